Context: an optimization exercise on an open-source flow, tuned for a short achievable clock period and few clock cycles. The choices shown serve that exercise and are no tape-out recipe.
RTL that was checked went through simulation tests only; none was proved equivalent to the original.
The runs stand in the order in which they began. Some may have run side by side, so a run need not build on the results above it, and the first need not be the original design.
The series may have gaps, and a smaller design here may also do less where the tests do not look.
No functional check of the RTL was part of runs 3 to 5 and 7 to 10.
No activity file was given, so power comes from the tool's default toggle rates.

==> design.v <==
`timescale 1ns / 1ps
module Mux_32(
    input SEL,
    input [31:0] in1,
    input [31:0] in2,
    output [31:0] out
    );
    assign out = (SEL)? in2 : in1;
endmodule
`timescale 1ns / 1ps
module Mux_5(
    input SEL,
    input [4:0] in1,
    input [4:0] in2,
    output [4:0] out
    );
    assign out = (SEL)? in2 : in1;
endmodule
`timescale 1ns / 1ps
module Signext(
    input [15:0] inst,
    output [31:0] data
    );
    assign data = (inst[15]) ? (inst | 32'hffff0000) : (inst | 32'h00000000);
endmodule
`timescale 1ns / 1ps
module Ctr(
    input [5:0] opCode,
    output reg regDst,
    output reg aluSrc,
    output reg memToReg,
    output reg regWrite,
    output reg memRead,
    output reg memWrite,
    output reg branch,
    output reg [1:0] aluOp,
    output reg jump
    );
    always @(*)
    begin
        case(opCode)
        6'b000000:  
        begin
            regDst = 1;
            aluSrc = 0;
            memToReg = 0;
            regWrite = 1;
            memRead = 0;
            memWrite = 0;
            branch = 0;
            aluOp = 2'b10;
            jump = 0;
        end
        6'b100011:  
        begin
            regDst = 0;
            aluSrc = 1;
            memToReg = 1;
            regWrite = 1;
            memRead = 1;
            memWrite = 0;
            branch = 0;
            aluOp = 2'b00;
            jump = 0;
        end
        6'b101011:  
        begin
            regDst = 0;
            aluSrc = 1;
            memToReg = 0;
            regWrite = 0;
            memRead = 0;
            memWrite = 1;
            branch = 0;
            aluOp = 2'b00;
            jump = 0;
        end
        6'b000100:  
        begin
            regDst = 0;
            aluSrc = 0;
            memToReg = 0;
            regWrite = 0;
            memRead = 0;
            memWrite = 0;
            branch = 1;
            aluOp = 2'b01;
            jump = 0;
        end
        6'b000010:  
        begin
            regDst = 0;
            aluSrc = 0;
            memToReg = 0;
            regWrite = 0;
            memRead = 0;
            memWrite = 0;
            branch = 0;
            aluOp = 2'b00;
            jump = 1;
        end
        default:
        begin
            regDst = 0;
            aluSrc = 0;
            memToReg = 0;
            regWrite = 0;
            memRead = 0;
            memWrite = 0;
            branch = 0;
            aluOp = 2'b00;
            jump = 0;
        end
        endcase
    end
endmodule
`timescale 1ns / 1ps
module ALUCtr(
    output reg [3:0] aluCtrOut,
    input [5:0] funct,
    input [1:0] aluOp
    );
    always @(*)
    begin
        casex({aluOp, funct})
        8'b00xxxxxx: aluCtrOut = 4'b0010;
        8'b1xxx0000: aluCtrOut = 4'b0010;
        8'b1xxx0010: aluCtrOut = 4'b0110;
        8'b1xxx0100: aluCtrOut = 4'b0000;
        8'b1xxx0101: aluCtrOut = 4'b0001;
        8'b1xxx1010: aluCtrOut = 4'b0111;
        8'bx1xxxxxx: aluCtrOut = 4'b0110;
        default: aluCtrOut = 4'b0000;
        endcase
    end
endmodule
`timescale 1ns / 1ps
module Alu(
    input [31:0] in1,
    input [31:0] in2,
    input [3:0] aluCtr,
    output reg zero,
    output reg [31:0] aluRes
    );
    always @(*)
    begin
        zero = 0;
        case (aluCtr)
        4'b0010:  
        begin
            aluRes = in1 + in2;
            if (aluRes == 0)
                zero = 1;
        end
        4'b0110:  
        begin
            aluRes = in1 - in2;
            if (aluRes == 0)
                zero = 1;
        end
        4'b0000:  
        begin
            aluRes = in1 & in2;
            if (aluRes == 0)
                zero = 1;
        end
        4'b0001:  
        begin
            aluRes = in1 | in2;
            if (aluRes == 0)
                zero = 1;
        end
        4'b1100:  
        begin
            aluRes = ~(in1 | in2);
            if (aluRes == 0)
                zero = 1;
        end
        4'b0111:  
        begin
            if (in1 < in2)
            begin
                aluRes = 1;
                zero = 0;
            end
            else 
            begin
                aluRes = 0;
                zero = 1;
            end
        end
        default: aluRes = 0;
        endcase
    end
endmodule
`timescale 1ns / 1ps
module Registers(
    input CLK,
    input [25:21] readReg1,
    input [20:16] readReg2,
    input [4:0] writeReg,
    input [31:0] writeData,
    input regWrite,
    input Reset,
    output reg [31:0] readData1,
    output reg [31:0] readData2
    );
    reg [31:0] regFile[0:31];
    always @ (*)
    begin
        if (readReg1)
            readData1 = (regWrite && writeReg == readReg1) ? writeData : regFile[readReg1];
        else 
            readData1 = 0;
        if (readReg2)
            readData2 = (regWrite && writeReg == readReg2) ? writeData : regFile[readReg2];
        else 
            readData2 = 0;
    end
    integer cnt;
    always @ (posedge CLK)
    begin
        if (Reset)                       
        begin
            for (cnt = 0; cnt < 32; cnt = cnt + 1)
                regFile[cnt] <= 0;
        end
        else if (regWrite)
            regFile[writeReg] <= writeData;
    end
endmodule
`timescale 1ns / 1ps
module Top(
    input clk,
    input reset,
    output [31:0] imem_addr,
    input [31:0] imem_rdata,
    output [31:0] dmem_addr,
    output [31:0] dmem_wdata,
    output dmem_we,
    input [31:0] dmem_rdata
    );
    reg [31:0] IFID_pcPlus4, IFID_instr;
    wire [4:0] IFID_INSTRS = IFID_instr[25:21], IFID_INSTRT = IFID_instr[20:16],
        IFID_INSTRD = IFID_instr[15:11];
    wire BRANCH;
    reg [31:0] IDEX_readData1, IDEX_readData2, IDEX_immSext;
    reg [4:0] IDEX_instrRs, IDEX_instrRt, IDEX_instrRd;
    reg [8:0] IDEX_ctrl;
    wire [1:0] IDEX_ALUOP = IDEX_ctrl[7:6];
    wire IDEX_REGDST = IDEX_ctrl[8], IDEX_ALUSRC= IDEX_ctrl[5], 
        IDEX_BRANCH = IDEX_ctrl[4], IDEX_MEMREAD = IDEX_ctrl[3], 
        IDEX_MEMWRITE = IDEX_ctrl[2], IDEX_REGWRITE = IDEX_ctrl[1],
        IDEX_MEMTOREG = IDEX_ctrl[0];
    reg [31:0] EXMEM_aluRes, EXMEM_writeData;
    reg [4:0] EXMEM_dstReg;
    reg [4:0] EXMEM_ctrl;
    reg EXMEM_zero;
    wire EXMEM_BRANCH = EXMEM_ctrl[4], EXMEM_MEMREAD = EXMEM_ctrl[3],
        EXMEM_MEMWRITE = EXMEM_ctrl[2], EXMEM_REGWRITE = EXMEM_ctrl[1],
        EXMEM_MEMTOREG = EXMEM_ctrl[0];
    reg [31:0] MEMWB_readData, MEMWB_aluRes;
    reg [4:0] MEMWB_dstReg;
    reg [1:0] MEMWB_ctrl;
    wire MEMWB_REGWRITE = MEMWB_ctrl[1], MEMWB_MEMTOREG = MEMWB_ctrl[0];
    wire [4:0] DST_REG;
    wire [8:0] CTRL_OUT;
    wire LOAD_STALL = IDEX_MEMREAD & 
        (IDEX_instrRt == IFID_INSTRS | IDEX_instrRt == IFID_INSTRT);
    wire BRANCH_STALL = CTRL_OUT[4] & (
        (IDEX_REGWRITE & DST_REG != 0 &
            (DST_REG == IFID_INSTRS | DST_REG == IFID_INSTRT)) |
        (EXMEM_REGWRITE & EXMEM_dstReg != 0 &
            (EXMEM_dstReg == IFID_INSTRS | EXMEM_dstReg == IFID_INSTRT)));
    wire STALL = LOAD_STALL | BRANCH_STALL;
    reg [31:0] PC;
    wire [31:0] PC_PLUS_4, BRANCH_ADDR, NEXT_PC, IF_INSTR;
    assign PC_PLUS_4 = PC + 4;
    Mux_32 nextPCMux(.in1(PC_PLUS_4), .in2(BRANCH_ADDR), .out(NEXT_PC),
        .SEL(BRANCH));
    assign imem_addr = PC;
    assign IF_INSTR = imem_rdata;
    always @ (posedge clk)
    begin
        if (reset)
        begin
            PC <= 0;
            IFID_pcPlus4 <= 0;
            IFID_instr <= 0;
        end
        else
        begin
            if (!STALL)
            begin
                IFID_pcPlus4 <= PC_PLUS_4;
                IFID_instr <= IF_INSTR;
                PC <= NEXT_PC;
            end
            if (BRANCH)
                IFID_instr <= 0;  
        end
    end
    Ctr mainCtrl(.opCode(IFID_instr[31:26]), .regDst(CTRL_OUT[8]), 
        .aluOp(CTRL_OUT[7:6]), .aluSrc(CTRL_OUT[5]), .branch(CTRL_OUT[4]),
        .memRead(CTRL_OUT[3]), .memWrite(CTRL_OUT[2]), .regWrite(CTRL_OUT[1]),
        .memToReg(CTRL_OUT[0]), .jump());
    wire [31:0] READ_DATA_1, READ_DATA_2, REG_WRITE_DATA;
    Registers regs(.CLK(clk), .readReg1(IFID_INSTRS), .readReg2(IFID_INSTRT), 
        .writeReg(MEMWB_dstReg), .writeData(REG_WRITE_DATA), 
        .regWrite(MEMWB_REGWRITE), .Reset(reset), .readData1(READ_DATA_1), 
        .readData2(READ_DATA_2));
    wire [31:0] IMM_SEXT;
    Signext sext(.inst(IFID_instr[15:0]), .data(IMM_SEXT));
    wire [31:0] IMM_SEXT_SHIFT = IMM_SEXT << 2;
    assign BRANCH_ADDR = IMM_SEXT_SHIFT + IFID_pcPlus4;
    assign BRANCH = (READ_DATA_1 == READ_DATA_2) & CTRL_OUT[4] & !STALL;
    always @ (posedge clk)
    begin
        if (reset)
        begin
            IDEX_ctrl <= 0;
            IDEX_readData1 <= 0;
            IDEX_readData2 <= 0;
            IDEX_immSext <= 0;
            IDEX_instrRs <= 0;
            IDEX_instrRt <= 0;
            IDEX_instrRd <= 0;
        end
        else
        begin
            IDEX_ctrl <= STALL ? 0 : CTRL_OUT;
            IDEX_readData1 <= READ_DATA_1;
            IDEX_readData2 <= READ_DATA_2;
            IDEX_immSext <= IMM_SEXT;
            IDEX_instrRs <= IFID_INSTRS;
            IDEX_instrRt <= IFID_INSTRT;
            IDEX_instrRd <= IFID_INSTRD;
        end
    end
    wire FWD_EX_A = 
        EXMEM_REGWRITE & EXMEM_dstReg != 0 & EXMEM_dstReg == IDEX_instrRs;
    wire FWD_EX_B = 
        EXMEM_REGWRITE & EXMEM_dstReg != 0 & EXMEM_dstReg == IDEX_instrRt;
    wire FWD_MEM_A = 
        MEMWB_REGWRITE & MEMWB_dstReg != 0 & 
        !(EXMEM_REGWRITE & EXMEM_dstReg != 0 & EXMEM_dstReg == IDEX_instrRs) &
        MEMWB_dstReg == IDEX_instrRs;
    wire FWD_MEM_B = 
        MEMWB_REGWRITE & MEMWB_dstReg != 0 & 
        !(EXMEM_REGWRITE & EXMEM_dstReg != 0 & EXMEM_dstReg == IDEX_instrRt) &
        MEMWB_dstReg == IDEX_instrRt;
    wire [31:0] ALU_SRC_A = FWD_EX_A ? EXMEM_aluRes : 
        FWD_MEM_A ? REG_WRITE_DATA : IDEX_readData1;
    wire [31:0] ALU_SRC_B = IDEX_ALUSRC ? IDEX_immSext : FWD_EX_B ? EXMEM_aluRes :
        FWD_EX_B ? EXMEM_aluRes : FWD_MEM_B ? REG_WRITE_DATA : IDEX_readData2;
    wire [31:0] MEM_WRITE_DATA = FWD_EX_B ? EXMEM_aluRes :
        FWD_EX_B ? EXMEM_aluRes : FWD_MEM_B ? REG_WRITE_DATA : IDEX_readData2;
    wire [3:0] ALU_CTRL_OUT;
    ALUCtr aluCtr(.funct(IDEX_immSext[5:0]), .aluOp(IDEX_ALUOP), 
        .aluCtrOut(ALU_CTRL_OUT));
    wire [31:0] ALU_RES;
    wire ZERO;
    Alu alu(.in1(ALU_SRC_A), .in2(ALU_SRC_B), .aluCtr(ALU_CTRL_OUT), .zero(ZERO),
        .aluRes(ALU_RES));
    Mux_5 dstRegMux(.in1(IDEX_instrRt), .in2(IDEX_instrRd), .SEL(IDEX_REGDST),
        .out(DST_REG));
    always @ (posedge clk)
    begin
        if (reset)
        begin
            EXMEM_ctrl <= 0;
            EXMEM_zero <= 0;
            EXMEM_aluRes <= 0;
            EXMEM_writeData <= 0;
            EXMEM_dstReg <= 0;
        end
        else
        begin
            EXMEM_ctrl <= IDEX_ctrl[4:0];
            EXMEM_zero <= ZERO;
            EXMEM_aluRes <= ALU_RES;
            EXMEM_writeData <= MEM_WRITE_DATA;
            EXMEM_dstReg <= DST_REG;
        end
    end
    wire [31:0] MEM_READ_DATA = dmem_rdata;
    assign dmem_addr = EXMEM_aluRes;
    assign dmem_wdata = EXMEM_writeData;
    assign dmem_we = EXMEM_MEMWRITE;
    always @ (posedge clk)
    begin
        if (reset)
        begin
            MEMWB_ctrl <= 0;
            MEMWB_readData <= 0;
            MEMWB_aluRes <= 0;
            MEMWB_dstReg <= 0;
        end
        else
        begin
            MEMWB_ctrl <= EXMEM_ctrl[1:0];
            MEMWB_readData <= MEM_READ_DATA;
            MEMWB_aluRes <= EXMEM_aluRes;
            MEMWB_dstReg <= EXMEM_dstReg;
        end
    end
    Mux_32 writeDataMux(.in2(MEMWB_readData), .in1(MEMWB_aluRes), 
        .SEL(MEMWB_MEMTOREG), .out(REG_WRITE_DATA));
endmodule
==> run.sh <==
#!/bin/bash
# synth_recipe.tcl (not shown) runs the flow's synth.tcl, then flattens the netlist and writes it again
# the make line also repeats each setting of config.mk as NAME=value (left out here)
make -C /OpenROAD-flow-scripts/flow DESIGN_CONFIG=/design/flow/config.mk WORK_HOME=/design/flow/orfs CLKGATE_MAP_FILE= SYNTH_SCRIPT=/design/flow/synth_recipe.tcl finish
==> config.mk <==
export PLATFORM = sky130hd
export DESIGN_NAME = Top
export DESIGN_NICKNAME = Top
export VERILOG_FILES = /design/flow/design.v
export SDC_FILE = /design/flow/constraint.sdc
export NUM_CORES = 4
export LEC_CHECK = 0
export CAP_MARGIN = 20
export CORE_MARGIN = 2
export CORE_UTILIZATION = 40
export SLEW_MARGIN = 20
==> constraint.sdc <==
create_clock -name core_clock -period 7.0 [get_ports {clk}]
set_input_delay 1.4000 -clock core_clock [delete_from_list [all_inputs] [get_ports {clk}]]
set_output_delay 1.4000 -clock core_clock [all_outputs]
set_load 0.01 [all_outputs]
==> impl_metrics.tcl, run 1 <==
set metrics [dict create \
    ys.flop_type "edfxtp_1" \
    status "complete, no violations" \
    insertion_delay_ns 0.83 \
    avgSynthCellArea_um2 11.8 \
    cts_buffers 150 \
    grt_pass1_vias 52600 \
    worst_path_largest_cell_delay_ns 0.63 \
    p_leak_nw 28.2 \
    cp_top_family "compound AO/OA/AOI/OAI gates" \
    wl_per_cell_um 29.9 \
    ir_worst_vdd_uv 223 \
    hold_viol_final 0 \
    totalPowerFinal_mw 20.0 \
    hpwlAfterDp_um 164000 \
    cts_root_buffer "clkbuf_16" \
    grt_use_met3_pct 7.55 \
    critPathLaunchType "flip-flop" \
    min_period_ns 6.32 \
    crit_chain "nor3_1, nand2_1, nand2_1, nor4_2, buf_6, nand2_1, o21ai_0, o21ai_0, mux2_2, ha_1, inv_1, a21oi_1, o211ai_1, a2111oi_0, o211ai_1, a211o_1, a21oi_1, o311ai_0, a221oi_1, and2_1, o32ai_1, a21oi_1" \
    yosys-top-cells-area "edfxtp_1 (42%), mux4_2 (15%), dfxtp_1 (9.6%), nor2_1 (6.7%), mux2i_1 (3.3%)" \
    synth_cell_types 77 \
    die_w_um 429 \
    synth_edf_count 1024 \
    path_max_fanout 64 \
    netlist_top_cells_count "nor2_1 (1300), edfxtp_1 (1024), mux4_2 (489)" \
    fmax_ghz 0.158 \
    synth_largest_area_cell "edfxtp_1" \
    crit_buf_inv 2 \
    yosys_warnings 5 \
    hp-class "reg -> reg" \
    slew_violations 0 \
    grt_overflow_total 0 \
    path_clk_slew_ns 0.06 \
    fin_worst_skew_ns 0.0434 \
    cts_buffer_depth 3 \
    ys_ff_latch 1370 \
    drv_cap 0 \
    port_buffers 162 \
    post_dp_cell_area_um2 77100 \
    antenna_found_initial 8 \
    grt-busiest-layer "met2" \
    num_vias 53400 \
    detail_route.first_pass.iterations 6 \
    area_growth_pct 13.2 \
    synthArstFlopShare_pct 0 \
    yosysSeqAreaShare_pct 52.0 \
    wirelength_um 258000 \
    crit_arrival_ns 7.07 \
    crit_type "reg -> reg" \
    cts-htree-levels 4 \
    setup_viol 0 \
    powerDensity_nw_per_um2 243 \
    grt_max_degree 175 \
    use_met1_pct 34.3 \
    drc 0 \
    fin_tns_setup_ns 0 \
    post-route-period-util_pct 90.3 \
    nFillCells 16200 \
    rows 156 \
    worst-slew-pin-transition_ns 1.13 \
    cts.sinks 1370 \
    start_util_pct 40.1 \
    syn_area_um2 72400 \
    worstPathRequired_ns 7.75 \
    die-area_um2 184000 \
    synth_most_common_cell "nor2_1" \
    relSlewSlack_pct 24.5 \
    viasPerCell 6.19 \
    post-cts-setup-buffer-count 0 \
    final_core_util_pct 45.5 \
    core_um2 180000 \
    synth_top_area_share_pct 42.5 \
    grt.total_usage_pct 27.5 \
    place_congestion 0.926 \
    worst_path_max_delay_cell "dfxtp_1" \
    ant_nets 0 \
    multi_input_area_um2 32500 \
    grt_pass1_wl_um 371000 \
    io_pins 163 \
    synthCells 6126 \
    regArea_um2 37700 \
    dieHeight_um 429 \
    fin_area_um2 82000 \
    grtUsageMet2_pct 45.3 \
    drt_iter0_markers 6577 \
    holdBufCountCts 0 \
    final_nets 6320 \
    end_kind "flip-flop" \
    drive_gt1_share_pct 16.9 \
    rsz0062_at_grt "false" \
    cts_tree "done" \
]
[cell usage in the layout, fill, tap and decap left out, types with 88 or more instances in the layout]
cell type / count
nor2_1: 1298
edfxtp_1: 1024
mux4_2: 489
dfxtp_1: 339
nand2_1: 313
o21ai_0: 230
buf_4: 210
mux2i_1: 205
nor2b_1: 193
a22oi_1: 168
clkdlybuf4s50_1: 161
a21oi_1: 155
clkbuf_16: 150
ha_1: 134
inv_1: 117
xnor2_1: 88
[cell type report]
| cell class | instances | share of cell area, % |
|---|---|---|
| Tap cell | 2370 | 3.62 |
| Multi-Input combinational cell | 4081 | 39.6 |
| Clock buffer | 198 | 4.94 |
| Timing Repair Buffer | 390 | 4.32 |
| Inverter | 124 | 0.568 |
| Antenna cell | 3 | 0.00916 |
| Sequential cell | 1370 | 46.0 |
| Clock inverter | 81 | 0.966 |
[registers in the layout (all words and copies together), names as in the netlist, named ones only]
name             flops
regs.regFile      1024
IDEX_readData2      32
IDEX_ctrl            7
MEMWB_ctrl           2
IFID_instr          32
EXMEM_writeData     32
IDEX_instrRt         5
IDEX_immSext        16
IDEX_instrRs         5
EXMEM_ctrl           3
MEMWB_dstReg         5
PC                  32
MEMWB_readData      32
MEMWB_aluRes        32
EXMEM_dstReg         5
IDEX_readData1      32
EXMEM_aluRes        32
IFID_pcPlus4        32
[through the flow]
stage	setup WS (ns)	hold slack, ns	instances
after floorplan	1.35	0.414	6126
after global placement	0.856	0.442	8334
after detailed placement	0.792	0.431	8334
after CTS	0.762	0.449	8613
after global routing	0.109	0.460	8614
final	0.676	0.447	8617
[kinds of logic (layout without fill, tap and decap cells)]
family	after synthesis	count (layout)	synth area share [%]
AND/OR/NAND/NOR	2099	2099	12.4
flip-flops	1370	1370	52.0
AO/OA/AOI/OAI	961	961	8.81
multiplexers	746	746	18.8
buffers and inverters	675	793	3.92
XOR/XNOR	138	138	1.67
adder cells (fa/ha/maj)	137	137	2.40
other	0	3	0
[routing by layer]
| metal | vias up | part of all wire [%] |
|---|---|---|
| met2 | 3289 | 48 |
| met4 | 14 | 4.3 |
| met5 | - | 0.039 |
| met1 | 26900 | 37 |
| li1 | 22600 | - |
| met3 | 609 | 11 |
[what timing repair did]
action | 4_1_cts | 5_1_grt
endpoints found under the hold margin | 0 | 0
gates resized for setup | 0 | 1
endpoints found under the setup margin | 0 | 2
[worst reg2reg max path: stages (launching register included)]
cell	delay (ns)
dfxtp_1	0.63
nor3_1	0.22
nand2_1	0.10
nand2_1	0.10
nor4_2	0.35
buf_6	0.41
nand2_1	0.11
o21ai_0	0.09
o21ai_0	0.13
mux2_2	0.31
ha_1	0.38
inv_1	0.08
a21oi_1	0.30
o211ai_1	0.23
a2111oi_0	0.60
o211ai_1	0.23
a211o_1	0.40
a21oi_1	0.29
o311ai_0	0.30
a221oi_1	0.56
and2_1	0.20
o32ai_1	0.08
a21oi_1	0.16
[power by group]
group	switching [mW]	internal (mW)	total [mW]
Combinational	1.72	1.05	2.77
Clock	3.49	4.38	7.88
Sequential	0.275	9.03	9.30
[path summary, 6_finish.rpt]
check	from	end	slack [ns]	depth (start not counted)
setup / recovery	MEMWB_dstReg[3]	EXMEM_aluRes[29]	0.68	22
hold / removal	IDEX_ctrl[2]	EXMEM_ctrl[2]	0.45	1
setup reg to reg	MEMWB_dstReg[3]	EXMEM_aluRes[29]	0.68	22
hold reg to reg	IDEX_ctrl[2]	EXMEM_ctrl[2]	0.45	1
Testbench counts, summed over its fixed seeds: cycles 79,816.
==> inputs of run 2 (changes only) <==
==> design.v (replaced) <==
`timescale 1ns / 1ps
module Mux_32(
    input SEL,
    input [31:0] in1,
    input [31:0] in2,
    output [31:0] out
    );
    assign out = (SEL)? in2 : in1;
endmodule
`timescale 1ns / 1ps
module Mux_5(
    input SEL,
    input [4:0] in1,
    input [4:0] in2,
    output [4:0] out
    );
    assign out = (SEL)? in2 : in1;
endmodule
`timescale 1ns / 1ps
module Signext(
    input [15:0] inst,
    output [31:0] data
    );
    assign data = (inst[15]) ? (inst | 32'hffff0000) : (inst | 32'h00000000);
endmodule
`timescale 1ns / 1ps
module Ctr(
    input [5:0] opCode,
    output reg regDst,
    output reg aluSrc,
    output reg memToReg,
    output reg regWrite,
    output reg memRead,
    output reg memWrite,
    output reg branch,
    output reg [1:0] aluOp,
    output reg jump
    );
    always @(*)
    begin
        case(opCode)
        6'b000000:  
        begin
            regDst = 1;
            aluSrc = 0;
            memToReg = 0;
            regWrite = 1;
            memRead = 0;
            memWrite = 0;
            branch = 0;
            aluOp = 2'b10;
            jump = 0;
        end
        6'b100011:  
        begin
            regDst = 0;
            aluSrc = 1;
            memToReg = 1;
            regWrite = 1;
            memRead = 1;
            memWrite = 0;
            branch = 0;
            aluOp = 2'b00;
            jump = 0;
        end
        6'b101011:  
        begin
            regDst = 0;
            aluSrc = 1;
            memToReg = 0;
            regWrite = 0;
            memRead = 0;
            memWrite = 1;
            branch = 0;
            aluOp = 2'b00;
            jump = 0;
        end
        6'b000100:  
        begin
            regDst = 0;
            aluSrc = 0;
            memToReg = 0;
            regWrite = 0;
            memRead = 0;
            memWrite = 0;
            branch = 1;
            aluOp = 2'b01;
            jump = 0;
        end
        6'b000010:  
        begin
            regDst = 0;
            aluSrc = 0;
            memToReg = 0;
            regWrite = 0;
            memRead = 0;
            memWrite = 0;
            branch = 0;
            aluOp = 2'b00;
            jump = 1;
        end
        default:
        begin
            regDst = 0;
            aluSrc = 0;
            memToReg = 0;
            regWrite = 0;
            memRead = 0;
            memWrite = 0;
            branch = 0;
            aluOp = 2'b00;
            jump = 0;
        end
        endcase
    end
endmodule
`timescale 1ns / 1ps
module ALUCtr(
    output reg [3:0] aluCtrOut,
    input [5:0] funct,
    input [1:0] aluOp
    );
    always @(*)
    begin
        casex({aluOp, funct})
        8'b00xxxxxx: aluCtrOut = 4'b0010;
        8'b1xxx0000: aluCtrOut = 4'b0010;
        8'b1xxx0010: aluCtrOut = 4'b0110;
        8'b1xxx0100: aluCtrOut = 4'b0000;
        8'b1xxx0101: aluCtrOut = 4'b0001;
        8'b1xxx1010: aluCtrOut = 4'b0111;
        8'bx1xxxxxx: aluCtrOut = 4'b0110;
        default: aluCtrOut = 4'b0000;
        endcase
    end
endmodule
`timescale 1ns / 1ps
module Alu(
    input [31:0] in1,
    input [31:0] in2,
    input [3:0] aluCtr,
    output reg zero,
    output reg [31:0] aluRes
    );
    always @(*)
    begin
        zero = 0;
        case (aluCtr)
        4'b0010:  
        begin
            aluRes = in1 + in2;
            if (aluRes == 0)
                zero = 1;
        end
        4'b0110:  
        begin
            aluRes = in1 - in2;
            if (aluRes == 0)
                zero = 1;
        end
        4'b0000:  
        begin
            aluRes = in1 & in2;
            if (aluRes == 0)
                zero = 1;
        end
        4'b0001:  
        begin
            aluRes = in1 | in2;
            if (aluRes == 0)
                zero = 1;
        end
        4'b1100:  
        begin
            aluRes = ~(in1 | in2);
            if (aluRes == 0)
                zero = 1;
        end
        4'b0111:  
        begin
            if (in1 < in2)
            begin
                aluRes = 1;
                zero = 0;
            end
            else 
            begin
                aluRes = 0;
                zero = 1;
            end
        end
        default: aluRes = 0;
        endcase
    end
endmodule
`timescale 1ns / 1ps
module Registers(
    input CLK,
    input [25:21] readReg1,
    input [20:16] readReg2,
    input [4:0] writeReg,
    input [31:0] writeData,
    input regWrite,
    input Reset,
    output reg [31:0] readData1,
    output reg [31:0] readData2
    );
    reg [31:0] regFile[0:31];
    always @ (*)
    begin
        if (readReg1)
            readData1 = (regWrite && writeReg == readReg1) ? writeData : regFile[readReg1];
        else 
            readData1 = 0;
        if (readReg2)
            readData2 = (regWrite && writeReg == readReg2) ? writeData : regFile[readReg2];
        else 
            readData2 = 0;
    end
    integer cnt;
    always @ (posedge CLK)
    begin
        if (Reset)                       
        begin
            for (cnt = 0; cnt < 32; cnt = cnt + 1)
                regFile[cnt] <= 0;
        end
        else if (regWrite)
            regFile[writeReg] <= writeData;
    end
endmodule
`timescale 1ns / 1ps
module Top(
    input clk,
    input reset,
    output [31:0] imem_addr,
    input [31:0] imem_rdata,
    output [31:0] dmem_addr,
    output [31:0] dmem_wdata,
    output dmem_we,
    input [31:0] dmem_rdata
    );
    reg [31:2] pcF, pcO;
    reg         bhS [0:31];
    reg [1:0]   bht [0:31];
    reg         huV, huT;        
    reg [4:0]   huI;
    reg        vD;
    reg [4:0]  rsD, rtD, dstD;
    reg [4:0]  keyD;
    reg [31:0] immD, rfA, rfB;
    reg        useRsD, useRtD, isImmD, rwD, ldD, stD, eLdD;
    reg        subD, andD, orD, sltD;
    reg        bqD, beqD, predD;
    reg        fXa, fXb, lXa, lXb, fMa, fMb;
    reg [31:2] altD;
    reg        vX, rwX, ldX, stX, eX, beqX, predX, bqX, sdLdX;
    reg        subX, andX, orX, sltX;
    reg [4:0]  dstX;
    reg [4:0]  idxX;
    reg [31:0] aX, bX, sdX;      
    reg [31:2] altX;
    reg        rwM, ldM, stM;
    reg [4:0]  dstM;
    reg [31:0] resM, wdM, addrR;
    reg [31:0] rf [1:31];
    wire [31:0] p0 = aX ^ bX;
    wire [31:0] g0 = aX & bX;
    wire [31:0] gl [0:5];
    wire [31:0] pl [0:5];
    assign gl[0] = {g0[31:1], g0[0] | (p0[0] & subX)};
    assign pl[0] = p0;
    genvar k, j;
    generate
        for (k = 0; k < 5; k = k + 1) begin : ks
            for (j = 0; j < 32; j = j + 1) begin : bt
                if (j >= (1 << k)) begin : m
                    assign gl[k+1][j] = gl[k][j] | (pl[k][j] & gl[k][j-(1<<k)]);
                    assign pl[k+1][j] = pl[k][j] & pl[k][j-(1<<k)];
                end else begin : c
                    assign gl[k+1][j] = gl[k][j];
                    assign pl[k+1][j] = pl[k][j];
                end
            end
        end
    endgenerate
    wire [31:0] cin = {gl[5][30:0], subX};
    wire cout = gl[5][31];
    wire [31:0] sum = p0 ^ cin;
    wire sltBit = ~cout;         
    wire useSum = !eX & !andX & !orX & !sltX;
    wire [31:0] xLog = eX ? dmem_rdata : andX ? (aX & bX) :
                       orX ? (aX | bX) : 32'd0;
    wire [31:0] xRes = useSum ? sum : sltX ? {31'd0, sltBit} : xLog;
    wire eqX = (aX == bX);
    wire misX = vX & beqX & (eqX != predX);
    wire [31:0] wbM = ldM ? dmem_rdata : resM;
    assign dmem_addr = addrR;
    assign dmem_wdata = wdM;
    assign dmem_we = stM;
    assign imem_addr = {pcO, 2'b00};
    wire fwdXrs = fXa, fwdXrt = fXb;
    wire ldXrs = lXa, ldXrt = lXb;
    wire fwdMrs = fMa, fwdMrt = fMb;
    wire [31:0] aOld = fwdMrs ? wbM : rfA;
    wire [31:0] tOld = fwdMrt ? wbM : rfB;
    wire [31:0] aEarly = fwdXrs ? xLog : aOld;
    wire [31:0] rtEarly = fwdXrt ? xLog : tOld;
    wire [31:0] bEarly = isImmD ? immD : rtEarly;
    wire aSum = fwdXrs & useSum, aSlt = fwdXrs & sltX;
    wire bSum = !isImmD & fwdXrt & useSum, bSlt = !isImmD & fwdXrt & sltX;
    wire tSum = fwdXrt & useSum, tSlt = fwdXrt & sltX;
    wire [31:0] sumB = (p0 ^ {32{subD}}) ^ cin;
    wire [31:0] aNext = aSum ? sum : aSlt ? {31'd0, sltBit} : aEarly;
    wire [31:0] bNext = bSum ? sumB :
                        bSlt ? {{31{subD}}, sltBit ^ subD} :
                        (bEarly ^ {32{subD}});
    wire [31:0] tNext = tSum ? sum : tSlt ? {31'd0, sltBit} : rtEarly;
    wire eLd = eLdD & !(vX & (ldX | stX));
    wire stallD = vD & ((useRsD & ldXrs) | (useRtD & ldXrt));
    wire goX = vD & !stallD & !misX;
    wire [4:0] idxF = pcF[6:2];
    wire [31:2] pcF1 = pcF + 30'd1;
    wire [31:0] fi = imem_rdata;
    wire [5:0] opF = fi[31:26];
    wire [4:0] rsF = fi[25:21], rtF = fi[20:16], rdF = fi[15:11];
    wire fR  = opF == 6'b000000;
    wire fLW = opF == 6'b100011;
    wire fSW = opF == 6'b101011;
    wire fBQ = opF == 6'b000100;
    wire [4:0] fDst = fR ? rdF : rtF;
    wire [31:0] fImm = {{16{fi[15]}}, fi[15:0]};
    wire [31:2] fTgt = pcF + fImm[29:0] + 30'd1;
    wire fSame = rsF == rtF;
    wire fBq = fBQ & (fi[15:0] != 16'd0);
    wire fPred = fBq & (fSame | (bhS[idxF] ? bht[idxF][1] : fi[15]));
    wire [3:0] fFn = fi[3:0];
    wire [31:0] fA = (rsF == 0) ? 32'd0 :
                     (rwM & (dstM == rsF)) ? wbM : rf[rsF];
    wire [31:0] fB = (rtF == 0) ? 32'd0 :
                     (rwM & (dstM == rtF)) ? wbM : rf[rtF];
    integer i;
    always @(posedge clk) begin
        aX <= aNext;
        bX <= bNext;
        sdX <= tNext;
        dstX <= dstD;
        altX <= altD;
        idxX <= keyD;
        dstM <= dstX;
        resM <= xRes;
        wdM <= sdLdX ? dmem_rdata : sdX;
        addrR <= (goX & eLd) ? immD : sum;
        if (rwM) rf[dstM] <= wbM;
        huI <= idxX;
        huT <= eqX;
        if (reset) begin
            pcF <= 0; pcO <= 0;
            vD <= 0;
            vX <= 0; rwX <= 0; ldX <= 0; stX <= 0; eX <= 0; beqX <= 0;
            predX <= 0; bqX <= 0; sdLdX <= 0;
            subX <= 0; andX <= 0; orX <= 0; sltX <= 0;
            rwM <= 0; ldM <= 0; stM <= 0;
            huV <= 0;
            for (i = 1; i < 32; i = i + 1) rf[i] <= 0;
            for (i = 0; i < 32; i = i + 1) bhS[i] <= 0;
        end else begin
            huV <= vX & bqX;
            if (huV) begin
                bhS[huI] <= 1;
                if (!bhS[huI]) bht[huI] <= huT ? 2'b10 : 2'b01;
                else if (huT & bht[huI] != 2'b11) bht[huI] <= bht[huI] + 2'd1;
                else if (!huT & bht[huI] != 2'b00) bht[huI] <= bht[huI] - 2'd1;
            end
            rwM <= vX & rwX;
            ldM <= vX & ldX;
            stM <= vX & stX;
            vX <= goX;
            rwX <= rwD; ldX <= ldD & !eLd; stX <= stD;
            eX <= goX & eLd;
            subX <= subD; andX <= andD; orX <= orD; sltX <= sltD;
            beqX <= beqD; predX <= predD; bqX <= bqD;
            sdLdX <= ldXrt;
            if (misX) begin
                pcF <= altX; pcO <= altX;
                vD <= 0;
                fXa <= 0; fXb <= 0; lXa <= 0; lXb <= 0; fMa <= 0; fMb <= 0;
            end else if (stallD) begin
                rfA <= aOld;
                rfB <= tOld;
                fXa <= 0; fXb <= 0; lXa <= 0; lXb <= 0;
                fMa <= vX & rwX & (dstX == rsD);
                fMb <= vX & rwX & (dstX == rtD);
            end else begin
                fXa <= vD & rwD & !(ldD & !eLd) & (dstD == rsF);
                fXb <= vD & rwD & !(ldD & !eLd) & (dstD == rtF);
                lXa <= vD & rwD & ldD & !eLd & (dstD == rsF);
                lXb <= vD & rwD & ldD & !eLd & (dstD == rtF);
                fMa <= vX & rwX & (dstX == rsF);
                fMb <= vX & rwX & (dstX == rtF);
                vD <= 1;
                rsD <= rsF; rtD <= rtF; dstD <= fDst;
                immD <= fImm;
                rfA <= fA; rfB <= fB;
                useRsD <= fR | fLW | fSW | fBQ;
                useRtD <= fR | fBQ;
                isImmD <= fLW | fSW;
                rwD <= (fR | fLW) & (fDst != 0);
                ldD <= fLW; stD <= fSW;
                eLdD <= fLW & (rsF == 0);
                subD <= fR & ((fFn == 4'b0010) | (fFn == 4'b1010));
                orD  <= fR & (fFn == 4'b0101);
                sltD <= fR & (fFn == 4'b1010);
                andD <= fR & !(fFn == 4'b0000 | fFn == 4'b0010 |
                               fFn == 4'b0101 | fFn == 4'b1010);
                bqD <= fBq;
                beqD <= fBq & !fSame;
                predD <= fPred;
                altD <= fPred ? pcF1 : fTgt;
                keyD <= idxF;
                pcF <= fPred ? fTgt : pcF1;
                pcO <= fPred ? fTgt : pcF1;
            end
        end
    end
endmodule
==> flow/run.sh (new file) <==
#!/bin/bash
# Standard layout, but the port buffers start as plain buffers (buf_4)
# instead of the delay buffers buffer_ports picks by default; the resizer
# then sizes them like any other buffer.
set -euo pipefail
export BUFFER_PORTS_ARGS="-buffer_cell sky130_fd_sc_hd__buf_4"
bash standard.sh finish > flow_make.log 2>&1
==> standard.sh (new file) <==
#!/bin/bash
# synth_recipe.tcl (not shown) runs the flow's synth.tcl, then flattens the netlist and writes it again
# the make line also repeats each setting of config.mk as NAME=value (left out here)
make -C /OpenROAD-flow-scripts/flow DESIGN_CONFIG=/design/flow/config.mk WORK_HOME=/design/flow/orfs CLKGATE_MAP_FILE= SYNTH_SCRIPT=/design/flow/synth_recipe.tcl "${@:-finish}"
--- a/config.mk
+++ b/config.mk
@@ -5,7 +5,10 @@
 export SDC_FILE = /design/flow/constraint.sdc
 export NUM_CORES = 4
 export LEC_CHECK = 0
+export ABC_CLOCK_PERIOD_IN_PS = 3000
 export CAP_MARGIN = 20
 export CORE_MARGIN = 2
-export CORE_UTILIZATION = 40
+export CORE_UTILIZATION = 60
+export SETUP_SLACK_MARGIN = 4.0
 export SLEW_MARGIN = 20
+export TNS_END_PERCENT = 10
removed: run.sh
==> impl_metrics.tcl, run 2 <==
set metrics [dict create \
    netlist_top_cells_count "nor2_1 (1325), dfxtp_1 (1320), a211oi_1 (1066)" \
    fin_tns_setup_ns 0 \
    grt_max_degree 203 \
    largest-register "rf" \
    start_util_pct 60.5 \
    place_congestion 0.953 \
    slew_violations 0 \
    place_ws_ns 2.21 \
    synth_most_common_cell "nor2_1" \
    synth_edf_count 246 \
    hold_viol_final 0 \
    hp-class "reg -> reg" \
    hold-path-cell-count 0 \
    end_kind "flip-flop" \
    largest_reg_flops 1024 \
    relSlewSlack_pct 15.0 \
    cp-startpoint "eX" \
    synthArstFlopShare_pct 0 \
    layout_commonest_cell "dfxtp_1" \
    grt.total_usage_pct 41.0 \
    crit_arrival_ns 3.97 \
    grt_overflow_total 0 \
    cts_tree "done" \
    area_growth_pct 16.8 \
    yosys-top-cells-area "dfxtp_1 (34%), mux4_2 (15%), a211oi_1 (10%), edfxtp_1 (9.6%), nor2_1 (6.4%)" \
    fin_worst_skew_ns 0.0396 \
    synth_top_family_by_area "multiplexers" \
    io_pins 163 \
    post-route-period-util_pct 47.2 \
    fmax_ghz 0.302 \
    wl_per_cell_um 31.9 \
    port_buffers 160 \
    cts_buffers 167 \
    hpwlAfterDp_um 156000 \
    drc 0 \
    syn_area_um2 77200 \
    critPathLaunchType "flip-flop" \
    synth_largest_area_cell "dfxtp_1" \
    antenna_found_initial 17 \
    synth_cell_types 78 \
    finalWorstSetupSlack_ns 3.69 \
    yosys.area_share.simple_pct 10.0 \
    final_nets 7609 \
    min_delay_worst_endpoint "altX[25]" \
    p_leak_nw 31.1 \
    holdBufCountCts 0 \
    core_um2 128000 \
    wirelength_um 295000 \
    largest_registers "rf x1024, bht x64" \
    ant_nets 0 \
    path_clk_slew_ns 0.06 \
    reg2reg_slack_ns 3.69 \
    ys_ff_latch 1566 \
    worst-slew-pin-transition_ns 1.27 \
    powerDensity_nw_per_um2 274 \
    final_core_util_pct 70.7 \
    min_from "altD[25]" \
    rsz0062_at_grt "true" \
    crit_type "reg -> reg" \
    drv_cap 0 \
    grt_pass1_wl_um 400000 \
    avgSynthCellArea_um2 10.3 \
    final_cell_mix "dfxtp_1 (1304), nor2_1 (1278), a211oi_1 (1059)" \
    ir_worst_vdd_uv 242 \
    path_max_fanout 62 \
    insertion_delay_ns 0.84 \
    synthXorXnorAreaFrac_pct 1.58 \
    finalHoldWorstSlack_ns 0.335 \
    yosys_warnings 1 \
    die_w_um 363 \
    cts-htree-levels 4 \
    cts.sinks 1566 \
    detail_route.first_pass.iterations 13 \
    yosysSeqAreaShare_pct 43.8 \
    rows 131 \
    drt_iter0_markers 9781 \
    ys.flop_type "dfxtp_1" \
    drive_gt1_share_pct 23.3 \
    synth_top_area_share_pct 34.2 \
    synth-adder-area-share_pct 1.63 \
    viasPerCell 7.10 \
    status "complete, no violations" \
    cts_buffer_depth 3 \
    worstPathRequired_ns 7.66 \
    min_period_ns 3.31 \
    synth_compound_area_share_pct 18.1 \
    regToRegStartpoint "eX" \
    die-area_um2 132000 \
    grt_pass1_vias 60200 \
    reg2reg_to "bX[0]" \
    num_vias 65700 \
    reg2regPathDepth 6 \
    synthCells 7488 \
    dieHeight_um 363 \
    cts_root_buffer "clkbuf_16" \
    setup_viol 0 \
    muxShareOfSynthArea_pct 20.4 \
]
## run 2: per-layer routing
metal / part of all wire, % / vias up / global-route usage [%] / wire [µm]
met5: 0.064 / - / 0 / 188
met4: 6.4 / 22 / 20.3 / 18900
met3: 14 / 1087 / 9.94 / 40200
met2: 43 / 4694 / 61.9 / 127000
met1: 37 / 31800 / 55.3 / 109000
li1: - / 28100 / - / -
## run 2: report_power, final
group / total, mW / switching, mW / internal [mW]
combinational: 5.70 / 3.79 / 1.92
clock: 9.05 / 3.82 / 5.23
sequential: 9.92 / 0.259 / 9.67
total: 24.7 / 7.86 / 16.8
## run 2: worst max path at each step
stage | to | slack [ns] | cells after the start
detailed placement | rfA[15] | 2.21 | 10
global route | pcO[26] | 3.63 | 14
finish | bX[0] | 3.69 | 6
CTS | pcO[26] | 3.48 | 10
floorplan | altD[10] | 2.47 | 12
global placement | rfA[15] | 2.19 | 10
## run 2: layout make-up
class,count,area (µm²)
clock inverters,59,592
fillers,9471,37300
multi-input cells,5029,42000
flip-flops and latches,1566,33800
repair buffers,540,6160
clock buffers,254,4960
diodes,4,10.0
well taps,1662,2080
inverters,140,549
## run 2: through the flow
step / area [µm²] / cells / total power, mW
detailed placement: 79800 / 8703 / 14.9
CTS: 86600 / 9078 / 24.0
floorplan: 77200 / 7489 / 13.0
global route: 90200 / 9251 / 25.3
global placement: 79700 / 8696 / 14.9
finish: 90200 / 9254 / 24.7
## run 2: cells by family after synthesis
| kind of cell | after synthesis |
|---|---|
| xor+xnor | 139 |
| compound gates | 2012 |
| flops | 1566 |
| mux | 899 |
| buf+inv | 911 |
| fa+ha+maj | 99 |
| simple gates | 1861 |
| other cells | 1 |
## run 2: worst max-delay path, cell delays in order, from the launching register on
cell and delay, ns:
dfxtp_2 0.38, buf_4 0.60, or4_1 1.02, nor2_1 0.09, or4b_2 0.63, o21ai_0 0.27
xnor2_1 0.10
## run 2: repair_timing
item / CTS / global route
buffers inserted: 49 / 117
pin swaps: 44 / 91
resized for setup: 132 / 285
cloned: 13 / 49
setup endpoints to repair: 1248 / 1302
Testbench counts for the RTL of run 2, summed over its fixed seeds: cycles 63,485.
==> inputs of run 3 (changes only) <==
--- a/design.v
+++ b/design.v
@@ -240,7 +240,7 @@
     output dmem_we,
     input [31:0] dmem_rdata
     );
-    reg [31:2] pcF, pcO;
+    reg [31:2] pcF;
     reg         bhS [0:31];
     reg [1:0]   bht [0:31];
     reg         huV, huT;        
@@ -252,8 +252,9 @@
     reg        useRsD, useRtD, isImmD, rwD, ldD, stD, eLdD;
     reg        subD, andD, orD, sltD;
     reg        bqD, beqD, predD;
-    reg        fXa, fXb, lXa, lXb, fMa, fMb;
-    reg [31:2] altD;
+    reg        fXa, fXb, lXa, lXb;
+    reg        fMLa, fMLb, fMAa, fMAb;    
+    reg [31:2] p1D, tgD;
     reg        vX, rwX, ldX, stX, eX, beqX, predX, bqX, sdLdX;
     reg        subX, andX, orX, sltX;
     reg [4:0]  dstX;
@@ -264,11 +265,12 @@
     reg [4:0]  dstM;
     reg [31:0] resM, wdM, addrR;
     reg [31:0] rf [1:31];
+    reg        rstR;
     wire [31:0] p0 = aX ^ bX;
     wire [31:0] g0 = aX & bX;
     wire [31:0] gl [0:5];
     wire [31:0] pl [0:5];
-    assign gl[0] = {g0[31:1], g0[0] | (p0[0] & subX)};
+    assign gl[0] = g0;
     assign pl[0] = p0;
     genvar k, j;
     generate
@@ -284,38 +286,40 @@
             end
         end
     endgenerate
-    wire [31:0] cin = {gl[5][30:0], subX};
+    wire [31:0] cin = {gl[5][30:0], 1'b0};
     wire cout = gl[5][31];
-    wire [31:0] sum = p0 ^ cin;
-    wire sltBit = ~cout;         
+    wire sltBit = cout;          
+    wire [31:0] pS = p0 ^ {32{subX}};    
     wire useSum = !eX & !andX & !orX & !sltX;
     wire [31:0] xLog = eX ? dmem_rdata : andX ? (aX & bX) :
                        orX ? (aX | bX) : 32'd0;
-    wire [31:0] xRes = useSum ? sum : sltX ? {31'd0, sltBit} : xLog;
+    wire [31:0] xE = sltX ? {31'd0, sltBit} : xLog;
+    wire [31:0] xRes = (cin & (useSum ? ~pS : xE)) | (~cin & (useSum ? pS : xE));
     wire eqX = (aX == bX);
     wire misX = vX & beqX & (eqX != predX);
     wire [31:0] wbM = ldM ? dmem_rdata : resM;
     assign dmem_addr = addrR;
     assign dmem_wdata = wdM;
     assign dmem_we = stM;
-    assign imem_addr = {pcO, 2'b00};
+    assign imem_addr = {pcF, 2'b00};
     wire fwdXrs = fXa, fwdXrt = fXb;
     wire ldXrs = lXa, ldXrt = lXb;
-    wire fwdMrs = fMa, fwdMrt = fMb;
-    wire [31:0] aOld = fwdMrs ? wbM : rfA;
-    wire [31:0] tOld = fwdMrt ? wbM : rfB;
+    wire [31:0] aOld = fMLa ? dmem_rdata : fMAa ? resM : rfA;
+    wire [31:0] tOld = fMLb ? dmem_rdata : fMAb ? resM : rfB;
     wire [31:0] aEarly = fwdXrs ? xLog : aOld;
     wire [31:0] rtEarly = fwdXrt ? xLog : tOld;
     wire [31:0] bEarly = isImmD ? immD : rtEarly;
     wire aSum = fwdXrs & useSum, aSlt = fwdXrs & sltX;
     wire bSum = !isImmD & fwdXrt & useSum, bSlt = !isImmD & fwdXrt & sltX;
     wire tSum = fwdXrt & useSum, tSlt = fwdXrt & sltX;
-    wire [31:0] sumB = (p0 ^ {32{subD}}) ^ cin;
-    wire [31:0] aNext = aSum ? sum : aSlt ? {31'd0, sltBit} : aEarly;
-    wire [31:0] bNext = bSum ? sumB :
-                        bSlt ? {{31{subD}}, sltBit ^ subD} :
-                        (bEarly ^ {32{subD}});
-    wire [31:0] tNext = tSum ? sum : tSlt ? {31'd0, sltBit} : rtEarly;
+    wire [31:0] pA = pS ^ {32{subD}};
+    wire [31:0] aE = aSlt ? {{31{subD}}, sltBit ^ subD} : (aEarly ^ {32{subD}});
+    wire [31:0] bE = bSlt ? {31'd0, sltBit} : bEarly;
+    wire [31:0] tE = tSlt ? {31'd0, sltBit} : rtEarly;
+    wire [31:0] aNext = (cin & (aSum ? ~pA : aE)) | (~cin & (aSum ? pA : aE));
+    wire [31:0] bNext = (cin & (bSum ? ~pS : bE)) | (~cin & (bSum ? pS : bE));
+    wire [31:0] tNext = (cin & (tSum ? ~pS : tE)) | (~cin & (tSum ? pS : tE));
+    wire [31:2] altD = predD ? p1D : tgD;
     wire eLd = eLdD & !(vX & (ldX | stX));
     wire stallD = vD & ((useRsD & ldXrs) | (useRtD & ldXrt));
     wire goX = vD & !stallD & !misX;
@@ -330,14 +334,15 @@
     wire fBQ = opF == 6'b000100;
     wire [4:0] fDst = fR ? rdF : rtF;
     wire [31:0] fImm = {{16{fi[15]}}, fi[15:0]};
-    wire [31:2] fTgt = pcF + fImm[29:0] + 30'd1;
+    wire [30:0] fTgt2 = {pcF, 1'b1} + {fImm[29:0], 1'b1};
+    wire [31:2] fTgt = fTgt2[30:1];      
     wire fSame = rsF == rtF;
     wire fBq = fBQ & (fi[15:0] != 16'd0);
-    wire fPred = fBq & (fSame | (bhS[idxF] ? bht[idxF][1] : fi[15]));
+    wire fPred = fBQ & (fSame | (bhS[idxF] ? bht[idxF][1] : fi[15]));
     wire [3:0] fFn = fi[3:0];
-    wire [31:0] fA = (rsF == 0) ? 32'd0 :
+    wire [31:0] fA = (rsF == 0 | rstR) ? 32'd0 :
                      (rwM & (dstM == rsF)) ? wbM : rf[rsF];
-    wire [31:0] fB = (rtF == 0) ? 32'd0 :
+    wire [31:0] fB = (rtF == 0 | rstR) ? 32'd0 :
                      (rwM & (dstM == rtF)) ? wbM : rf[rtF];
     integer i;
     always @(posedge clk) begin
@@ -350,19 +355,21 @@
         dstM <= dstX;
         resM <= xRes;
         wdM <= sdLdX ? dmem_rdata : sdX;
-        addrR <= (goX & eLd) ? immD : sum;
-        if (rwM) rf[dstM] <= wbM;
+        addrR <= (goX & eLd) ? immD : (cin & ~pS) | (~cin & pS);
+        rstR <= reset;
+        if (rstR) begin
+            for (i = 1; i < 32; i = i + 1) rf[i] <= 0;
+        end else if (rwM) rf[dstM] <= wbM;
         huI <= idxX;
         huT <= eqX;
         if (reset) begin
-            pcF <= 0; pcO <= 0;
+            pcF <= 0;
             vD <= 0;
             vX <= 0; rwX <= 0; ldX <= 0; stX <= 0; eX <= 0; beqX <= 0;
             predX <= 0; bqX <= 0; sdLdX <= 0;
             subX <= 0; andX <= 0; orX <= 0; sltX <= 0;
             rwM <= 0; ldM <= 0; stM <= 0;
             huV <= 0;
-            for (i = 1; i < 32; i = i + 1) rf[i] <= 0;
             for (i = 0; i < 32; i = i + 1) bhS[i] <= 0;
         end else begin
             huV <= vX & bqX;
@@ -382,23 +389,28 @@
             beqX <= beqD; predX <= predD; bqX <= bqD;
             sdLdX <= ldXrt;
             if (misX) begin
-                pcF <= altX; pcO <= altX;
-                vD <= 0;
-                fXa <= 0; fXb <= 0; lXa <= 0; lXb <= 0; fMa <= 0; fMb <= 0;
-            end else if (stallD) begin
+                pcF <= altX;
+            end else if (!stallD) begin
+                pcF <= fPred ? fTgt : pcF1;
+            end
+            vD <= !misX & (vD | !stallD);
+            if (stallD) begin
                 rfA <= aOld;
                 rfB <= tOld;
                 fXa <= 0; fXb <= 0; lXa <= 0; lXb <= 0;
-                fMa <= vX & rwX & (dstX == rsD);
-                fMb <= vX & rwX & (dstX == rtD);
+                fMLa <= vX & rwX & ldX & (dstX == rsD);
+                fMLb <= vX & rwX & ldX & (dstX == rtD);
+                fMAa <= vX & rwX & !ldX & (dstX == rsD);
+                fMAb <= vX & rwX & !ldX & (dstX == rtD);
             end else begin
                 fXa <= vD & rwD & !(ldD & !eLd) & (dstD == rsF);
                 fXb <= vD & rwD & !(ldD & !eLd) & (dstD == rtF);
                 lXa <= vD & rwD & ldD & !eLd & (dstD == rsF);
                 lXb <= vD & rwD & ldD & !eLd & (dstD == rtF);
-                fMa <= vX & rwX & (dstX == rsF);
-                fMb <= vX & rwX & (dstX == rtF);
-                vD <= 1;
+                fMLa <= vX & rwX & ldX & (dstX == rsF);
+                fMLb <= vX & rwX & ldX & (dstX == rtF);
+                fMAa <= vX & rwX & !ldX & (dstX == rsF);
+                fMAb <= vX & rwX & !ldX & (dstX == rtF);
                 rsD <= rsF; rtD <= rtF; dstD <= fDst;
                 immD <= fImm;
                 rfA <= fA; rfB <= fB;
@@ -416,10 +428,9 @@
                 bqD <= fBq;
                 beqD <= fBq & !fSame;
                 predD <= fPred;
-                altD <= fPred ? pcF1 : fTgt;
+                p1D <= pcF1;
+                tgD <= fTgt;
                 keyD <= idxF;
-                pcF <= fPred ? fTgt : pcF1;
-                pcO <= fPred ? fTgt : pcF1;
             end
         end
     end
==> impl_metrics.tcl, run 3 <==
set metrics [dict create \
    hold-path-cell-count 0 \
    setup_viol 0 \
    hp-class "reg -> reg" \
    drv_cap 0 \
    cts_buffer_depth 3 \
    place_ws_ns 1.80 \
    hold_viol_final 0 \
    path_max_fanout 16 \
    powerDensity_nw_per_um2 292 \
    antenna_found_initial 9 \
    synthCells 6195 \
    cts-htree-levels 4 \
    grtUsageMet2_pct 62.1 \
    ys_ff_latch 1599 \
    grt_overflow_total 0 \
    drive_gt1_share_pct 27.9 \
    cp_top_family "multiplexers" \
    min_from "idxX[2]" \
    core_um2 133000 \
    switching_share_pct 31.4 \
    largest_registers "rf x1024, bht x64" \
    grt_pass1_wl_um 398000 \
    ant_nets 0 \
    wirelength_um 283000 \
    grt_max_degree 96 \
    fin_tns_setup_ns 0 \
    viasPerCell 7.08 \
    rows 134 \
    cts_root_buffer "clkbuf_16" \
    place_congestion 0.915 \
    power.share.clock_pct 33.1 \
    synth_edf_count 1270 \
    reg2reg_to "rf[9][4]" \
    slew_violations 0 \
    worst_path_max_delay_cell "mux4_2" \
    final_cells 8189 \
    p_sw_mw 8.57 \
    grt-busiest-layer "met2" \
    seq_power_share_pct 42.2 \
    layout_commonest_cell "nor2_1" \
    port_buffers 160 \
    io_pins 163 \
    yosys-top-cells-area "edfxtp_1 (47%), mux4_2 (17%), dfxtp_1 (8.2%), nor2_1 (6.4%), mux2i_1 (3.1%)" \
    ir_worst_vdd_uv 216 \
    crit_type "in -> reg" \
    use_met1_pct 56.6 \
    drc 0 \
    cts_buffers 166 \
    holdBufCountCts 0 \
    critical-path-top-cell-by-count "mux4_2" \
    status "complete, no violations" \
    hpwlAfterDp_um 160000 \
    grt.total_usage_pct 40.9 \
    area_growth_pct 16.2 \
    grt_pass1_vias 55600 \
    yosysSeqAreaShare_pct 55.6 \
    synth_cell_types 70 \
    final_nets 6441 \
    end_kind "flip-flop" \
    detail_route.first_pass.iterations 8 \
    regToRegStartpoint "rwM" \
    final_cell_mix "nor2_1 (1337), edfxtp_1 (1270), mux4_2 (615)" \
    die-area_um2 137000 \
    path_clk_slew_ns 0.06 \
    finalWorstSetupSlack_ns 3.65 \
    crit_chain "buf_16, mux4_2, mux4_2, nor2b_1, nor3_1, a21oi_1, o22ai_1" \
    start_util_pct 60.3 \
    avgSynthCellArea_um2 13.0 \
    insertion_delay_ns 0.82 \
    reg2reg_slack_ns 3.72 \
    worst-slew-pin-transition_ns 1.25 \
    dpl.cell_count 7718 \
    worstPathRequired_ns 7.51 \
    yosys_warnings 1 \
    cts.sinks 1599 \
    drt_iter0_markers 9120 \
    grt_use_met3_pct 11.4 \
    worst_path_largest_cell_delay_ns 0.58 \
    die_w_um 370 \
    critPathLaunchType "primary input" \
    fin_worst_skew_ns 0.0307 \
    synthArstFlopShare_pct 0 \
    relSlewSlack_pct 16.8 \
    combPwrFrac_pct 24.7 \
    p_int_mw 18.7 \
    nFillCells 9312 \
    cts_tree "done" \
    post-route-period-util_pct 47.8 \
    ys.flop_type "edfxtp_1" \
    reg2regPathDepth 6 \
    syn_area_um2 80400 \
    rsz0062_at_grt "true" \
    dieHeight_um 370 \
    largest-register "rf" \
    min_delay_worst_endpoint "huI[2]" \
    netlist_top_cells_count "nor2_1 (1368), edfxtp_1 (1270), mux4_2 (615)" \
    fmax_ghz 0.299 \
    p_leak_nw 34.6 \
    cp-startpoint "imem_rdata[16]" \
    crit_buf_inv 1 \
    num_vias 57900 \
    synth_most_common_cell "nor2_1" \
    totalPowerFinal_mw 27.3 \
    crit_arrival_ns 3.86 \
    wl_per_cell_um 34.6 \
    synth_top_area_share_pct 47.4 \
    largest_reg_flops 1024 \
    synth_largest_area_cell "edfxtp_1" \
    min_period_ns 3.35 \
]
[run 3: final cells by class]
class,instances,area [µm²],share of cell area [%]
Multi-Input combinational cell,3922,35300,37.8
Tap cell,1768,2210,2.37
Clock inverter,89,945,1.01
Timing Repair Buffer,463,5150,5.51
Clock buffer,218,4530,4.85
Sequential cell,1599,44800,47.9
Inverter,125,475,0.509
Timing Repair inverter,1,5.00,0.00536
Antenna cell,4,10.0,0.0107
[run 3: routing by layer]
layer / vias to the layer above / part of all wire, %
met5: - / 0.017
met3: 806 / 14
met1: 29200 / 36
met2: 4518 / 45
met4: 8 / 4.5
li1: 23400 / -
[run 3: timing repair]
item / in CTS / in global routing
endpoints found under the hold margin: 0 / 0
gates cloned: 34 / 12
endpoints found under the setup margin: 809 / 853
resized for setup: 292 / 134
buffers inserted: 78 / 28
pin swaps: 54 / 32
[run 3: worst max path at each step]
stage                         end  cells after the start  slack (ns)
final                      rfB[2]                      7        3.65
after global placement    rfB[27]                      8        1.79
after global routing      pcF[11]                     13        3.72
after CTS                  aX[26]                     11        3.64
after floorplan              andD                      3        3.30
after detailed placement  rfB[27]                      8        1.80
[run 3: through the flow]
step | area (µm²) | hold slack [ns] | util, %
5_1_grt | 93400 | 0.342 | 70.1
4_1_cts | 92200 | 0.332 | 69.1
3_5_place_dp | 83600 | 0.314 | 62.7
2_1_floorplan | 80700 | 0.310 | -
6_report | 93400 | 0.331 | 70.1
3_3_place_gp | 83600 | 0.315 | 62.7
[run 3: power groups by stage]
stage / combinational (mW) / sequential (mW) / clock [mW]
3_5_place_dp: 5.44 / 11.6 / 0
6_report: 6.73 / 11.5 / 9.03
3_3_place_gp: 5.39 / 11.6 / 0
5_1_grt: 7.01 / 11.6 / 9.40
4_1_cts: 6.05 / 11.5 / 9.05
2_1_floorplan: 3.43 / 11.5 / 0
[run 3: cell families after synthesis]
logic type      after synthesis  share of synthesized area (%)
simple gates               1876                           9.72
xor+xnor                    180                           1.96
buf+inv                     682                           3.24
mux                         988                           22.1
other cells                   1                        0.00466
fa+ha+maj                    97                           1.52
flops                      1599                           55.6
compound gates              772                           5.88
==> inputs of run 4 (changes only) <==
--- a/design.v
+++ b/design.v
@@ -243,11 +243,14 @@
     reg [31:2] pcF;
     reg         bhS [0:31];
     reg [1:0]   bht [0:31];
-    reg         huV, huT;        
-    reg [4:0]   huI;
+    reg         huV;             
+    reg [4:0]   huI;             
+    reg [1:0]   huN;
     reg        vD;
     reg [4:0]  rsD, rtD, dstD;
     reg [4:0]  keyD;
+    reg        bsD;              
+    reg [1:0]  bcD;
     reg [31:0] immD, rfA, rfB;
     reg        useRsD, useRtD, isImmD, rwD, ldD, stD, eLdD;
     reg        subD, andD, orD, sltD;
@@ -259,6 +262,8 @@
     reg        subX, andX, orX, sltX;
     reg [4:0]  dstX;
     reg [4:0]  idxX;
+    reg        bsX;
+    reg [1:0]  bcX;
     reg [31:0] aX, bX, sdX;      
     reg [31:2] altX;
     reg        rwM, ldM, stM;
@@ -339,6 +344,9 @@
     wire fSame = rsF == rtF;
     wire fBq = fBQ & (fi[15:0] != 16'd0);
     wire fPred = fBQ & (fSame | (bhS[idxF] ? bht[idxF][1] : fi[15]));
+    wire selT = fPred & !misX & !stallD & !reset;
+    wire [31:2] pcOther = reset ? 30'd0 : misX ? altX : stallD ? pcF : pcF1;
+    wire [31:2] pcNext = selT ? fTgt : pcOther;
     wire [3:0] fFn = fi[3:0];
     wire [31:0] fA = (rsF == 0 | rstR) ? 32'd0 :
                      (rwM & (dstM == rsF)) ? wbM : rf[rsF];
@@ -352,6 +360,8 @@
         dstX <= dstD;
         altX <= altD;
         idxX <= keyD;
+        bsX <= bsD;
+        bcX <= bcD;
         dstM <= dstX;
         resM <= xRes;
         wdM <= sdLdX ? dmem_rdata : sdX;
@@ -361,9 +371,11 @@
             for (i = 1; i < 32; i = i + 1) rf[i] <= 0;
         end else if (rwM) rf[dstM] <= wbM;
         huI <= idxX;
-        huT <= eqX;
+        huN <= !bsX ? (eqX ? 2'b10 : 2'b01) :
+               eqX ? (bcX == 2'b11 ? 2'b11 : bcX + 2'd1) :
+                     (bcX == 2'b00 ? 2'b00 : bcX - 2'd1);
+        pcF <= pcNext;
         if (reset) begin
-            pcF <= 0;
             vD <= 0;
             vX <= 0; rwX <= 0; ldX <= 0; stX <= 0; eX <= 0; beqX <= 0;
             predX <= 0; bqX <= 0; sdLdX <= 0;
@@ -375,9 +387,7 @@
             huV <= vX & bqX;
             if (huV) begin
                 bhS[huI] <= 1;
-                if (!bhS[huI]) bht[huI] <= huT ? 2'b10 : 2'b01;
-                else if (huT & bht[huI] != 2'b11) bht[huI] <= bht[huI] + 2'd1;
-                else if (!huT & bht[huI] != 2'b00) bht[huI] <= bht[huI] - 2'd1;
+                bht[huI] <= huN;
             end
             rwM <= vX & rwX;
             ldM <= vX & ldX;
@@ -388,11 +398,6 @@
             subX <= subD; andX <= andD; orX <= orD; sltX <= sltD;
             beqX <= beqD; predX <= predD; bqX <= bqD;
             sdLdX <= ldXrt;
-            if (misX) begin
-                pcF <= altX;
-            end else if (!stallD) begin
-                pcF <= fPred ? fTgt : pcF1;
-            end
             vD <= !misX & (vD | !stallD);
             if (stallD) begin
                 rfA <= aOld;
@@ -431,6 +436,8 @@
                 p1D <= pcF1;
                 tgD <= fTgt;
                 keyD <= idxF;
+                bsD <= bhS[idxF];
+                bcD <= bht[idxF];
             end
         end
     end
==> impl_metrics.tcl, run 4 <==
set metrics [dict create \
    p_sw_mw 8.22 \
    finalWorstSetupSlack_ns 3.51 \
    slew_violations 0 \
    status "complete, no violations" \
    rows 133 \
    muxShareOfSynthArea_pct 21.1 \
    drv_cap 0 \
    switching_share_pct 30.9 \
    grt_overflow_total 0 \
    final_cells 8115 \
    detail_route.first_pass.iterations 6 \
    hp-class "reg -> reg" \
    core_um2 132000 \
    finalHoldWorstSlack_ns 0.330 \
    min_period_ns 3.49 \
    grt_pass1_vias 55300 \
    yosysSeqAreaShare_pct 56.6 \
    ir_worst_vdd_uv 241 \
    crit_arrival_ns 4.17 \
    start_util_pct 60.5 \
    synthArstFlopShare_pct 0 \
    port_buffers 160 \
    antenna_found_initial 10 \
    grt.total_usage_pct 40.6 \
    post-route-period-util_pct 49.9 \
    hpwlAfterDp_um 156000 \
    path_clk_slew_ns 0.06 \
    synth_largest_area_cell "edfxtp_1" \
    grt_max_degree 67 \
    worstPathRequired_ns 7.68 \
    drive_gt1_share_pct 24.6 \
    num_vias 57200 \
    final_nets 6379 \
    power.share.clock_pct 33.3 \
    reg2reg_slack_ns 3.51 \
    drt_iter0_markers 9048 \
    wirelength_um 276000 \
    p_leak_nw 34.3 \
    crit_type "reg -> reg" \
    setup_viol 0 \
    path_max_fanout 7 \
    synth_cell_types 70 \
    post_dp_cell_area_um2 83200 \
    dpl.cell_count 7680 \
    ys_ff_latch 1606 \
    wl_per_cell_um 34.0 \
    viasPerCell 7.04 \
    largest-register "rf" \
    synthXorXnorAreaFrac_pct 1.94 \
    synth_compound_area_share_pct 6.06 \
    holdBufCountCts 0 \
    dieHeight_um 369 \
    seq_power_share_pct 43.5 \
    fin_worst_skew_ns 0.0261 \
    place_ws_ns 2.24 \
    avgSynthCellArea_um2 13.0 \
    yosys.area_share.simple_pct 9.58 \
    synth_top_area_share_pct 49.0 \
    fin_tns_setup_ns 0 \
    fmax_ghz 0.286 \
    cts_tree "done" \
    totalPowerFinal_mw 26.6 \
    synth_top_family_by_area "multiplexers" \
    netlist_top_cells_count "nor2_1 (1397), edfxtp_1 (1303), mux4_2 (572)" \
    cts_buffers 168 \
    powerDensity_nw_per_um2 290 \
    relSlewSlack_pct 20.7 \
    p_int_mw 18.4 \
    insertion_delay_ns 0.81 \
    critPathLaunchType "flip-flop" \
    grt_pass1_wl_um 392000 \
    combPwrFrac_pct 23.2 \
    final_cell_mix "nor2_1 (1391), edfxtp_1 (1303), mux4_2 (572)" \
    largest_reg_flops 1024 \
    cts-htree-levels 4 \
    ant_nets 0 \
    area_growth_pct 15.0 \
    final_core_util_pct 69.6 \
    cts.sinks 1606 \
    layout_commonest_cell "nor2_1" \
    synth-adder-area-share_pct 1.51 \
    ys.flop_type "edfxtp_1" \
    yosys-top-cells-area "edfxtp_1 (49%), mux4_2 (16%), dfxtp_1 (7.6%), nor2_1 (6.6%), mux2i_1 (3.6%)" \
    synth_most_common_cell "nor2_1" \
    end_kind "flip-flop" \
    synthCells 6147 \
    drc 0 \
    fin_area_um2 91800 \
    die-area_um2 136000 \
    cts_buffer_depth 3 \
    synth_edf_count 1303 \
    syn_area_um2 79800 \
    hold-path-cell-count 0 \
    nFillCells 9201 \
    io_pins 163 \
    cts_root_buffer "clkbuf_16" \
    reg2regPathDepth 11 \
    yosys_warnings 1 \
    hold_viol_final 0 \
    largest_registers "rf x1024, bht x64" \
    rsz0062_at_grt "true" \
    place_congestion 0.949 \
    worst-slew-pin-transition_ns 1.19 \
    die_w_um 369 \
]
run 4: changes by cell type after synthesis, sizes merged, moves of 39 or more:
cell and delta:
mux4 -43, o21ai +71, a221oi +79, nand2 +59
a21oi -101, nor3 -39
run 4: area by class of cell:
class / instances / area, µm² / area share, %
Sequential cell: 1606 / 45200 / 49.3
Multi-Input combinational cell: 3882 / 33500 / 36.5
Timing Repair Buffer: 433 / 4980 / 5.42
Clock buffer: 217 / 4630 / 5.04
Tap cell: 1755 / 2200 / 2.39
Clock inverter: 88 / 727 / 0.792
Inverter: 127 / 492 / 0.536
Antenna cell: 7 / 17.5 / 0.0191
run 4: worst min path at each step:
stage / startpoint / to / slack (ns)
floorplan: idxX[0] / huI[0] / 0.31
global route: idxX[3] / huI[3] / 0.34
CTS: idxX[3] / huI[3] / 0.33
finish: idxX[3] / huI[3] / 0.33
global placement: idxX[2] / huI[2] / 0.31
detailed placement: idxX[4] / huI[4] / 0.31
run 4: cells by family after synthesis:
logic type / Yosys count
simple gates: 1880
flops: 1606
mux: 955
compound gates: 770
buf+inv: 662
xor+xnor: 177
fa+ha+maj: 96
other cells: 1
run 4: worst max-delay path, cell delays in order (launching register included):
cell	delay, ns
dfxtp_4	0.40
buf_12	0.13
mux4_2	0.54
mux4_2	0.51
nand2_2	0.10
o311ai_4	0.20
o311a_1	0.37
o21a_4	0.13
and3_4	0.24
buf_12	0.16
mux2_4	0.30
mux2_4	0.26
run 4: metal layers:
| metal | routed length, µm | up-vias | share of wire [%] | GRT usage, % |
|---|---|---|---|---|
| li1 | - | 23200 | - | - |
| met1 | 100000 | 28700 | 36 | 56.4 |
| met2 | 123000 | 4527 | 44 | 60.1 |
| met3 | 39600 | 799 | 14 | 12.0 |
| met4 | 13300 | 2 | 4.8 | 17.6 |
| met5 | 11 | - | 0.0040 | 0 |
run 4: timing repair:
| item | CTS | global route |
|---|---|---|
| cloned | 38 | 0 |
| endpoints found under the setup margin | 592 | 742 |
| buffers inserted | 72 | 7 |
| endpoints found under the hold margin | 0 | 0 |
| pin swaps | 65 | 20 |
| resized for setup | 273 | 37 |
run 4: power by group through the flow:
stage / clock network (mW) / registers, mW / logic (mW)
after floorplan: 0 / 11.6 / 3.37
after global placement: 0 / 11.8 / 5.36
after detailed placement: 0 / 11.8 / 5.50
after CTS: 8.88 / 11.6 / 5.83
after global routing: 9.24 / 11.7 / 6.46
final: 8.86 / 11.6 / 6.18
==> inputs of run 5 (changes only) <==
--- a/design.v
+++ b/design.v
@@ -240,37 +240,30 @@
     output dmem_we,
     input [31:0] dmem_rdata
     );
-    reg [31:2] pcF;
+    reg [31:2] pcF, pcO;
     reg         bhS [0:31];
     reg [1:0]   bht [0:31];
-    reg         huV;             
-    reg [4:0]   huI;             
-    reg [1:0]   huN;
+    reg         huV, huT;        
+    reg [4:0]   huI;
     reg        vD;
     reg [4:0]  rsD, rtD, dstD;
     reg [4:0]  keyD;
-    reg        bsD;              
-    reg [1:0]  bcD;
     reg [31:0] immD, rfA, rfB;
     reg        useRsD, useRtD, isImmD, rwD, ldD, stD, eLdD;
     reg        subD, andD, orD, sltD;
     reg        bqD, beqD, predD;
-    reg        fXa, fXb, lXa, lXb;
-    reg        fMLa, fMLb, fMAa, fMAb;    
-    reg [31:2] p1D, tgD;
+    reg        fXa, fXb, lXa, lXb, fMa, fMb;
+    reg [31:2] altD;
     reg        vX, rwX, ldX, stX, eX, beqX, predX, bqX, sdLdX;
     reg        subX, andX, orX, sltX;
     reg [4:0]  dstX;
     reg [4:0]  idxX;
-    reg        bsX;
-    reg [1:0]  bcX;
     reg [31:0] aX, bX, sdX;      
     reg [31:2] altX;
     reg        rwM, ldM, stM;
     reg [4:0]  dstM;
     reg [31:0] resM, wdM, addrR;
     reg [31:0] rf [1:31];
-    reg        rstR;
     wire [31:0] p0 = aX ^ bX;
     wire [31:0] g0 = aX & bX;
     wire [31:0] gl [0:5];
@@ -306,11 +299,12 @@
     assign dmem_addr = addrR;
     assign dmem_wdata = wdM;
     assign dmem_we = stM;
-    assign imem_addr = {pcF, 2'b00};
+    assign imem_addr = {pcO, 2'b00};
     wire fwdXrs = fXa, fwdXrt = fXb;
     wire ldXrs = lXa, ldXrt = lXb;
-    wire [31:0] aOld = fMLa ? dmem_rdata : fMAa ? resM : rfA;
-    wire [31:0] tOld = fMLb ? dmem_rdata : fMAb ? resM : rfB;
+    wire fwdMrs = fMa, fwdMrt = fMb;
+    wire [31:0] aOld = fwdMrs ? wbM : rfA;
+    wire [31:0] tOld = fwdMrt ? wbM : rfB;
     wire [31:0] aEarly = fwdXrs ? xLog : aOld;
     wire [31:0] rtEarly = fwdXrt ? xLog : tOld;
     wire [31:0] bEarly = isImmD ? immD : rtEarly;
@@ -324,7 +318,6 @@
     wire [31:0] aNext = (cin & (aSum ? ~pA : aE)) | (~cin & (aSum ? pA : aE));
     wire [31:0] bNext = (cin & (bSum ? ~pS : bE)) | (~cin & (bSum ? pS : bE));
     wire [31:0] tNext = (cin & (tSum ? ~pS : tE)) | (~cin & (tSum ? pS : tE));
-    wire [31:2] altD = predD ? p1D : tgD;
     wire eLd = eLdD & !(vX & (ldX | stX));
     wire stallD = vD & ((useRsD & ldXrs) | (useRtD & ldXrt));
     wire goX = vD & !stallD & !misX;
@@ -339,18 +332,14 @@
     wire fBQ = opF == 6'b000100;
     wire [4:0] fDst = fR ? rdF : rtF;
     wire [31:0] fImm = {{16{fi[15]}}, fi[15:0]};
-    wire [30:0] fTgt2 = {pcF, 1'b1} + {fImm[29:0], 1'b1};
-    wire [31:2] fTgt = fTgt2[30:1];      
+    wire [31:2] fTgt = pcF + fImm[29:0] + 30'd1;
     wire fSame = rsF == rtF;
     wire fBq = fBQ & (fi[15:0] != 16'd0);
-    wire fPred = fBQ & (fSame | (bhS[idxF] ? bht[idxF][1] : fi[15]));
-    wire selT = fPred & !misX & !stallD & !reset;
-    wire [31:2] pcOther = reset ? 30'd0 : misX ? altX : stallD ? pcF : pcF1;
-    wire [31:2] pcNext = selT ? fTgt : pcOther;
+    wire fPred = fBq & (fSame | (bhS[idxF] ? bht[idxF][1] : fi[15]));
     wire [3:0] fFn = fi[3:0];
-    wire [31:0] fA = (rsF == 0 | rstR) ? 32'd0 :
+    wire [31:0] fA = (rsF == 0) ? 32'd0 :
                      (rwM & (dstM == rsF)) ? wbM : rf[rsF];
-    wire [31:0] fB = (rtF == 0 | rstR) ? 32'd0 :
+    wire [31:0] fB = (rtF == 0) ? 32'd0 :
                      (rwM & (dstM == rtF)) ? wbM : rf[rtF];
     integer i;
     always @(posedge clk) begin
@@ -360,34 +349,30 @@
         dstX <= dstD;
         altX <= altD;
         idxX <= keyD;
-        bsX <= bsD;
-        bcX <= bcD;
         dstM <= dstX;
         resM <= xRes;
         wdM <= sdLdX ? dmem_rdata : sdX;
         addrR <= (goX & eLd) ? immD : (cin & ~pS) | (~cin & pS);
-        rstR <= reset;
-        if (rstR) begin
-            for (i = 1; i < 32; i = i + 1) rf[i] <= 0;
-        end else if (rwM) rf[dstM] <= wbM;
+        if (rwM) rf[dstM] <= wbM;
         huI <= idxX;
-        huN <= !bsX ? (eqX ? 2'b10 : 2'b01) :
-               eqX ? (bcX == 2'b11 ? 2'b11 : bcX + 2'd1) :
-                     (bcX == 2'b00 ? 2'b00 : bcX - 2'd1);
-        pcF <= pcNext;
+        huT <= eqX;
         if (reset) begin
+            pcF <= 0; pcO <= 0;
             vD <= 0;
             vX <= 0; rwX <= 0; ldX <= 0; stX <= 0; eX <= 0; beqX <= 0;
             predX <= 0; bqX <= 0; sdLdX <= 0;
             subX <= 0; andX <= 0; orX <= 0; sltX <= 0;
             rwM <= 0; ldM <= 0; stM <= 0;
             huV <= 0;
+            for (i = 1; i < 32; i = i + 1) rf[i] <= 0;
             for (i = 0; i < 32; i = i + 1) bhS[i] <= 0;
         end else begin
             huV <= vX & bqX;
             if (huV) begin
                 bhS[huI] <= 1;
-                bht[huI] <= huN;
+                if (!bhS[huI]) bht[huI] <= huT ? 2'b10 : 2'b01;
+                else if (huT & bht[huI] != 2'b11) bht[huI] <= bht[huI] + 2'd1;
+                else if (!huT & bht[huI] != 2'b00) bht[huI] <= bht[huI] - 2'd1;
             end
             rwM <= vX & rwX;
             ldM <= vX & ldX;
@@ -398,24 +383,24 @@
             subX <= subD; andX <= andD; orX <= orD; sltX <= sltD;
             beqX <= beqD; predX <= predD; bqX <= bqD;
             sdLdX <= ldXrt;
-            vD <= !misX & (vD | !stallD);
-            if (stallD) begin
+            if (misX) begin
+                pcF <= altX; pcO <= altX;
+                vD <= 0;
+                fXa <= 0; fXb <= 0; lXa <= 0; lXb <= 0; fMa <= 0; fMb <= 0;
+            end else if (stallD) begin
                 rfA <= aOld;
                 rfB <= tOld;
                 fXa <= 0; fXb <= 0; lXa <= 0; lXb <= 0;
-                fMLa <= vX & rwX & ldX & (dstX == rsD);
-                fMLb <= vX & rwX & ldX & (dstX == rtD);
-                fMAa <= vX & rwX & !ldX & (dstX == rsD);
-                fMAb <= vX & rwX & !ldX & (dstX == rtD);
+                fMa <= vX & rwX & (dstX == rsD);
+                fMb <= vX & rwX & (dstX == rtD);
             end else begin
                 fXa <= vD & rwD & !(ldD & !eLd) & (dstD == rsF);
                 fXb <= vD & rwD & !(ldD & !eLd) & (dstD == rtF);
                 lXa <= vD & rwD & ldD & !eLd & (dstD == rsF);
                 lXb <= vD & rwD & ldD & !eLd & (dstD == rtF);
-                fMLa <= vX & rwX & ldX & (dstX == rsF);
-                fMLb <= vX & rwX & ldX & (dstX == rtF);
-                fMAa <= vX & rwX & !ldX & (dstX == rsF);
-                fMAb <= vX & rwX & !ldX & (dstX == rtF);
+                fMa <= vX & rwX & (dstX == rsF);
+                fMb <= vX & rwX & (dstX == rtF);
+                vD <= 1;
                 rsD <= rsF; rtD <= rtF; dstD <= fDst;
                 immD <= fImm;
                 rfA <= fA; rfB <= fB;
@@ -433,11 +418,10 @@
                 bqD <= fBq;
                 beqD <= fBq & !fSame;
                 predD <= fPred;
-                p1D <= pcF1;
-                tgD <= fTgt;
+                altD <= fPred ? pcF1 : fTgt;
                 keyD <= idxF;
-                bsD <= bhS[idxF];
-                bcD <= bht[idxF];
+                pcF <= fPred ? fTgt : pcF1;
+                pcO <= fPred ? fTgt : pcF1;
             end
         end
     end
==> impl_metrics.tcl, run 5 <==
set metrics [dict create \
    yosys_warnings 1 \
    min_from "idxX[3]" \
    synth_largest_area_cell "dfxtp_1" \
    netlist_top_cells_count "nor2_1 (1377), dfxtp_1 (1320), a211oi_1 (1020)" \
    place_congestion 0.954 \
    grt_max_degree 226 \
    largest_reg_flops 1024 \
    final_cells 8905 \
    cts_buffers 164 \
    reg2reg_to "altD[31]" \
    rows 131 \
    cts.sinks 1566 \
    wirelength_um 260000 \
    largest-register "rf" \
    grt_pass1_wl_um 380000 \
    reg2reg_slack_ns 3.44 \
    grt_pass1_vias 58500 \
    die_w_um 362 \
    ant_nets 0 \
    crit_arrival_ns 4.31 \
    relSlewSlack_pct 6.16 \
    dieHeight_um 362 \
    drv_cap 0 \
    synth_top_area_share_pct 34.4 \
    ys_ff_latch 1566 \
    grt_overflow_total 0 \
    drive_gt1_share_pct 21.9 \
    final_nets 7265 \
    crit_type "in -> reg" \
    fin_worst_skew_ns 0.0287 \
    cts_buffer_depth 3 \
    hp-class "reg -> reg" \
    start_util_pct 60.3 \
    synth_most_common_cell "nor2_1" \
    drc 0 \
    rsz0062_at_grt "true" \
    port_buffers 160 \
    ir_worst_vdd_uv 275 \
    path_clk_slew_ns 0.07 \
    critPathLaunchType "primary input" \
    p_leak_nw 30.0 \
    fmax_ghz 0.265 \
    synth_top_family_by_area "multiplexers" \
    end_kind "flip-flop" \
    num_vias 61500 \
    insertion_delay_ns 0.82 \
    synthCells 7299 \
    setup_viol 0 \
    reg2regPathDepth 11 \
    final_cell_mix "nor2_1 (1330), dfxtp_1 (1304), a211oi_1 (1018)" \
    status "complete, no violations" \
    die-area_um2 131000 \
    yosys.area_share.simple_pct 9.81 \
    min_period_ns 3.78 \
    regToRegStartpoint "pcO[2]" \
    synth_compound_area_share_pct 16.3 \
    io_pins 163 \
    synth_edf_count 246 \
    hpwlAfterDp_um 145000 \
    final_core_util_pct 68.5 \
    cts-htree-levels 4 \
    cts_tree "done" \
    synth_cell_types 75 \
    path_max_fanout 29 \
    dpl.cell_count 8495 \
    cts_root_buffer "clkbuf_16" \
    post-route-period-util_pct 54.0 \
    worst-slew-pin-transition_ns 1.41 \
    detail_route.first_pass.iterations 6 \
    area_growth_pct 13.6 \
    cp-startpoint "imem_rdata[19]" \
    antenna_found_initial 8 \
    slew_violations 0 \
    muxShareOfSynthArea_pct 21.7 \
    ys.flop_type "dfxtp_1" \
    yosys-top-cells-area "dfxtp_1 (34%), mux4_2 (18%), a211oi_1 (10%), edfxtp_1 (9.6%), nor2_1 (6.7%)" \
    syn_area_um2 76800 \
    synthArstFlopShare_pct 0 \
    hold_viol_final 0 \
    powerDensity_nw_per_um2 283 \
    fin_tns_setup_ns 0 \
    worstPathRequired_ns 7.53 \
    yosysSeqAreaShare_pct 44.0 \
    wl_per_cell_um 29.2 \
    largest_registers "rf x1024, bht x64" \
    synth-adder-area-share_pct 1.59 \
    avgSynthCellArea_um2 10.5 \
    crit_end "rfB[16]" \
    core_um2 127000 \
    synthXorXnorAreaFrac_pct 2.11 \
    viasPerCell 6.91 \
    layout_commonest_cell "nor2_1" \
    grt.total_usage_pct 38.5 \
    drt_iter0_markers 7972 \
]
## run 5: cell types whose count changed after synthesis, moves of 36 or more
cell      previous run  this run
a211oi_1             9      1020
dfxtp_1            303      1320
a221oi_1           100        34
edfxtp_1          1303       246
mux2i_1            290       200
clkbuf_1           421       642
mux4_2             572       610
a21oi_1            234       309
a21o_1              72        36
nand2_1            229       188
## run 5: metal layers
metal  wire, µm  GRT usage [%]
met2     117000           59.5
met3      27000           7.24
met1     105000           53.5
met5         55              0
met4      11100           16.3
## run 5: layout make-up
type                    instances  area [µm²]
repair inverters                3        26.3
clock inverters                65         728
repair buffers                390        4050
multi-input cells            4845       41100
fillers                      9684       40100
diodes                          2        5.00
well taps                    1662        2080
clock buffers                 240        4920
inverters                     132         542
flip-flops and latches       1566       33800
## run 5: critical path, cell delays in order
cell      delay, ns
buf_4          0.38
buf_6          0.50
buf_4          0.48
mux2_2         0.39
a221oi_1       0.62
a211oi_1       0.18
a21oi_1        0.15
o22ai_1        0.09
## run 5: worst min-delay path by stage
stage | endpoint | slack, ns | depth (start not counted)
after floorplan | huI[0] | 0.31 | 0
after global placement | huI[1] | 0.31 | 0
after detailed placement | huI[1] | 0.31 | 0
after CTS | huI[3] | 0.33 | 0
after global routing | huI[3] | 0.33 | 0
final | huI[3] | 0.33 | 0
## run 5: kinds of logic after synthesis
logic type	count (synthesis)
AO/OA/AOI/OAI	1828
XOR/XNOR	185
adder cells (fa/ha/maj)	97
buffers and inverters	895
flip-flops	1566
multiplexers	893
other	1
AND/OR/NAND/NOR	1834
## run 5: what timing repair did
item | 4_1_cts | 5_1_grt
buffers inserted | 35 | 33
gates resized for setup | 119 | 97
setup endpoints to repair | 1077 | 1156
pin swaps | 32 | 18
hold buffers | 0 | 0
gates cloned | 10 | 19
## run 5: through the flow
| step | hold slack (ns) | power (mW) | setup WS, ns | area [µm²] |
|---|---|---|---|---|
| floorplan | 0.310 | 13.2 | 3.27 | 77600 |
| global placement | 0.313 | 15.0 | 2.21 | 79300 |
| detailed placement | 0.312 | 15.1 | 2.21 | 79300 |
| CTS | 0.326 | 24.4 | 3.42 | 86100 |
| global route | 0.331 | 25.4 | 3.28 | 87300 |
| finish | 0.325 | 24.7 | 3.22 | 87300 |
## run 5: power breakdown
group / total, mW / switching, mW / internal, mW
clock: 9.17 / 3.82 / 5.34
combinational: 5.55 / 3.65 / 1.90
sequential: 9.94 / 0.263 / 9.68
total: 24.7 / 7.73 / 16.9
==> inputs of run 6 (changes only) <==
--- a/design.v
+++ b/design.v
@@ -268,7 +268,7 @@
     wire [31:0] g0 = aX & bX;
     wire [31:0] gl [0:5];
     wire [31:0] pl [0:5];
-    assign gl[0] = g0;
+    assign gl[0] = {g0[31:1], g0[0] | (p0[0] & subX)};
     assign pl[0] = p0;
     genvar k, j;
     generate
@@ -284,15 +284,14 @@
             end
         end
     endgenerate
-    wire [31:0] cin = {gl[5][30:0], 1'b0};
+    wire [31:0] cin = {gl[5][30:0], subX};
     wire cout = gl[5][31];
-    wire sltBit = cout;          
-    wire [31:0] pS = p0 ^ {32{subX}};    
+    wire [31:0] sum = p0 ^ cin;
+    wire sltBit = ~cout;         
     wire useSum = !eX & !andX & !orX & !sltX;
     wire [31:0] xLog = eX ? dmem_rdata : andX ? (aX & bX) :
                        orX ? (aX | bX) : 32'd0;
-    wire [31:0] xE = sltX ? {31'd0, sltBit} : xLog;
-    wire [31:0] xRes = (cin & (useSum ? ~pS : xE)) | (~cin & (useSum ? pS : xE));
+    wire [31:0] xRes = useSum ? sum : sltX ? {31'd0, sltBit} : xLog;
     wire eqX = (aX == bX);
     wire misX = vX & beqX & (eqX != predX);
     wire [31:0] wbM = ldM ? dmem_rdata : resM;
@@ -311,14 +310,14 @@
     wire aSum = fwdXrs & useSum, aSlt = fwdXrs & sltX;
     wire bSum = !isImmD & fwdXrt & useSum, bSlt = !isImmD & fwdXrt & sltX;
     wire tSum = fwdXrt & useSum, tSlt = fwdXrt & sltX;
-    wire [31:0] pA = pS ^ {32{subD}};
-    wire [31:0] aE = aSlt ? {{31{subD}}, sltBit ^ subD} : (aEarly ^ {32{subD}});
-    wire [31:0] bE = bSlt ? {31'd0, sltBit} : bEarly;
-    wire [31:0] tE = tSlt ? {31'd0, sltBit} : rtEarly;
-    wire [31:0] aNext = (cin & (aSum ? ~pA : aE)) | (~cin & (aSum ? pA : aE));
-    wire [31:0] bNext = (cin & (bSum ? ~pS : bE)) | (~cin & (bSum ? pS : bE));
-    wire [31:0] tNext = (cin & (tSum ? ~pS : tE)) | (~cin & (tSum ? pS : tE));
-    wire eLd = eLdD & !(vX & (ldX | stX));
+    wire [31:0] sumB = (p0 ^ {32{subD}}) ^ cin;
+    wire [31:0] aNext = aSum ? sum : aSlt ? {31'd0, sltBit} : aEarly;
+    wire [31:0] bNext = bSum ? sumB :
+                        bSlt ? {{31{subD}}, sltBit ^ subD} :
+                        (bEarly ^ {32{subD}});
+    wire [31:0] tNext = tSum ? sum : tSlt ? {31'd0, sltBit} : rtEarly;
+    wire eLd = eLdD & !fXa & !lXa & !fMa & !(vX & (ldX | stX));
+    wire [31:0] eAddr = rfA + immD;
     wire stallD = vD & ((useRsD & ldXrs) | (useRtD & ldXrt));
     wire goX = vD & !stallD & !misX;
     wire [4:0] idxF = pcF[6:2];
@@ -352,7 +351,7 @@
         dstM <= dstX;
         resM <= xRes;
         wdM <= sdLdX ? dmem_rdata : sdX;
-        addrR <= (goX & eLd) ? immD : (cin & ~pS) | (~cin & pS);
+        addrR <= eLd ? eAddr : sum;
         if (rwM) rf[dstM] <= wbM;
         huI <= idxX;
         huT <= eqX;
@@ -409,7 +408,7 @@
                 isImmD <= fLW | fSW;
                 rwD <= (fR | fLW) & (fDst != 0);
                 ldD <= fLW; stD <= fSW;
-                eLdD <= fLW & (rsF == 0);
+                eLdD <= fLW;
                 subD <= fR & ((fFn == 4'b0010) | (fFn == 4'b1010));
                 orD  <= fR & (fFn == 4'b0101);
                 sltD <= fR & (fFn == 4'b1010);
==> impl_metrics.tcl, run 6 <==
set metrics [dict create \
    num_vias 66900 \
    synth_cell_types 85 \
    grt_overflow_total 0 \
    p_leak_nw 31.9 \
    regArea_um2 33800 \
    core_um2 130000 \
    port_buffers 160 \
    drc 0 \
    drive_gt1_share_pct 23.7 \
    post-route-period-util_pct 47.9 \
    powerDensity_nw_per_um2 280 \
    fin_tns_setup_ns 0 \
    start_util_pct 60.5 \
    ir_worst_vdd_uv 262 \
    ant_nets 0 \
    final_core_util_pct 70.7 \
    layout_commonest_cell "dfxtp_1" \
    synth_edf_count 245 \
    end_kind "flip-flop" \
    regToRegStartpoint "aX[0]" \
    place_ws_ns 2.09 \
    fmax_ghz 0.298 \
    crit_arrival_ns 4.05 \
    avgSynthCellArea_um2 10.4 \
    largest_reg_flops 1024 \
    p_sw_mw 8.33 \
    hold-path-cell-count 0 \
    area_growth_pct 17.0 \
    path_max_fanout 4 \
    yosys-top-cells-area "dfxtp_1 (34%), mux4_2 (16%), a211oi_1 (10%), edfxtp_1 (9.4%), nor2_1 (6.1%)" \
    cts-htree-levels 4 \
    power.share.clock_pct 36.7 \
    io_pins 163 \
    cts.sinks 1565 \
    syn_area_um2 78400 \
    min_period_ns 3.36 \
    synth_largest_area_cell "dfxtp_1" \
    finalWorstSetupSlack_ns 3.64 \
    rsz0062_at_grt "true" \
    final_nets 7748 \
    antenna_found_initial 23 \
    slew_violations 0 \
    wirelength_um 296000 \
    drt_iter0_markers 9960 \
    switching_share_pct 32.5 \
    hpwlAfterDp_um 162000 \
    combPwrFrac_pct 24.6 \
    yosysSeqAreaShare_pct 43.1 \
    rows 132 \
    p_int_mw 17.3 \
    netlist_top_cells_count "dfxtp_1 (1320), nor2_1 (1269), a211oi_1 (1055)" \
    detail_route.first_pass.iterations 7 \
    insertion_delay_ns 0.84 \
    min_delay_worst_endpoint "huI[0]" \
    seq_power_share_pct 38.8 \
    wl_per_cell_um 31.4 \
    min_from "idxX[0]" \
    worstPathRequired_ns 7.69 \
    reg2reg_to "aX[24]" \
    setup_viol 0 \
    status "complete, no violations" \
    path_clk_slew_ns 0.06 \
    grt_max_degree 221 \
    critPathLaunchType "flip-flop" \
    synthCells 7565 \
    worst-slew-pin-transition_ns 1.34 \
    hold_viol_final 0 \
    reg2regPathDepth 15 \
    holdBufCountCts 0 \
    place_congestion 0.951 \
    fin_worst_skew_ns 0.0420 \
    viasPerCell 7.08 \
    synthArstFlopShare_pct 0 \
    cts_tree "done" \
    die-area_um2 134000 \
    cts_root_buffer "clkbuf_16" \
    drv_cap 0 \
    multi_input_area_um2 43100 \
    ys.flop_type "dfxtp_1" \
    die_w_um 365 \
    yosys_warnings 1 \
    totalPowerFinal_mw 25.7 \
    crit_type "reg -> reg" \
    synth_top_area_share_pct 33.7 \
    cts_buffers 167 \
    final_cell_mix "dfxtp_1 (1310), nor2_1 (1210), a211oi_1 (1051)" \
    largest-register "rf" \
    grt_pass1_wl_um 404000 \
    ys_ff_latch 1565 \
    hp-class "reg -> reg" \
    relSlewSlack_pct 10.3 \
    synth_most_common_cell "dfxtp_1" \
    cts_buffer_depth 3 \
    dieHeight_um 365 \
    reg2reg_slack_ns 3.64 \
    nFillCells 9527 \
    grt.total_usage_pct 40.6 \
    grt_pass1_vias 61200 \
    largest_registers "rf x1024, bht x64" \
]
[run 6: cell count changes after synthesis, sizes merged, moves of 23 or more]
cell,previous run,this run
a211oi,1020,1055
o211ai,19,58
ha,96,127
a21oi,309,245
mux4,610,542
o21ai,163,204
mux2i,200,233
nor2,1377,1270
mux2,83,126
nand2,188,258
o22ai,134,175
a21o,36,59
[run 6: area by class of cell]
type,count,share of cell area [%]
clock buffers,228,5.38
clock inverters,84,0.971
diodes,4,0.0109
repair buffers,567,6.84
well taps,1742,2.38
multi-input cells,5109,47.0
flip-flops and latches,1565,36.9
inverters,141,0.584
[run 6: worst max-delay path by stage]
stage | start | endpoint | slack, ns
2_1_floorplan | imem_rdata[0] | altD[30] | 3.34
3_3_place_gp | imem_rdata[16] | rfB[23] | 2.12
4_1_cts | imem_rdata[22] | rfA[29] | 3.31
6_report | aX[0] | aX[24] | 3.64
5_1_grt | imem_rdata[0] | altD[30] | 3.60
3_5_place_dp | imem_rdata[16] | rfB[23] | 2.09
[run 6: power groups by stage]
stage	sequential [mW]	combinational [mW]	clock, mW
after floorplan	10.1	3.13	0
after global placement	10.1	5.13	0
after detailed placement	10.1	5.17	0
after CTS	9.94	5.46	9.42
after global routing	9.98	6.49	9.79
final	9.95	6.30	9.41
[run 6: kinds of logic (layout without fill, tap and decap cells)]
family | Yosys count | in the layout | share of synthesized area, %
and+or+nand+nor | 1851 | 1863 | 9.90
buffers and inverters | 905 | 1020 | 4.45
AOI/OAI and AO/OA | 2042 | 2042 | 18.2
DFF | 1565 | 1565 | 43.1
xor gates and xnor gates | 169 | 169 | 1.89
other | 1 | 6 | 0.00478
muxes | 901 | 902 | 20.4
adders and majority gates | 131 | 131 | 2.13
[run 6: what timing repair did]
action	4_1_cts	5_1_grt
pin swaps	47	53
endpoints found under the setup margin	834	1187
buffers inserted	51	138
cloned	11	54
resized for setup	151	232
[run 6: routing by layer]
| layer | vias to the layer above | wire length [µm] | share of wire (%) | track usage [%] |
|---|---|---|---|---|
| li1 | 28500 | - | - | - |
| met2 | 4760 | 128000 | 43 | 61.0 |
| met4 | 22 | 16600 | 5.6 | 19.5 |
| met5 | - | 246 | 0.083 | 0 |
| met1 | 32500 | 110000 | 37 | 55.2 |
| met3 | 1008 | 41500 | 14 | 10.2 |
[run 6: per-stage QoR]
stage                     instance area, µm²  cells  hold WS [ns]
after CTS                              88200   9240         0.319
after detailed placement               81100   8866         0.315
after floorplan                        78600   7566         0.310
final                                  91700   9440         0.328
after global routing                   91700   9436         0.329
after global placement                 81000   8862         0.313
[run 6: critical path, cell delays in order (launching register included)]
cell and delay (ns):
dfxtp_2 0.32, inv_2 0.07, fa_2 0.25, inv_2 0.05
fa_2 0.36, a21oi_2 0.22, o22a_1 0.21, a2111oi_2 0.09
buf_4 0.17, or3_4 0.38, a21oi_4 0.24, o21bai_1 0.15
xnor2_2 0.19, buf_4 0.18, o22ai_2 0.10, a21o_1 0.25
Testbench counts for the RTL of run 6, summed over its fixed seeds: cycles 62,905.
==> inputs of run 7 (changes only) <==
--- a/design.v
+++ b/design.v
@@ -316,8 +316,10 @@
                         bSlt ? {{31{subD}}, sltBit ^ subD} :
                         (bEarly ^ {32{subD}});
     wire [31:0] tNext = tSum ? sum : tSlt ? {31'd0, sltBit} : rtEarly;
-    wire eLd = eLdD & !fXa & !lXa & !fMa & !(vX & (ldX | stX));
-    wire [31:0] eAddr = rfA + immD;
+    wire xLogOp = andX | orX;
+    wire eLd = eLdD & !lXa & !fMa & (!fXa | xLogOp) & !(vX & (ldX | stX));
+    wire [31:0] eAddrF = rfA + immD;
+    wire [31:0] eAddrX = (andX ? (aX & bX) : (aX | bX)) + immD;
     wire stallD = vD & ((useRsD & ldXrs) | (useRtD & ldXrt));
     wire goX = vD & !stallD & !misX;
     wire [4:0] idxF = pcF[6:2];
@@ -351,7 +353,7 @@
         dstM <= dstX;
         resM <= xRes;
         wdM <= sdLdX ? dmem_rdata : sdX;
-        addrR <= eLd ? eAddr : sum;
+        addrR <= !eLd ? sum : fXa ? eAddrX : eAddrF;
         if (rwM) rf[dstM] <= wbM;
         huI <= idxX;
         huT <= eqX;
==> impl_metrics.tcl, run 7 <==
set metrics [dict create \
    status "complete, but fails checks" \
    failed_checks "capacitance limit, slew limit" \
    yosys-top-cells-area "dfxtp_1 (34%), mux4_2 (15%), a211oi_1 (10%), edfxtp_1 (9.3%), nor2_1 (6.2%)" \
    num_vias 67300 \
    largest_reg_flops 1024 \
    crit_type "reg -> reg" \
    synth_most_common_cell "dfxtp_1" \
    ir_worst_vdd_uv 269 \
    totalPowerFinal_mw 25.2 \
    final_nets 7883 \
    synth_top_family_by_area "multiplexers" \
    die_w_um 367 \
    avgSynthCellArea_um2 10.2 \
    crit_end "aX[30]" \
    drt_iter0_markers 9760 \
    largest_registers "rf x1024, bht x64" \
    nFillCells 9747 \
    crit_arrival_ns 4.20 \
    fin_worst_skew_ns 0.0286 \
    path_max_fanout 6 \
    cts_buffers 167 \
    die-area_um2 134000 \
    ys.flop_type "dfxtp_1" \
    reg2reg_to "aX[30]" \
    min_period_ns 3.50 \
    muxShareOfSynthArea_pct 20.5 \
    grt_pass1_vias 62000 \
    critPathLaunchType "flip-flop" \
    relSlewSlack_pct -13.2 \
    p_leak_nw 32.3 \
    holdBufCountCts 0 \
    synth_largest_area_cell "dfxtp_1" \
    rsz0062_at_grt "true" \
    hpwlAfterDp_um 163000 \
    end_kind "flip-flop" \
    yosys.area_share.simple_pct 10.0 \
    yosys_warnings 1 \
    insertion_delay_ns 0.82 \
    final_cells 9583 \
    setup_viol 0 \
    grt_pass1_wl_um 410000 \
    cts.sinks 1565 \
    area_growth_pct 17.9 \
    worstPathRequired_ns 7.70 \
    fin_tns_setup_ns 0 \
    yosysSeqAreaShare_pct 42.8 \
    grt_overflow_total 0 \
    port_buffers 160 \
    cp-startpoint "bX[0]" \
    fmax_ghz 0.286 \
    netlist_top_cells_count "dfxtp_1 (1320), nor2_1 (1308), a211oi_1 (1047)" \
    ant_nets 0 \
    antenna_found_initial 17 \
    powerDensity_nw_per_um2 271 \
    detail_route.first_pass.iterations 6 \
    drv_cap 1 \
    rows 133 \
    largest-register "rf" \
    synth-adder-area-share_pct 2.12 \
    cts_buffer_depth 3 \
    viasPerCell 7.02 \
    layout_commonest_cell "dfxtp_1" \
    wl_per_cell_um 31.1 \
    slew_violations 16 \
    dpl.cell_count 9008 \
    drc 0 \
    synthCells 7702 \
    place_congestion 0.958 \
    cts-htree-levels 4 \
    io_pins 163 \
    synthArstFlopShare_pct 0 \
    drive_gt1_share_pct 24.5 \
    ys_ff_latch 1565 \
    synth_top_area_share_pct 33.5 \
    start_util_pct 60.2 \
    synthXorXnorAreaFrac_pct 1.88 \
    regToRegStartpoint "bX[0]" \
    synth_edf_count 245 \
    synth_cell_types 85 \
    cts_tree "done" \
    worst-slew-pin-transition_ns 1.70 \
    synth_compound_area_share_pct 18.1 \
    post-route-period-util_pct 50.0 \
    hold_viol_final 0 \
    reg2regPathDepth 16 \
    syn_area_um2 78900 \
    hp-class "reg -> reg" \
    path_clk_slew_ns 0.06 \
    core_um2 131000 \
    cts_root_buffer "clkbuf_16" \
    wirelength_um 298000 \
    grt.total_usage_pct 40.7 \
    reg2reg_slack_ns 3.50 \
    grt_max_degree 227 \
    dieHeight_um 367 \
    final_cell_mix "dfxtp_1 (1300), nor2_1 (1250), a211oi_1 (1038)" \
]
==> run 7: cell count changes after synthesis, sizes merged, moves of 20 or more <==
cell,delta
nor2,+38
o21ai,+88
o22ai,-46
a21oi,+33
o221ai,-20
==> run 7: how the worst min path moves through the flow <==
stage,to,start,cells past startpoint
2_1_floorplan,huI[0],idxX[0],0
3_3_place_gp,huI[0],idxX[0],0
3_5_place_dp,huI[3],idxX[3],0
4_1_cts,huI[0],idxX[0],0
5_1_grt,huI[2],idxX[2],0
6_report,huI[2],idxX[2],0
==> run 7: worst max-delay path, cell delays in order, from the launching register on <==
cell and delay, ns:
dfxtp_2 0.33, inv_2 0.06, fa_2 0.24, inv_2 0.05, fa_2 0.37, a21o_1 0.22, a311o_1 0.42, nand3_2 0.14
nand2_4 0.08, o211ai_1 0.19, buf_4 0.18, a21oi_4 0.06, o31a_1 0.28, o31ai_4 0.38, buf_4 0.17, nand2_1 0.04
o21ai_0 0.15
==> run 7: cell families (layout without fill, tap and decap cells) <==
group / after synthesis / count (layout)
other: 1 / 4
DFF: 1565 / 1565
xor gates and xnor gates: 169 / 169
muxes: 919 / 919
buffers and inverters: 930 / 1033
adders and majority gates: 131 / 131
AOI/OAI and AO/OA: 2085 / 2088
and+or+nand+nor: 1902 / 1919
==> run 7: through the flow <==
step	instance area (µm²)	setup slack (ns)	utilization, %	hold slack (ns)
after floorplan	79100	3.30	-	0.310
after global placement	81500	2.07	62.2	0.315
after detailed placement	81600	1.97	62.3	0.312
after CTS	89200	3.59	68.1	0.327
after global routing	93000	3.46	71.0	0.330
final	93000	3.50	71.0	0.320
==> run 7: where the power goes <==
group | switching (mW) | internal [mW]
sequential | 0.282 | 9.65
clock | 3.81 | 5.31
combinational | 3.98 | 2.15
==> run 7: repair_timing <==
action	in CTS	in global routing
gates resized for setup	212	362
buffers inserted	47	144
pin swaps	45	122
endpoints found under the setup margin	842	1012
gates cloned	23	47
==> run 7: cell type report <==
cell class              count  area (µm²)  share of cell area (%)
clock buffers             245        4910                    5.28
flip-flops and latches   1565       33800                    36.4
repair buffers            563        6310                    6.78
well taps                1755        2200                    2.36
inverters                 161         633                   0.681
clock inverters            64         692                   0.744
diodes                      2        5.00                 0.00538
multi-input cells        5228       44400                    47.8
==> run 7: layer usage <==
metal  global-route usage, %  routed length (µm)  up-vias
met2                    60.8              129000     4524
met1                    56.2              113000    32900
li1                        -                   -    28900
met3                    9.49               38800      936
met5                       0                  82        -
met4                    18.8               16300       12
==> inputs of run 8 (changes only) <==
--- a/config.mk
+++ b/config.mk
@@ -8,7 +8,7 @@
 export ABC_CLOCK_PERIOD_IN_PS = 3000
 export CAP_MARGIN = 20
 export CORE_MARGIN = 2
-export CORE_UTILIZATION = 60
+export CORE_UTILIZATION = 55
 export SETUP_SLACK_MARGIN = 4.0
 export SLEW_MARGIN = 20
 export TNS_END_PERCENT = 10
==> impl_metrics.tcl, run 8 <==
set metrics [dict create \
    reg2reg_slack_ns 3.57 \
    synth_most_common_cell "dfxtp_1" \
    viasPerCell 6.86 \
    synthArstFlopShare_pct 0 \
    syn_area_um2 78900 \
    end_kind "flip-flop" \
    synth_edf_count 245 \
    wirelength_um 306000 \
    status "complete, no violations" \
    final_nets 7916 \
    slew_violations 0 \
    antenna_found_initial 18 \
    die_w_um 383 \
    rsz0062_at_grt "true" \
    path_clk_slew_ns 0.06 \
    largest_reg_flops 1024 \
    yosysSeqAreaShare_pct 42.8 \
    hpwlAfterDp_um 166000 \
    worst-slew-pin-transition_ns 1.32 \
    synth_top_area_share_pct 33.5 \
    dieHeight_um 383 \
    place_congestion 0.959 \
    critPathLaunchType "flip-flop" \
    io_pins 163 \
    final_cell_mix "dfxtp_1 (1298), nor2_1 (1230), a211oi_1 (1039)" \
    crit_arrival_ns 4.15 \
    hp-class "reg -> reg" \
    drive_gt1_share_pct 24.9 \
    die-area_um2 146000 \
    cts_buffer_depth 3 \
    area_growth_pct 19.1 \
    largest-register "rf" \
    start_util_pct 55.6 \
    ir_worst_vdd_uv 287 \
    min_from "idxX[3]" \
    ys_ff_latch 1565 \
    insertion_delay_ns 0.84 \
    ant_nets 0 \
    drv_cap 0 \
    crit_end "rf[15][21]" \
    drt_iter0_markers 8792 \
    grt.total_usage_pct 38.6 \
    grt_max_degree 212 \
    powerDensity_nw_per_um2 270 \
    synthCells 7702 \
    hold_viol_final 0 \
    min_period_ns 3.43 \
    yosys_warnings 1 \
    reg2regPathDepth 5 \
    fin_worst_skew_ns 0.0311 \
    wl_per_cell_um 31.3 \
    ys.flop_type "dfxtp_1" \
    cts.sinks 1565 \
    fmax_ghz 0.291 \
    largest_registers "rf x1024, bht x64" \
    holdBufCountCts 0 \
    grt_pass1_wl_um 420000 \
    relSlewSlack_pct 11.4 \
    cts_buffers 170 \
    reg2reg_to "rf[15][21]" \
    fin_tns_setup_ns 0 \
    detail_route.first_pass.iterations 6 \
    path_max_fanout 42 \
    p_leak_nw 32.5 \
    worstPathRequired_ns 7.72 \
    crit_type "reg -> reg" \
    grt_pass1_vias 61400 \
    post-route-period-util_pct 49.1 \
    rows 138 \
    cts_root_buffer "clkbuf_16" \
    core_um2 142000 \
    regToRegStartpoint "rwM" \
    layout_commonest_cell "dfxtp_1" \
    cts_tree "done" \
    setup_viol 0 \
    num_vias 66900 \
    avgSynthCellArea_um2 10.2 \
    finalHoldWorstSlack_ns 0.330 \
    synth_largest_area_cell "dfxtp_1" \
    cp-startpoint "rwM" \
    totalPowerFinal_mw 25.3 \
    port_buffers 160 \
    netlist_top_cells_count "dfxtp_1 (1320), nor2_1 (1308), a211oi_1 (1047)" \
    grt_overflow_total 0 \
    yosys-top-cells-area "dfxtp_1 (34%), mux4_2 (15%), a211oi_1 (10%), edfxtp_1 (9.3%), nor2_1 (6.2%)" \
    synth_cell_types 85 \
    cts-htree-levels 4 \
    drc 0 \
]
==> run 8: changes by cell type in the layout (fill, tap and decap cells not counted), moves of 6 or more <==
cell	delta
a21oi_2	-14
nor2_1	-20
nor2_4	+31
clkinv_1	-9
nor2_2	-18
clkbuf_1	+8
buf_4	+17
buf_16	+10
a21oi_1	+13
clkinv_2	-6
bufinv_16	-6
clkbuf_8	+16
==> run 8: logic make-up after synthesis <==
kind of cell / count (synthesis) / share of synthesized area (%)
AND/OR/NAND/NOR: 1902 / 10.0
adder cells (fa/ha/maj): 131 / 2.12
other: 1 / 0.00476
flip-flops: 1565 / 42.8
XOR/XNOR: 169 / 1.88
multiplexers: 919 / 20.5
AO/OA/AOI/OAI: 2085 / 18.1
buffers and inverters: 930 / 4.57
==> run 8: timing repair <==
item	CTS	global route
endpoints found under the setup margin	1065	1168
pin swaps	58	112
gates resized for setup	211	409
cloned	30	46
buffers inserted	71	137
==> run 8: layout make-up <==
type	instances	area (µm²)
diodes	3	7.51
clock buffers	266	5120
clock inverters	47	520
fillers	11200	48100
inverters	161	643
multi-input cells	5226	44600
flip-flops and latches	1565	33800
well taps	1890	2360
repair buffers	594	6800
repair inverters	1	7.51
==> run 8: worst max-delay path, stage by stage, from the launching register on <==
cell and delay (ns):
dfxtp_1 0.82, nand3_2 0.64, nor2_4 0.83, buf_4 0.67
nor2_1 0.09, a211oi_1 0.24
==> run 8: stage by stage <==
| stage | setup WS [ns] | instance area (µm²) | utilization, % | cells |
|---|---|---|---|---|
| after detailed placement | 2.21 | 81800 | 57.6 | 9150 |
| after floorplan | 3.30 | 79100 | - | 7703 |
| after CTS | 3.59 | 89700 | 63.2 | 9564 |
| after global placement | 2.22 | 81700 | 57.6 | 9146 |
| after global routing | 3.55 | 93900 | 66.1 | 9751 |
| final | 3.57 | 93900 | 66.1 | 9753 |
==> run 8: routing by layer <==
| layer | global-route usage, % | part of all wire (%) | routed length (µm) |
|---|---|---|---|
| met3 | 8.21 | 12 | 37000 |
| met1 | 54.1 | 39 | 120000 |
| met4 | 15.2 | 5.1 | 15500 |
| met2 | 58.3 | 43 | 133000 |
| met5 | 0 | 0.080 | 246 |
==> run 8: where the power goes <==
group	internal [mW]	total, mW	switching (mW)
Combinational	2.22	6.24	4.02
Sequential	9.65	9.94	0.293
Clock	5.26	9.15	3.89
Total	17.1	25.3	8.21
==> run 8: how the worst min path moves through the flow <==
stage	to	slack, ns	cells past startpoint
finish	huI[3]	0.33	0
floorplan	huI[0]	0.31	0
CTS	huI[1]	0.33	0
detailed placement	huI[0]	0.31	0
global route	huI[4]	0.34	0
global placement	huI[4]	0.31	0
==> inputs of run 9 (changes only) <==
--- a/design.v
+++ b/design.v
@@ -316,10 +316,9 @@
                         bSlt ? {{31{subD}}, sltBit ^ subD} :
                         (bEarly ^ {32{subD}});
     wire [31:0] tNext = tSum ? sum : tSlt ? {31'd0, sltBit} : rtEarly;
-    wire xLogOp = andX | orX;
-    wire eLd = eLdD & !lXa & !fMa & (!fXa | xLogOp) & !(vX & (ldX | stX));
+    wire eLd = eLdD & !lXa & !fMa & (!fXa | andX) & !(vX & (ldX | stX));
     wire [31:0] eAddrF = rfA + immD;
-    wire [31:0] eAddrX = (andX ? (aX & bX) : (aX | bX)) + immD;
+    wire [31:0] eAddrX = (aX & bX) + immD;
     wire stallD = vD & ((useRsD & ldXrs) | (useRtD & ldXrt));
     wire goX = vD & !stallD & !misX;
     wire [4:0] idxF = pcF[6:2];
--- a/config.mk
+++ b/config.mk
@@ -8,7 +8,7 @@
 export ABC_CLOCK_PERIOD_IN_PS = 3000
 export CAP_MARGIN = 20
 export CORE_MARGIN = 2
-export CORE_UTILIZATION = 55
+export CORE_UTILIZATION = 60
 export SETUP_SLACK_MARGIN = 4.0
 export SLEW_MARGIN = 20
 export TNS_END_PERCENT = 10
==> impl_metrics.tcl, run 9 <==
set metrics [dict create \
    area_growth_pct 17.4 \
    fin_worst_skew_ns 0.0282 \
    rsz0062_at_grt "true" \
    worst_path_largest_cell_delay_ns 0.84 \
    final_nets 7843 \
    cts.sinks 1565 \
    syn_area_um2 78800 \
    synth_top_family_by_area "multiplexers" \
    path_max_fanout 46 \
    ant_nets 0 \
    ir_worst_vdd_uv 251 \
    cts_buffer_depth 3 \
    dieHeight_um 366 \
    worstPathRequired_ns 7.71 \
    largest-register "rf" \
    synth_edf_count 245 \
    relSlewSlack_pct 10.4 \
    muxShareOfSynthArea_pct 20.3 \
    port_buffers 160 \
    synthArstFlopShare_pct 0 \
    fin_tns_setup_ns 0 \
    wl_per_cell_um 31.2 \
    layout_commonest_cell "dfxtp_1" \
    worst-slew-pin-transition_ns 1.33 \
    cp-startpoint "rwM" \
    viasPerCell 7.04 \
    crit_type "reg -> reg" \
    yosys-top-cells-area "dfxtp_1 (34%), mux4_2 (15%), a211oi_1 (10%), edfxtp_1 (9.3%), nor2_1 (6.4%)" \
    antenna_found_initial 15 \
    crit_chain "or3b_2, nor2_4, buf_6, nor2_1, a211oi_1" \
    reg2reg_to "rf[24][2]" \
    yosys.area_share.simple_pct 10.0 \
    reg2reg_slack_ns 3.60 \
    final_cell_mix "dfxtp_1 (1310), nor2_1 (1276), a211oi_1 (1047)" \
    power.share.clock_pct 35.2 \
    hold-path-cell-count 0 \
    grt_pass1_wl_um 411000 \
    reg2regPathDepth 5 \
    synth_cell_types 91 \
    grt_max_degree 175 \
    largest_reg_flops 1024 \
    end_kind "flip-flop" \
    synth_most_common_cell "nor2_1" \
    drive_gt1_share_pct 24.5 \
    p_leak_nw 32.1 \
    rows 132 \
    die_w_um 366 \
    yosysSeqAreaShare_pct 42.9 \
    totalPowerFinal_mw 25.0 \
    place_congestion 0.956 \
    io_pins 163 \
    cts-htree-levels 4 \
    hpwlAfterDp_um 161000 \
    yosys_warnings 1 \
    dpl.cell_count 8937 \
    largest_registers "rf x1024, bht x64" \
    min_delay_worst_endpoint "huI[1]" \
    worst_path_max_delay_cell "dfxtp_1" \
    start_util_pct 60.6 \
    hold_viol_final 0 \
    synth_top_area_share_pct 33.5 \
    die-area_um2 134000 \
    num_vias 67100 \
    synthXorXnorAreaFrac_pct 1.93 \
    nFillCells 9593 \
    grt_overflow_total 0 \
    slew_violations 0 \
    synth-adder-area-share_pct 2.12 \
    synth_largest_area_cell "dfxtp_1" \
    wirelength_um 297000 \
    detail_route.first_pass.iterations 6 \
    drt_iter0_markers 9484 \
    combPwrFrac_pct 25.2 \
    hp-class "reg -> reg" \
    seq_power_share_pct 39.7 \
    synthCells 7659 \
    grt_pass1_vias 61600 \
    drc 0 \
    grt.total_usage_pct 40.7 \
    critPathLaunchType "flip-flop" \
    final_cells 9530 \
    drv_cap 0 \
    avgSynthCellArea_um2 10.3 \
    fmax_ghz 0.294 \
    ys.flop_type "dfxtp_1" \
    crit_arrival_ns 4.10 \
    min_period_ns 3.40 \
    cts_buffers 166 \
    switching_share_pct 32.7 \
    netlist_top_cells_count "nor2_1 (1334), dfxtp_1 (1320), a211oi_1 (1059)" \
    powerDensity_nw_per_um2 271 \
    setup_viol 0 \
    post-route-period-util_pct 48.5 \
    regToRegStartpoint "rwM" \
    p_sw_mw 8.19 \
    cts_tree "done" \
    status "complete, no violations" \
    path_clk_slew_ns 0.06 \
    cts_root_buffer "clkbuf_16" \
    core_um2 130000 \
    min_from "idxX[1]" \
    p_int_mw 16.8 \
    insertion_delay_ns 0.82 \
    synth_compound_area_share_pct 18.1 \
    ys_ff_latch 1565 \
    finalHoldWorstSlack_ns 0.322 \
]
run 9: cell count changes after synthesis, sizes merged, moves of 20 or more:
cell    previous run  this run
nand2            277       231
inv              160       139
o221ai            15        39
buf              122       149
nor2            1308      1335
o21ai            292       216
o22ai            129       155
o211ai            55        35
run 9: cell families after synthesis:
kind of cell,count (synthesis)
multiplexers,921
AO/OA/AOI/OAI,2062
buffers and inverters,916
XOR/XNOR,174
AND/OR/NAND/NOR,1889
adder cells (fa/ha/maj),131
flip-flops,1565
other,1
run 9: timing repair:
action | 4_1_cts | 5_1_grt
endpoints found under the setup margin | 906 | 1244
hold buffers | 0 | 0
resized for setup | 163 | 376
buffers inserted | 50 | 162
cloned | 22 | 46
endpoints found under the hold margin | 0 | 0
pin swaps | 41 | 112
run 9: worst max path at each step:
stage / end / depth (start not counted)
2_1_floorplan: rfA[2] / 10
4_1_cts: bX[30] / 13
5_1_grt: addrR[28] / 13
3_3_place_gp: flip-flop / 11
6_report: rf[24][2] / 5
3_5_place_dp: flip-flop / 11
run 9: layout make-up:
type	count	area (µm²)	area share, %
diodes	6	15.0	0.0162
clock buffers	244	4880	5.27
clock inverters	60	479	0.518
inverters	139	571	0.617
multi-input cells	5196	44100	47.7
flip-flops and latches	1565	33800	36.5
well taps	1742	2180	2.36
repair buffers	578	6480	7.00
run 9: power groups by stage:
stage / logic [mW] / clock network [mW] / registers, mW
floorplan: 3.12 / 0 / 10.1
global placement: 5.03 / 0 / 10.1
detailed placement: 5.06 / 0 / 10.1
CTS: 5.35 / 8.79 / 9.92
global route: 6.55 / 9.16 / 9.96
finish: 6.30 / 8.80 / 9.93
run 9: worst max-delay path, delay by kind of cell, from the launching register on:
family	cells	cell delay (ns)
buf+inv	1	0.58
compound gates	1	0.28
flops	1	0.84
simple gates	3	1.58
run 9: through the flow:
step / setup WS (ns) / instance area, µm² / utilization [%]
6_report: 3.60 / 92500 / 71.2
5_1_grt: 3.60 / 92500 / 71.2
4_1_cts: 3.45 / 88300 / 68.0
3_5_place_dp: 1.97 / 81300 / 62.6
3_3_place_gp: 2.07 / 81200 / 62.5
2_1_floorplan: 3.20 / 79000 / -
run 9: routing by layer:
layer  vias to the layer above  share of wire (%)  GRT usage [%]
li1                      28800                  -              -
met1                     32700                 38           55.5
met4                        22                5.1           18.4
met5                         -              0.056              0
met3                       961                 13           9.95
met2                      4605                 44           61.6
==> inputs of run 10 (changes only) <==
--- a/config.mk
+++ b/config.mk
@@ -8,7 +8,7 @@
 export ABC_CLOCK_PERIOD_IN_PS = 3000
 export CAP_MARGIN = 20
 export CORE_MARGIN = 2
-export CORE_UTILIZATION = 60
+export CORE_UTILIZATION = 65
 export SETUP_SLACK_MARGIN = 4.0
 export SLEW_MARGIN = 20
 export TNS_END_PERCENT = 10
==> impl_metrics.tcl, run 10 <==
set metrics [dict create \
    rows 127 \
    grt_use_met3_pct 12.3 \
    cts_root_buffer "clkbuf_16" \
    worst_path_largest_cell_delay_ns 0.74 \
    crit_cells 5 \
    wirelength_um 298000 \
    hpwlAfterDp_um 161000 \
    dpl.cell_count 8794 \
    finalWorstSetupSlack_ns 3.57 \
    reg2regPathDepth 5 \
    cts-htree-levels 4 \
    p_leak_nw 32.3 \
    syn_area_um2 78800 \
    synth_cell_types 91 \
    fin_tns_setup_ns 0 \
    fin_worst_skew_ns 0.0266 \
    start_util_pct 65.6 \
    grt_overflow_total 0 \
    final_cells 9426 \
    insertion_delay_ns 0.82 \
    end_kind "flip-flop" \
    drc 0 \
    powerDensity_nw_per_um2 270 \
    grt-busiest-layer "met2" \
    path_max_fanout 44 \
    largest_registers "rf x1024, bht x64" \
    hold-path-cell-count 0 \
    synth_largest_area_cell "dfxtp_1" \
    viasPerCell 7.29 \
    regToRegStartpoint "rwM" \
    ant_nets 0 \
    relSlewSlack_pct 16.6 \
    synth_most_common_cell "nor2_1" \
    cts.sinks 1565 \
    rsz0062_at_grt "true" \
    ir_worst_vdd_uv 292 \
    crit_arrival_ns 4.10 \
    synthCells 7659 \
    detail_route.first_pass.iterations 10 \
    status "complete, no violations" \
    path_clk_slew_ns 0.06 \
    post-route-period-util_pct 48.9 \
    area_growth_pct 17.8 \
    place_congestion 0.955 \
    critPathLaunchType "flip-flop" \
    drive_gt1_share_pct 24.9 \
    final_nets 7865 \
    synthArstFlopShare_pct 0 \
    drt_iter0_markers 10800 \
    grt_max_degree 225 \
    yosysSeqAreaShare_pct 42.9 \
    cts_buffer_depth 3 \
    cts_buffers 163 \
    grt_pass1_vias 62300 \
    grt.total_usage_pct 43.3 \
    final_cell_mix "dfxtp_1 (1308), nor2_1 (1279), a211oi_1 (1051)" \
    synth_edf_count 245 \
    totalPowerFinal_mw 25.1 \
    use_met1_pct 58.5 \
    wl_per_cell_um 31.6 \
    yosys-top-cells-area "dfxtp_1 (34%), mux4_2 (15%), a211oi_1 (10%), edfxtp_1 (9.3%), nor2_1 (6.4%)" \
    slew_violations 0 \
    die_w_um 352 \
    core_um2 120000 \
    hp-class "reg -> reg" \
    largest-register "rf" \
    ys_ff_latch 1565 \
    setup_viol 0 \
    largest_reg_flops 1024 \
    die-area_um2 124000 \
    io_pins 163 \
    dieHeight_um 352 \
    crit_chain "or3b_2, nor2_4, buf_6, nor2_1, a211oi_1" \
    ys.flop_type "dfxtp_1" \
    drv_cap 0 \
    fmax_ghz 0.292 \
    grt_pass1_wl_um 406000 \
    avgSynthCellArea_um2 10.3 \
    yosys_warnings 1 \
    place_ws_ns 2.11 \
    cp_top_family "simple AND/OR/NAND/NOR gates" \
    layout_commonest_cell "dfxtp_1" \
    worst-slew-pin-transition_ns 1.24 \
    min_period_ns 3.43 \
    cp-startpoint "rwM" \
    worst_path_max_delay_cell "or3b_2" \
    crit_buf_inv 1 \
    grtUsageMet2_pct 64.2 \
    antenna_found_initial 15 \
    synth_top_area_share_pct 33.5 \
    holdBufCountCts 0 \
    worstPathRequired_ns 7.68 \
    num_vias 68700 \
    port_buffers 160 \
    netlist_top_cells_count "nor2_1 (1334), dfxtp_1 (1320), a211oi_1 (1059)" \
    min_from "idxX[4]" \
    hold_viol_final 0 \
    cts_tree "done" \
    crit_type "reg -> reg" \
]
-- run 10: cell counts after synthesis --
Identical to the previous run, type by type.
-- run 10: metal layers --
layer	wire length, µm	vias up
met5	334	-
met4	19500	20
met3	44600	1236
met2	127000	5526
met1	106000	33100
li1	-	28800
-- run 10: layout make-up --
type,instances,area (µm²)
multi-input combinational,5194,44300
sequential,1565,33800
fill,8035,27300
timing repair buffer,604,6820
clock buffer,249,4860
tap,1612,2020
inverter,139,568
clock inverter,51,428
antenna,11,27.5
timing repair inverter,1,11.3
-- run 10: cell families (layout without fill, tap and decap cells) --
logic type               count (synthesis)  after routing  share of synthesized area [%]
AO/OA/AOI/OAI                         2062           2062                           18.1
XOR/XNOR                               174            174                           1.93
adder cells (fa/ha/maj)                131            131                           2.12
buffers and inverters                  916           1044                           4.64
flip-flops                            1565           1565                           42.9
multiplexers                           921            924                           20.3
other                                    1             13                        0.00476
AND/OR/NAND/NOR                       1889           1901                           10.0
-- run 10: worst reg2reg max path, cell delays in order (launching register included) --
cell      delay [ns]
dfxtp_1         0.73
or3b_2          0.74
nor2_4          0.71
buf_6           0.61
nor2_1          0.17
a211oi_1        0.32
-- run 10: metrics by stage --
step	util, %	hold slack, ns	cell area [µm²]
floorplan	-	0.310	79000
global placement	67.4	0.314	81000
detailed placement	67.5	0.315	81100
CTS	72.9	0.325	87600
global route	77.2	0.327	92800
finish	77.2	0.321	92800
-- run 10: worst paths after layout --
check / end / slack (ns)
worst max-delay path: rf[28][23] / 3.57
worst min-delay path: huI[4] / 0.32
worst max register to register: rf[28][23] / 3.57
worst min register to register: huI[4] / 0.32
-- run 10: what timing repair did --
action | CTS | global route
resized for setup | 120 | 438
setup endpoints to repair | 921 | 1151
pin swaps | 20 | 121
buffers inserted | 40 | 200
gates cloned | 20 | 56
-- run 10: power breakdown --
part / leakage (nW) / switching [mW] / internal, mW
clock network: 2.61 / 3.79 / 4.94
logic: 16.4 / 4.12 / 2.26
registers: 13.3 / 0.297 / 9.65
==> inputs of run 11 (changes only) <==
--- a/design.v
+++ b/design.v
@@ -316,9 +316,8 @@
                         bSlt ? {{31{subD}}, sltBit ^ subD} :
                         (bEarly ^ {32{subD}});
     wire [31:0] tNext = tSum ? sum : tSlt ? {31'd0, sltBit} : rtEarly;
-    wire eLd = eLdD & !lXa & !fMa & (!fXa | andX) & !(vX & (ldX | stX));
-    wire [31:0] eAddrF = rfA + immD;
-    wire [31:0] eAddrX = (aX & bX) + immD;
+    wire eLd = eLdD & !fXa & !lXa & !fMa & !(vX & (ldX | stX));
+    wire [31:0] eAddr = rfA + immD;
     wire stallD = vD & ((useRsD & ldXrs) | (useRtD & ldXrt));
     wire goX = vD & !stallD & !misX;
     wire [4:0] idxF = pcF[6:2];
@@ -352,7 +351,7 @@
         dstM <= dstX;
         resM <= xRes;
         wdM <= sdLdX ? dmem_rdata : sdX;
-        addrR <= !eLd ? sum : fXa ? eAddrX : eAddrF;
+        addrR <= eLd ? eAddr : sum;
         if (rwM) rf[dstM] <= wbM;
         huI <= idxX;
         huT <= eqX;
--- a/config.mk
+++ b/config.mk
@@ -8,7 +8,7 @@
 export ABC_CLOCK_PERIOD_IN_PS = 3000
 export CAP_MARGIN = 20
 export CORE_MARGIN = 2
-export CORE_UTILIZATION = 65
+export CORE_UTILIZATION = 58
 export SETUP_SLACK_MARGIN = 4.0
 export SLEW_MARGIN = 20
 export TNS_END_PERCENT = 10
==> impl_metrics.tcl, run 11 <==
set metrics [dict create \
    fin_worst_skew_ns 0.0265 \
    nFillCells 10300 \
    viasPerCell 6.99 \
    cts.sinks 1565 \
    cts_buffers 166 \
    synth_edf_count 245 \
    p_leak_nw 31.6 \
    syn_area_um2 78400 \
    status "complete, no violations" \
    hpwlAfterDp_um 162000 \
    hp-class "reg -> reg" \
    die-area_um2 138000 \
    path_clk_slew_ns 0.06 \
    detail_route.first_pass.iterations 6 \
    yosysSeqAreaShare_pct 43.1 \
    final_cell_mix "dfxtp_1 (1307), nor2_1 (1205), a211oi_1 (1050)" \
    crit_type "reg -> reg" \
    drv_cap 0 \
    drt_iter0_markers 9157 \
    final_nets 7740 \
    avgSynthCellArea_um2 10.4 \
    path_max_fanout 46 \
    synth_largest_area_cell "dfxtp_1" \
    layout_commonest_cell "dfxtp_1" \
    wirelength_um 293000 \
    post_dp_cell_area_um2 81200 \
    hold_viol_final 0 \
    largest-register "rf" \
    drc 0 \
    end_kind "flip-flop" \
    place_ws_ns 2.39 \
    worstPathRequired_ns 7.69 \
    synthCells 7565 \
    insertion_delay_ns 0.81 \
    grt_overflow_total 0 \
    finalWorstSetupSlack_ns 3.44 \
    slew_violations 0 \
    dieHeight_um 372 \
    rows 134 \
    grt_max_degree 223 \
    io_pins 163 \
    critPathLaunchType "flip-flop" \
    crit_arrival_ns 4.25 \
    synth_most_common_cell "dfxtp_1" \
    synth_cell_types 85 \
    cts_tree "done" \
    netlist_top_cells_count "dfxtp_1 (1320), nor2_1 (1269), a211oi_1 (1055)" \
    largest_registers "rf x1024, bht x64" \
    yosys-top-cells-area "dfxtp_1 (34%), mux4_2 (16%), a211oi_1 (10%), edfxtp_1 (9.4%), nor2_1 (6.1%)" \
    grt_pass1_vias 60700 \
    yosys_warnings 1 \
    min_period_ns 3.56 \
    wl_per_cell_um 31.0 \
    dpl.cell_count 8902 \
    finalHoldWorstSlack_ns 0.316 \
    fin_area_um2 91300 \
    synthArstFlopShare_pct 0 \
    cts_buffer_depth 3 \
    ys_ff_latch 1565 \
    ys.flop_type "dfxtp_1" \
    core_um2 134000 \
    grt.total_usage_pct 39.4 \
    die_w_um 372 \
    ant_nets 0 \
    final_core_util_pct 68.3 \
    antenna_found_initial 17 \
    relSlewSlack_pct 4.77 \
    totalPowerFinal_mw 25.1 \
    num_vias 66000 \
    holdBufCountCts 0 \
    place_congestion 0.945 \
    grt_pass1_wl_um 405000 \
    cts_root_buffer "clkbuf_16" \
    powerDensity_nw_per_um2 275 \
    port_buffers 160 \
    rsz0062_at_grt "true" \
    cts-htree-levels 4 \
    worst-slew-pin-transition_ns 1.43 \
    setup_viol 0 \
    largest_reg_flops 1024 \
    start_util_pct 58.6 \
    final_cells 9450 \
    drive_gt1_share_pct 23.3 \
    fin_tns_setup_ns 0 \
    area_growth_pct 16.5 \
    ir_worst_vdd_uv 230 \
    post-route-period-util_pct 50.8 \
    fmax_ghz 0.281 \
    synth_top_area_share_pct 33.7 \
]
## run 11: cell count changes in the layout (fill, tap and decap cells not counted), moves of 15 or more
cell / delta
o211ai_1: +22
and2_1: +15
a21oi_2: -28
o22ai_1: +16
ha_4: -30
mux2_2: -24
nand2b_1: -15
nand2_1: +25
ha_1: +38
a21oi_1: -17
a221oi_1: +16
nor2_1: -74
## run 11: critical path, stage by stage, from the launching register on
cell	delay, ns
dfxtp_1	0.78
or3b_2	0.82
nor2_4	0.65
buf_4	0.79
nor2_1	0.10
a211oi_1	0.26
## run 11: timing repair
item	CTS	global route
setup buffers	38	141
pin swaps	37	63
gates resized for setup	119	295
endpoints found under the setup margin	986	1015
hold endpoints to repair	0	0
gates cloned	16	41
## run 11: power breakdown
| part | switching (mW) | internal [mW] | leakage (nW) | total [mW] |
|---|---|---|---|---|
| sequential | 0.285 | 9.67 | 13.3 | 9.95 |
| clock | 3.82 | 5.06 | 2.66 | 8.88 |
| combinational | 4.17 | 2.12 | 15.7 | 6.29 |
## run 11: path summary, 6_finish.rpt
kind | from | to | slack, ns | cells after the start
max | rwM | rf[28][19] | 3.44 | 5
min reg2reg | idxX[4] | huI[4] | 0.32 | 0
max reg2reg | rwM | rf[28][19] | 3.44 | 5
min | idxX[4] | huI[4] | 0.32 | 0
## run 11: layer usage
layer	wire length, µm	track usage, %
met4	14400	16.5
met1	115000	54.7
met5	253	0.559
met3	36500	9.49
met2	127000	58.9
## run 11: area by class of cell
type	instances	area [µm²]	share of cell area, %
Tap cell	1768	2210	2.42
Inverter	141	556	0.608
Timing Repair Buffer	560	6150	6.73
Multi-Input combinational cell	5108	43200	47.3
Timing Repair inverter	1	5.00	0.00548
Sequential cell	1565	33800	37.0
Antenna cell	3	7.51	0.00822
Clock inverter	50	432	0.473
Clock buffer	254	4980	5.46
## run 11: logic make-up (layout without fill, tap and decap cells)
logic type	Yosys count	after routing	synth area share, %
adders and majority gates	131	131	2.13
AOI/OAI and AO/OA	2042	2042	18.2
other	1	5	0.00478
DFF	1565	1565	43.1
buffers and inverters	905	1006	4.45
muxes	901	901	20.4
and+or+nand+nor	1851	1863	9.90
xor gates and xnor gates	169	169	1.89
Testbench counts for the RTL of run 11, summed over its fixed seeds: cycles 62,905.

[separate check: timing with driven ports]
In the flow no input, the clock included, has a driving cell. The finished layouts below were timed again as built, in two steps. Step 1 sets driving cells, clkbuf_16 on the clock port and buf_2 on the other inputs (assumed; they add their load-dependent delay and slew). Step 2 adds t to the input delays and takes it off the output delays; t is the mean of the earliest and latest rising clock arrival at the registers after step 1. Input paths then give back, and output paths get back, about the clock's delay inside the block. Three values: ideal ports, drivers, drivers and shift; two values: the first two.
run | shift t [ns] | setup slack, ns | hold WS [ns] | worst data-port slew with drivers (ns)
run 1 | 0.905 | 0.676 / 0.676 / 0.676 | 0.447 / 0.447 / 0.447 | 0.08
run 2 | 0.903 | 3.694 / 3.583 / 2.680 | 0.335 / 0.335 / 0.335 | 0.54
run 3 | 0.894 | 3.651 / 3.334 / 2.440 | 0.331 / 0.331 / 0.331 | 0.47
run 4 | 0.882 | 3.507 / 3.411 / 2.529 | 0.330 / 0.330 / 0.330 | 0.39
run 5 | 0.891 | 3.223 / 3.283 / 2.392 | 0.325 / 0.325 / 0.325 | 0.45
run 6 | 0.899 | 3.644 / 3.443 / 2.544 | 0.328 / 0.328 / 0.328 | 0.51
run 7 | 0.897 | 3.500 / 3.464 / 2.568 | 0.320 / 0.320 / 0.320 | 0.44
run 8 | 0.897 | 3.566 / 3.439 / 2.542 | 0.330 / 0.330 / 0.330 | 0.50
run 9 | 0.882 | 3.604 / 3.446 / 2.564 | 0.322 / 0.322 / 0.322 | 0.58
run 10 | 0.887 | 3.575 / 3.416 / 2.528 | 0.321 / 0.321 / 0.321 | 0.56
run 11 | 0.881 | 3.443 / 3.417 / 2.535 | 0.316 / 0.316 / 0.316 | 0.50
The setup slack of run 3, which loses most, moves by -0.317 ns with the drivers and by -1.211 ns with both steps.
